This design comes from an exercise in tuning for small area on the open sky130 flow, not from production work. At most, simulation tests tie the RTL to the original design; equivalence was not proved. The runs stand in the order in which they began. Some may have run side by side, so a run need not build on the results above it, and the first need not be the original design. The series may have gaps, and a smaller design here may also do less where the tests do not look. Only the layout flow was run in run 1; the RTL was not checked for function there. The clock port is modelled as an ideal driver; clocking choices that lean on that would not hold on a real chip. Power figures rest on the tool's default switching activity, not on a simulated workload.

==> flow/run.sh <==
#!/bin/bash
# synth_recipe.tcl (not shown) runs the flow's synth.tcl, then flattens the netlist and writes it again
# the make line also repeats each setting of config.mk as NAME=value (left out here)
make -C /OpenROAD-flow-scripts/flow DESIGN_CONFIG=/design/flow/config.mk WORK_HOME=/design/flow/orfs CLKGATE_MAP_FILE= SYNTH_SCRIPT=/design/flow/synth_recipe.tcl finish
==> flow/config.mk <==
export PLATFORM = sky130hd
export DESIGN_NAME = votingmachine
export DESIGN_NICKNAME = votingmachine
export VERILOG_FILES = /design/flow/design.v
export SDC_FILE = /design/flow/constraint.sdc
export NUM_CORES = 4
export LEC_CHECK = 0
export CAP_MARGIN = 20
export CORE_MARGIN = 2
export CORE_UTILIZATION = 40
export SLEW_MARGIN = 20
==> flow/constraint.sdc <==
create_clock -name core_clock -period 5.0 [get_ports {clk}]
set_input_delay 1.0000 -clock core_clock [delete_from_list [all_inputs] [get_ports {clk}]]
set_output_delay 1.0000 -clock core_clock [all_outputs]
set_load 0.01 [all_outputs]
==> flow/design.v <==
`timescale 1ns / 1ps
module votingmachine(
    input reset,
    input clk,
    input mode,
    input button1,
    input button2,
    input button3,
    input button4,
    output [7:0] leds
);
    wire any_valid_vote;
    wire valid_vote1;
    wire valid_vote2;
    wire valid_vote3;
    wire valid_vote4;
    wire [7:0] candidate1;
    wire [7:0] candidate2;
    wire [7:0] candidate3;
    wire [7:0] candidate4;
    buttonControl bc1(reset,clk,button1,valid_vote1); 
    buttonControl bc2(reset,clk,button2,valid_vote2); 
    buttonControl bc3(reset,clk,button3,valid_vote3); 
    buttonControl bc4(reset,clk,button4,valid_vote4); 
    assign any_valid_vote=valid_vote1|valid_vote2|valid_vote3|valid_vote4;
    vote_logger candidates_register(reset,clk,mode,valid_vote1,valid_vote2,valid_vote3,valid_vote4,candidate1,candidate2,candidate3,candidate4);
    modeControl mC(reset,clk,mode,any_valid_vote,valid_vote1,valid_vote2,valid_vote3,valid_vote4,candidate1,candidate2,candidate3,candidate4,leds);
endmodule
module buttonControl(
    input reset,
    input clk,
    input button,
    output reg valid_vote
    );
    reg [30:0] counter;
    always@(posedge clk or posedge reset) begin
        if(reset) counter<=0;
        else if(button & counter<11)
            counter<=counter+1;
        else if(!button) counter<=0;
    end 
    always@(posedge clk or posedge reset) begin
        if(reset) valid_vote<=0;
        else begin
            if(counter==10) valid_vote<=1;
            else valid_vote<=0;
        end
    end
endmodule
module vote_logger(
    input reset,
    input clk,
    input mode,
    input valid_vote1,
    input valid_vote2,
    input valid_vote3,
    input valid_vote4,
    output reg [7:0] candidate1,
    output reg [7:0] candidate2,
    output reg [7:0] candidate3,
    output reg [7:0] candidate4
);
    always@(posedge clk or posedge reset) begin
        if(reset) begin
            candidate1<=0;
            candidate2<=0;
            candidate3<=0;
            candidate4<=0;
        end
        else if(mode==0) begin
            if(valid_vote1) candidate1<=candidate1+1;
            else if(valid_vote2) candidate2<=candidate2+1;
            else if(valid_vote3) candidate3<=candidate3+1;
            else if(valid_vote4) candidate4<=candidate4+1;
        end
    end
endmodule
module modeControl(
    input reset,
    input clk,
    input mode,
    input any_valid_vote,
    input valid_vote1,
    input valid_vote2,
    input valid_vote3,
    input valid_vote4,
    input [7:0] candidate1,
    input [7:0] candidate2,
    input [7:0] candidate3,
    input [7:0] candidate4,
    output reg [7:0] leds
);
    always@(posedge clk or posedge reset) begin
        if(reset) leds<=0;
        else if(mode==0 & any_valid_vote) leds=8'hFF;
        else if(mode==0 & !any_valid_vote) leds=8'h00;
        else if(mode==1) begin
            if(valid_vote1) leds<=candidate1;
            else if(valid_vote2) leds<=candidate2;
            else if(valid_vote3) leds<=candidate3;
            else if(valid_vote4) leds<=candidate4;
            else leds<=0;
        end            
    end
endmodule
==> flow_summary_export.csv, run 1 <==
group,metric,value,unit
outcome,status,"finished clean",
die,fp.dieArea,17600,um2
drt,drtAntennaViolNets,0,
placed_design,place.port_buffers,14,
synthesis,synth_area_per_cell,12.4,um2
power,power_density,377,nW/um2
clocking,htree_num_levels,4,
timing,achievable-frequency,435,MHz
timing,timing_max_transition_violations_final,0,
critical_path,max_stage_delay,0.58,ns
clocking,clk-insertion-delay-late,0.42,ns
synthesis,synth-warning-count,3,
drt,detail_route.wl_per_cell,13.2,um
timing,timing.final.crit_share,46.0,%
global_routing,grt_first_pass_wirelength,18900,um
layout,antenna_cells_inserted,0,
critical_path,timing.critical_path.to_type,"flip-flop",
critical_path,slowest_stage_cell_on_the_critical_path,"sky130_fd_sc_hd__clkdlybuf4s50_1",
critical_path,crit_path_start_kind,"primary input",
die,dieWidth,133,um
die,rows,47,
drt,drt-pass1-iter-count,5,
clocking,path_clk_slew,0.06,ns
critical_path,reg_to_reg_critical_path_startpoint,"bc1.valid_vote$_DFF_PP0_",
timing,rsz0062_at_grt,"false",
synthesis,post_synth_instance_area,6610,um2
clocking,root_buffer,"sky130_fd_sc_hd__clkbuf_16",
timing,report.final.setup_viol,0,
critical_path,top_delay_family_on_crit_path,"simple AND/OR/NAND/NOR gates",
timing,hold_viol_final,0,
layout,ratio_of_cells_with_drive_above_1_in_the_final_layout,7.80,%
timing,worst_clock_skew,0.00730,ns
layout,net_count_of_the_finished_layout,570,
layout,layout_overhead_on_the_synthesized_area,15.6,%
critical_path,cp_cell_sequence,"clkdlybuf4s50_1, nor4b_4, and4_1, and3_1, xor2_1",
drt,route.detailed.drc,0,
drt,routed_wirelength,10300,um
power,design_power_total,2.88,mW
timing,finalWorstPathRequiredPeriod,2.30,ns
clocking,numCtsBuffers,17,
critical_path,worst-endpoint-required,5.34,ns
synthesis,synth.yosys.seq_area_share,63.6,%
critical_path,worstSetupPathType,"in -> reg",
timing,timing.setup.tns,0,ns
clocking,clockBufferDepth,2,
die,io_pins,15,
job,drv_cap,0,
clocking,postCtsHoldBufs,0,
placed_design,gp_congestion,0.802,
timing,max_slew_margin,38.1,%
drt,iteration_0_drc_markers,363,
drt,avgViaCountPerCell,4.82,
critical_path,crit_path_max_fanout,6,
global_routing,first_global_vias,3989,
layout,seqCellArea,4200,um2
clocking,setup_fix_buffers_added_after_clock_tree_synthesis,0,
layout,stdcell_count,784,
clocking,cts_tree,"yes",
global_routing,initial_antenna_violation_count,0,
synthesis,ys_seq_elements,168,
synthesis,syn_nets,552,
critical_path,worst_setup_startpoint,"mode",
die,coreArea,16300,um2
critical_path,worst-endpoint-arrival,2.64,ns
layout,fillerInstances,1470,
global_routing,grt_max_degree,52,
die,die_h,133,um
synthesis,post_synth_num_cell_types,34,
global_routing,globalRouteTotalUtil,13.3,%
power,power.ir.vdd_worst,0.211,mV
timing,slew_at_the_pin_closest_to_its_max_slew_limit,0.917,ns
clocking,cts_sinks,168,
hold_path,hold_path_class,"reg -> reg",
critical_path,cp_bufs_invs,1,
drt,vias,3776,
layout,multi_input_gate_area,2300,um2
synthesis,syn-instance-count,533,
hold_path,min-delay-start,"candidates_register.candidate2[7]$_DFFE_PP0P_",
die,start_util,40.4,%
placed_design,dp.final_hpwl,6770,um
power,leakage_component_of_the_power,3.79,nW
placed_design,place_inst,751,
global_routing,globalRoute.totalOverflow,0,
clocking,cts_repair_resize_count,0,
placed cells by master (no fill, tap or decap), drive strengths merged, types with 5 or more instances in the layout:
cell type	n
ha	12
inv	6
nor3	13
xor2	16
nand2b	8
xnor2	12
and3	5
dfrtp	168
nor4	29
nand3	12
nor4b	6
mux2i	12
clkbuf	22
nand3b	8
and2	109
a21oi	12
bufinv	5
a221oi	8
nand2	40
and4	5
clkdlybuf4s50	14
nand4	6
o21ai	8
nor2b	5
logic make-up after synthesis:
kind of cell | count (synthesis) | share of synthesized area (%)
simple gates | 251 | 23.1
flops | 168 | 63.6
compound gates | 33 | 3.16
xor+xnor | 28 | 3.71
buf+inv | 25 | 1.67
mux | 16 | 2.50
fa+ha+maj | 12 | 2.27
registers in the layout, summed over array words and instances, names as in the netlist:
name	flops
bc1.counter	31
bc3.counter	31
candidates_register.candidate3	8
mC.leds	8
bc4.counter	31
candidates_register.candidate2	8
bc4.valid_vote	1
bc2.valid_vote	1
bc3.valid_vote	1
bc2.counter	31
candidates_register.candidate1	8
candidates_register.candidate4	8
bc1.valid_vote	1
power breakdown:
part / switching, mW / internal [mW] / total [mW]
Clock: 0.515 / 0.916 / 1.43
Sequential: 0.0122 / 1.37 / 1.38
Combinational: 0.0503 / 0.0217 / 0.0720
Total: 0.578 / 2.31 / 2.88
Yosys cell counts, drive strengths merged:
library cell | instances | area [um2]
dfrtp | 168 | 4200
nor3 | 13 | 65.1
a21oi | 12 | 60.1
nor2b | 5 | 31.3
o41ai | 1 | 8.76
a221oi | 8 | 70.1
inv | 6 | 22.5
and3 | 5 | 31.3
buf | 3 | 27.5
nand3 | 12 | 60.1
nor4 | 29 | 188
clkbuf | 16 | 60.1
nor2 | 3 | 11.3
mux2 | 4 | 45.0
xor2 | 16 | 140
nand3b | 8 | 60.1
and2 | 109 | 682
o21ai | 8 | 40.0
ha | 12 | 150
o21a | 4 | 30.0
nand2b | 8 | 50.1
nand2 | 40 | 153
mux2i | 12 | 120
nor4b | 6 | 82.6
xnor2 | 12 | 105
nand4 | 6 | 43.8
and4 | 5 | 43.8
and2b | 1 | 7.51
nor3b | 1 | 18.8
metrics by stage:
stage / worst slack [ns] / cell area, um2 / utilization (%) / hold WS, ns
final: 2.70 / 7640 / 46.7 / 0.474
after global routing: 2.62 / 7640 / 46.7 / 0.489
after CTS: 2.59 / 7620 / 46.6 / 0.475
after detailed placement: 2.13 / 6970 / 42.6 / 0.460
after global placement: 2.24 / 6970 / 42.6 / 0.469
after floorplan: 1.86 / 6620 / - / 0.441
metal layers:
layer | vias to the layer above | GRT usage, % | wire, um
li1 | 1861 | - | -
met5 | - | 0 | 0
met4 | 0 | 6.39 | 199
met3 | 14 | 2.91 | 226
met2 | 41 | 19.9 | 4690
met1 | 1860 | 18.6 | 5220
cell type report:
class	instances	area share [%]
multi-input cells	340	30.1
clock inverters	10	2.51
well taps	220	3.60
clock buffers	22	6.07
inverters	6	0.344
repair buffers	18	2.39
flip-flops and latches	168	55.0
final timing paths:
check	end	cells past startpoint	slack [ns]
worst max-delay path	candidates_register.candidate3[7]$_DFFE_PP0P_	5	2.70
worst min-delay path	candidates_register.candidate2[7]$_DFFE_PP0P_	1	0.47
worst max register to register	candidates_register.candidate4[1]$_DFFE_PP0P_	3	2.90
worst min register to register	candidates_register.candidate2[7]$_DFFE_PP0P_	1	0.47
max in group asynchronous	bc4.counter[24]$_DFFE_PP0P_	4	2.92
min in group asynchronous	bc3.counter[10]$_DFFE_PP0P_	2	0.92
==> run 2: changes to the inputs <==
==> flow/design.v (replaced) <==
module votingmachine(
    input reset,
    input clk,
    input mode,
    input button1,
    input button2,
    input button3,
    input button4,
    output [7:0] leds
);
    wire [3:0] btn = {button4, button3, button2, button1};
    reg  [3:0] st [0:3];
    wire [3:0] vv;
    genvar g;
    generate
        for (g = 0; g < 4; g = g + 1) begin : deb
            assign vv[g] = st[g][3] & st[g][2] & st[g][1];
            always @(posedge clk or posedge reset) begin
                if (reset) st[g] <= 4'd0;
                else if (btn[g]) begin
                    if (st[g] == 4'd10) st[g] <= 4'hF;
                    else if (st[g][3] & st[g][1] & st[g][0]) st[g] <= 4'hB;   
                    else if (st[g] == 4'hE) st[g] <= 4'd1;
                    else st[g] <= st[g] + 4'd1;
                end else begin
                    if (st[g] == 4'd10) st[g] <= 4'hE;
                    else st[g] <= 4'd0;
                end
            end
        end
    endgenerate
    wire       any = |vv;
    wire [1:0] idx = vv[0] ? 2'd0 : vv[1] ? 2'd1 : vv[2] ? 2'd2 : 2'd3;
    reg [7:0] cnt [0:3];
    generate
        for (g = 0; g < 4; g = g + 1) begin : vc
            always @(posedge clk or posedge reset) begin
                if (reset) cnt[g] <= 8'd0;
                else if (!mode && any && idx == g) cnt[g] <= cnt[g] + 8'd1;
            end
        end
    endgenerate
    reg [2:0] ds;
    always @(posedge clk or posedge reset) begin
        if (reset) ds <= 3'd0;
        else if (mode) ds <= any ? {1'b1, idx} : 3'd0;
        else ds <= {2'b00, any};
    end
    assign leds = ds[2] ? cnt[ds[1:0]] : {8{ds[0]}};
endmodule
==> flow_summary_export.csv, run 2 <==
group,metric,value,unit
outcome,status,"finished clean",
synthesis,muxShareOfSynthArea,9.33,%
placed_design,placed_cell_area,2870,um2
drt,routed_wirelength,4870,um
timing,hold_viol_final,0,
layout,fin_area,3010,um2
global_routing,first_global_vias,1734,
global_routing,grt_first_pass_wirelength,8560,um
timing,max_slew_margin,41.1,%
hold_path,hold_path_class,"reg -> reg",
synthesis,syn-instance-count,263,
layout,net_count_of_the_finished_layout,283,
layout,top_register,"cnt",
clocking,postCtsHoldBufs,0,
synthesis,yosys.area_share.simple,16.2,%
critical_path,reg2reg_end,"cnt[1][1]$_DFFE_PP0P_",
power,power.ir.vdd_worst,0.151,mV
die,start_util,41.9,%
synthesis,synth.yosys.seq_area_share,47.1,%
clocking,root_buffer,"sky130_fd_sc_hd__clkbuf_8",
timing,worst_clock_skew,0.00816,ns
synthesis,post_synth_instance_area,2710,um2
timing,achievable-frequency,306,MHz
die,rows,29,
synthesis,synth_xor_xnor_area_share,9.33,%
synthesis,synthFlopType,"sky130_fd_sc_hd__dfrtp_1",
synthesis,post_synth_num_cell_types,36,
synthesis,dominant_combinational_cell_family_by_area_after_synthesis,"simple AND/OR/NAND/NOR gates",
hold_path,hold_end,"cnt[0][7]$_DFFE_PP0P_",
power,cellInternalPower,0.644,mW
layout,ratio_of_cells_with_drive_above_1_in_the_final_layout,11.0,%
synthesis,synth.top_cell.area_share,47.1,%
synthesis,synth.top_cells.by_area,"sky130_fd_sc_hd__dfrtp_1 (47%), sky130_fd_sc_hd__xnor2_1 (7.1%), sky130_fd_sc_hd__mux2_2 (5.8%)",
synthesis,synth.largest_area_cell,"sky130_fd_sc_hd__dfrtp_1",
job,drv_cap,0,
die,coreArea,6460,um2
clocking,htree_num_levels,2,
power,power_density,275,nW/um2
clocking,cts_sinks,51,
critical_path,rr_worst_depth,3,
timing,finalWorstPathRequiredPeriod,3.27,ns
synthesis,yosys.cell_count.top_type,"sky130_fd_sc_hd__dfrtp_1",
layout,layout_overhead_on_the_synthesized_area,11.1,%
clocking,setup_fix_buffers_added_after_clock_tree_synthesis,0,
synthesis,yosys-top-cells-count,"sky130_fd_sc_hd__dfrtp_1 (51), sky130_fd_sc_hd__nand2_1 (26), sky130_fd_sc_hd__xnor2_1 (22), sky130_fd_sc_hd__o21ai_0 (18), sky130_fd_sc_hd__a21oi_1 (17)",
critical_path,worst_setup_startpoint,"ds[1]$_DFF_PP0_",
drt,iteration_0_drc_markers,105,
global_routing,globalRoute.totalOverflow,0,
power,leakage_component_of_the_power,1.32,nW
power,switching_share,22.3,%
critical_path,timing.critical_path.to_type,"primary output",
timing,timing.final.crit_share,65.4,%
drt,drt-pass1-iter-count,4,
layout,mostFrequentLayoutCell,"sky130_fd_sc_hd__dfrtp_1",
power,p_clk_share,41.3,%
power,power_frac_comb,5.8,%
clocking,clockBufferDepth,2,
hold_path,instance_count_along_the_most_critical_hold_path,1,
timing,report.final.setup_viol,0,
drt,avgViaCountPerCell,5.33,
synthesis,synth-edff-count,0,
clocking,cts_repair_resize_count,0,
global_routing,initial_antenna_violation_count,0,
timing,timing.setup.tns,0,ns
drt,route.detailed.drc,0,
synthesis,synthAdderAreaFrac,1.85,%
synthesis,synth_area_in_compound_gates,12.3,%
drt,vias,1864,
placed_design,dp.final_hpwl,3410,um
critical_path,worstSetupPathType,"reg -> out",
synthesis,ys_seq_elements,51,
layout,antenna_cells_inserted,0,
clocking,path_clk_slew,0.10,ns
synthesis,syn_nets,274,
critical_path,crit_path_start_kind,"flip-flop",
die,dieWidth,86.3,um
layout,most-common-layout-cells,"sky130_fd_sc_hd__dfrtp_1 (51), sky130_fd_sc_hd__nand2_1 (26), sky130_fd_sc_hd__xnor2_1 (22), sky130_fd_sc_hd__o21ai_0 (18), sky130_fd_sc_hd__a21oi_1 (17)",
timing,rsz0062_at_grt,"false",
placed_design,place.port_buffers,14,
timing,slew_at_the_pin_closest_to_its_max_slew_limit,0.883,ns
clocking,clk-insertion-delay-late,0.31,ns
die,die_h,86.3,um
clocking,cts_tree,"yes",
critical_path,r2r_setup_slack,3.15,ns
power,power_switching,0.185,mW
power,seq_power_share,52.8,%
die,io_pins,15,
global_routing,grt_max_degree,52,
clocking,numCtsBuffers,5,
drt,drtAntennaViolNets,0,
critical_path,worst-endpoint-arrival,2.27,ns
placed_design,gp_congestion,0.749,
synthesis,synth-async-reset-ratio,100,%
drt,detail_route.wl_per_cell,13.9,um
die,fp.dieArea,7440,um2
synthesis,synth_area_per_cell,10.3,um2
hold_path,min-delay-start,"cnt[0][7]$_DFFE_PP0P_",
layout,largest_reg_flops,32,
global_routing,globalRouteTotalUtil,14.4,%
critical_path,crit_path_max_fanout,16,
synthesis,synth-warning-count,3,
layout,layout_top_registers,"cnt x32, st x16, ds x3",
critical_path,reg_to_reg_critical_path_startpoint,"st[0][1]$_DFF_PP0_",
timing,timing_max_transition_violations_final,0,
critical_path,worst-endpoint-required,4.00,ns
## run 2: cell count changes in the layout (fill, tap and decap cells not counted), moves of 11 or more
cell | before | now
sky130_fd_sc_hd__dfrtp_1 | 168 | 51
sky130_fd_sc_hd__and2_1 | 109 | 0
sky130_fd_sc_hd__nor4_1 | 28 | 0
sky130_fd_sc_hd__clkbuf_16 | 17 | 0
sky130_fd_sc_hd__nand2_1 | 39 | 26
sky130_fd_sc_hd__nor3_1 | 13 | 0
sky130_fd_sc_hd__xor2_1 | 16 | 5
## run 2: power groups by stage
stage / sequential [mW] / combinational, mW / clock (mW)
4_1_cts: 0.438 / 0.0493 / 0.352
6_report: 0.438 / 0.0481 / 0.343
3_5_place_dp: 0.446 / 0.0491 / 0
2_1_floorplan: 0.440 / 0.0386 / 0
5_1_grt: 0.441 / 0.0564 / 0.367
3_3_place_gp: 0.446 / 0.0478 / 0
## run 2: critical path, stage by stage (launching register included)
cell                              delay, ns
sky130_fd_sc_hd__dfrtp_1               0.81
sky130_fd_sc_hd__mux2_2                0.40
sky130_fd_sc_hd__a21oi_1               0.16
sky130_fd_sc_hd__a31oi_1               0.07
sky130_fd_sc_hd__clkdlybuf4s50_1       0.51
## run 2: stage by stage
stage | instances | hold WS [ns] | setup slack, ns | util [%] | total power, mW
6_report | 350 | 0.476 | 1.73 | 46.6 | 0.829
5_1_grt | 350 | 0.518 | 1.63 | 46.6 | 0.864
4_1_cts | 350 | 0.481 | 1.74 | 46.6 | 0.839
3_5_place_dp | 342 | 0.467 | 2.09 | 44.5 | 0.495
3_3_place_gp | 342 | 0.470 | 2.11 | 44.5 | 0.494
2_1_floorplan | 263 | 0.442 | 2.73 | - | 0.479
## run 2: how the worst max path moves through the flow
stage	end	slack, ns	depth (start not counted)
floorplan	leds[5]	2.73	5
global placement	leds[4]	2.11	4
detailed placement	leds[2]	2.09	4
CTS	leds[2]	1.74	4
global route	leds[4]	1.63	4
finish	leds[4]	1.73	4
## run 2: area by class of cell
cell class              count  area (um2)
fillers                   617        3450
multi-input cells         192        1330
flip-flops and latches     51        1280
repair buffers             14         140
well taps                  77        96.3
clock buffers               5        68.8
clock inverters             3        67.6
inverters                   8        31.3
## run 2: logic make-up after synthesis
kind of cell | count (synthesis)
adder cells (fa/ha/maj) | 4
XOR/XNOR | 28
multiplexers | 23
buffers and inverters | 20
flip-flops | 51
AND/OR/NAND/NOR | 81
AO/OA/AOI/OAI | 56
## run 2: per-layer routing
| metal | up-vias | wire (um) | GRT usage [%] |
|---|---|---|---|
| met3 | 5 | 120 | 2.76 |
| met2 | 16 | 2230 | 21.6 |
| met4 | 0 | 50 | 4.26 |
| li1 | 954 | - | - |
| met5 | - | 0 | 0 |
| met1 | 889 | 2470 | 21.2 |
==> run 3: changes to the inputs <==
==> flow/design.v (replaced) <==
module votingmachine(
    input reset,
    input clk,
    input mode,
    input button1,
    input button2,
    input button3,
    input button4,
    output [7:0] leds
);
    wire [3:0] btn = {button4, button3, button2, button1};
    wire [3:0] vv;
    genvar g;
    generate
        for (g = 0; g < 4; g = g + 1) begin : deb
            reg  [3:0] st;
            reg        nb, at10, v;
            always @(*) begin
                case (st)
                    4'b0001, 4'b0011, 4'b0101, 4'b1010: nb = 1'b0;
                    default:                            nb = 1'b1;
                endcase
                at10 = (st == 4'b1011) | (st == 4'b1110);
                v    = (st == 4'b0111) | (st == 4'b1000) | (st == 4'b1100);
            end
            assign vv[g] = v;
            always @(posedge clk or posedge reset) begin
                if (reset)       st <= 4'b0000;
                else if (btn[g]) st <= {st[2:0], nb};
                else             st <= {at10, 3'b000};
            end
        end
    endgenerate
    wire       any = |vv;
    wire [1:0] idx = vv[0] ? 2'd0 : vv[1] ? 2'd1 : vv[2] ? 2'd2 : 2'd3;
    wire [3:0] en;
    assign en[0] = !mode & vv[0];
    assign en[1] = !mode & !vv[0] & vv[1];
    assign en[2] = !mode & !vv[0] & !vv[1] & vv[2];
    assign en[3] = !mode & !vv[0] & !vv[1] & !vv[2] & vv[3];
    reg [7:0] cnt [0:3];
    generate
        for (g = 0; g < 4; g = g + 1) begin : vc
            wire [8:0] t;
            assign t[0] = en[g];
            genvar b;
            for (b = 0; b < 8; b = b + 1) begin : bt
                assign t[b+1] = t[b] & cnt[g][b];
            end
            always @(posedge clk or posedge reset) begin
                if (reset) cnt[g] <= 8'd0;
                else cnt[g] <= cnt[g] ^ t[7:0];
            end
        end
    endgenerate
    reg [2:0] ds;
    always @(posedge clk or posedge reset) begin
        if (reset) ds <= 3'd0;
        else if (mode) ds <= any ? {1'b1, idx} : 3'd0;
        else ds <= {2'b00, any};
    end
    assign leds = ds[2] ? cnt[ds[1:0]] : {8{ds[0]}};
endmodule
==> flow_summary_export.csv, run 3 <==
group,metric,value,unit
synthesis,synth.top_cell.area_share,54.0,%
critical_path,slowest_stage_cell_on_the_critical_path,"sky130_fd_sc_hd__dfrtp_1",
clocking,root_buffer,"sky130_fd_sc_hd__clkbuf_8",
timing,report.final.setup_viol,0,
timing,rsz0062_at_grt,"false",
critical_path,cp_cell_sequence,"mux2i_1, o21ai_0, clkdlybuf4s50_1",
drt,iteration_0_drc_markers,48,
layout,largest_reg_flops,32,
layout,mostFrequentLayoutCell,"sky130_fd_sc_hd__dfrtp_1",
clocking,cts_sinks,51,
job,drv_cap,0,
clocking,numCtsBuffers,5,
synthesis,syn_nets,229,
placed_design,placed_cell_area,2570,um2
critical_path,worst-endpoint-required,4.00,ns
critical_path,cp-endpoint,"leds[0]",
critical_path,reg2reg_end,"cnt[2][7]$_DFF_PP0_",
drt,routed_wirelength,3540,um
global_routing,grt_first_pass_wirelength,6290,um
timing,timing.hold.ws,0.467,ns
timing,slew_at_the_pin_closest_to_its_max_slew_limit,0.860,ns
die,fp.dieArea,6540,um2
timing,timing.final.crit_share,65.3,%
timing,finalWorstPathRequiredPeriod,3.27,ns
timing,achievable-frequency,306,MHz
die,io_pins,15,
drt,avgViaCountPerCell,4.92,
synthesis,synth-edff-count,0,
global_routing,first_global_vias,1440,
synthesis,synth_area_per_cell,12.2,um2
timing,max_slew_margin,42.6,%
placed_design,gp_congestion,0.693,
synthesis,post_synth_num_cell_types,29,
outcome,status,"finished clean",
critical_path,worst_setup_startpoint,"ds[1]$_DFF_PP0_",
placed_design,detailedPlace.worstSlack,1.76,ns
critical_path,max_stage_delay,0.91,ns
drt,drt-pass1-iter-count,4,
synthesis,post_synth_instance_area,2360,um2
global_routing,grt_max_degree,52,
global_routing,globalRouteTotalUtil,12.8,%
placed_design,place.port_buffers,14,
critical_path,rr_worst_depth,11,
global_routing,globalRoute.totalOverflow,0,
die,dieWidth,80.9,um
clocking,path_clk_slew,0.09,ns
synthesis,synthFlopType,"sky130_fd_sc_hd__dfrtp_1",
clocking,cts_repair_resize_count,0,
placed_design,place_inst,276,
clocking,setup_fix_buffers_added_after_clock_tree_synthesis,0,
layout,layout_overhead_on_the_synthesized_area,13.9,%
synthesis,synth-async-reset-ratio,100,%
synthesis,syn-instance-count,194,
synthesis,yosys-top-cells-count,"sky130_fd_sc_hd__dfrtp_1 (51), sky130_fd_sc_hd__nand2_1 (29), sky130_fd_sc_hd__ha_1 (28), sky130_fd_sc_hd__mux2i_1 (20), sky130_fd_sc_hd__o21ai_0 (13)",
critical_path,crit_path_start_kind,"flip-flop",
clocking,htree_num_levels,2,
critical_path,crit_path_max_fanout,16,
drt,detail_route.wl_per_cell,12.5,um
critical_path,worstSetupPathType,"reg -> out",
timing,hold_viol_final,0,
placed_design,dp.final_hpwl,2580,um
power,design_power_total,0.863,mW
synthesis,synth.largest_area_cell,"sky130_fd_sc_hd__dfrtp_1",
layout,fin_area,2690,um2
hold_path,hold_path_class,"reg -> reg",
die,coreArea,5610,um2
critical_path,timing.critical_path.depth,3,
layout,stdcell_count,284,
synthesis,synth.yosys.seq_area_share,54.0,%
critical_path,reg_to_reg_critical_path_startpoint,"deb[2].st[0]$_DFF_PP0_",
timing,timing.setup.tns,0,ns
power,power_density,321,nW/um2
die,die_h,80.9,um
drt,route.detailed.drc,0,
layout,antenna_cells_inserted,0,
power,power.ir.vdd_worst,0.168,mV
synthesis,synth.top_cells.by_area,"sky130_fd_sc_hd__dfrtp_1 (54%), sky130_fd_sc_hd__ha_1 (15%), sky130_fd_sc_hd__mux2i_1 (8.5%)",
synthesis,synth-warning-count,2,
die,start_util,42.1,%
timing,timing_max_transition_violations_final,0,
clocking,postCtsHoldBufs,0,
critical_path,top_delay_family_on_crit_path,"flip-flops",
layout,layout.core_utilization,48.0,%
layout,ratio_of_cells_with_drive_above_1_in_the_final_layout,7.55,%
synthesis,yosys.cell_count.top_type,"sky130_fd_sc_hd__dfrtp_1",
layout,top_register,"cnt",
synthesis,ys_seq_elements,51,
timing,worst_slack,1.73,ns
clocking,clockBufferDepth,2,
critical_path,cp_bufs_invs,1,
drt,vias,1398,
layout,net_count_of_the_finished_layout,246,
layout,layout_top_registers,"cnt x32, deb.st x16, ds x3",
clocking,cts_tree,"yes",
clocking,clk-insertion-delay-late,0.30,ns
power,leakage_component_of_the_power,1.34,nW
drt,drtAntennaViolNets,0,
global_routing,initial_antenna_violation_count,0,
layout,most-common-layout-cells,"sky130_fd_sc_hd__dfrtp_1 (51), sky130_fd_sc_hd__nand2_1 (29), sky130_fd_sc_hd__ha_1 (28), sky130_fd_sc_hd__mux2i_1 (20), sky130_fd_sc_hd__clkdlybuf4s50_1 (14)",
hold_path,min-delay-start,"cnt[2][7]$_DFF_PP0_",
die,rows,27,
timing,worst_clock_skew,0.00736,ns
critical_path,worst-endpoint-arrival,2.27,ns
critical_path,r2r_setup_slack,2.42,ns
critical_path,timing.critical_path.to_type,"primary output",
## run 3: cell types whose count changed after synthesis, sizes merged, moves of 7 or more
cell,previous run,this run
ha,4,28
xnor2,22,0
mux2,15,0
nand4,14,0
a21oi,17,4
mux2i,8,20
and2,0,10
a31oi,9,0
and3,9,0
buf,10,2
a22o,7,0
inv,8,1
## run 3: report_power, final
part           total [mW]  leakage, nW  switching (mW)  internal [mW]
logic              0.0842        0.586          0.0416         0.0426
clock network       0.294       0.0612           0.132          0.162
registers           0.485        0.688          0.0312          0.454
total               0.863         1.34           0.205          0.658
## run 3: kinds of logic after synthesis
family	after synthesis	share of synthesized area [%]
simple gates	58	12.1
flops	51	54.0
compound gates	28	8.05
fa+ha+maj	28	14.8
mux	20	8.47
buf+inv	5	1.01
xor+xnor	4	1.48
## run 3: worst min-delay path by stage
stage	to	cells after the start
after floorplan	cnt[0][7]$_DFF_PP0_	1
after global placement	cnt[2][7]$_DFF_PP0_	1
after detailed placement	cnt[2][7]$_DFF_PP0_	1
after CTS	cnt[2][7]$_DFF_PP0_	1
after global routing	cnt[2][7]$_DFF_PP0_	1
final	cnt[2][7]$_DFF_PP0_	1
## run 3: final cells by class
cell class / count / area [um2]
flip-flops and latches: 51 / 1280
multi-input cells: 138 / 1060
inverters: 1 / 5.00
clock buffers: 6 / 82.6
fillers: 530 / 2920
well taps: 72 / 90.1
clock inverters: 2 / 35.0
repair buffers: 14 / 140
## run 3: per-layer routing
layer | vias to the layer above | GRT usage (%) | share of wire [%]
met5 | - | 0 | 0
met4 | 0 | 4.58 | 1.4
met3 | 5 | 5.00 | 4.0
met2 | 19 | 20.7 | 47
met1 | 662 | 15.6 | 48
li1 | 712 | - | -
## run 3: worst register-to-register path, stage by stage, from the launching register on
cell and delay [ns]:
sky130_fd_sc_hd__dfrtp_1 0.45, sky130_fd_sc_hd__and2b_1 0.19, sky130_fd_sc_hd__a32oi_1 0.31, sky130_fd_sc_hd__nor3_1 0.10
sky130_fd_sc_hd__ha_1 0.20, sky130_fd_sc_hd__ha_1 0.18, sky130_fd_sc_hd__ha_1 0.18, sky130_fd_sc_hd__ha_1 0.18
sky130_fd_sc_hd__ha_1 0.18, sky130_fd_sc_hd__ha_1 0.18, sky130_fd_sc_hd__ha_1 0.18, sky130_fd_sc_hd__xor2_1 0.13
==> run 4: changes to the inputs <==
==> flow/flow/run.sh (new file) <==
#!/bin/bash
# Standard ORFS layout (standard.sh), with two changes:
#  - ports are buffered with the smallest buffer (buf_1) instead of the
#    default choice;
#  - CTS uses small clock buffers and inserts no dummy balancing loads.
set -euo pipefail
export BUFFER_PORTS_ARGS="-buffer_cell sky130_fd_sc_hd__buf_1"
export CTS_ARGS="-sink_clustering_enable -repair_clock_nets -dont_use_dummy_load -buf_list {sky130_fd_sc_hd__clkbuf_2 sky130_fd_sc_hd__clkbuf_4 sky130_fd_sc_hd__clkbuf_8}"
bash standard.sh > standard_flow.log 2>&1
==> flow/standard.sh (new file) <==
#!/bin/bash
# synth_recipe.tcl (not shown) runs the flow's synth.tcl, then flattens the netlist and writes it again
# the make line also repeats each setting of config.mk as NAME=value (left out here)
make -C /OpenROAD-flow-scripts/flow DESIGN_CONFIG=/design/flow/config.mk WORK_HOME=/design/flow/orfs CLKGATE_MAP_FILE= SYNTH_SCRIPT=/design/flow/synth_recipe.tcl "${@:-finish}"
removed: flow/run.sh
==> flow_summary_export.csv, run 4 <==
group,metric,value,unit
timing,max_slew_margin,42.8,%
synthesis,syn-instance-count,194,
drt,avgViaCountPerCell,5.09,
critical_path,worstSetupPathType,"reg -> out",
clocking,clk-insertion-delay-late,0.30,ns
placed_design,dp.final_hpwl,2510,um
critical_path,crit_path_max_fanout,16,
timing,report.final.setup_viol,0,
synthesis,synth.top_cells.by_area,"sky130_fd_sc_hd__dfrtp_1 (54%), sky130_fd_sc_hd__ha_1 (15%), sky130_fd_sc_hd__mux2i_1 (8.5%)",
timing,rsz0062_at_grt,"false",
die,rows,27,
clocking,cts_repair_resize_count,0,
die,io_pins,15,
global_routing,gr-usage-met1,15.0,%
synthesis,ys_seq_elements,51,
global_routing,first_global_vias,1405,
drt,vias,1429,
power,power_density,302,nW/um2
timing,finalWorstPathRequiredPeriod,2.87,ns
drt,drtAntennaViolNets,0,
layout,ratio_of_cells_with_drive_above_1_in_the_final_layout,6.22,%
layout,antenna_cells_inserted,0,
timing,timing_max_transition_violations_final,0,
hold_path,instance_count_along_the_most_critical_hold_path,1,
hold_path,hold_path_class,"reg -> reg",
drt,routed_wirelength,3430,um
synthesis,synth-edff-count,0,
clocking,cts_sinks,51,
layout,top_register,"cnt",
power,power.ir.vdd_worst,0.164,mV
layout,layout_top_registers,"cnt x32, deb.st x16, ds x3",
synthesis,synth-async-reset-ratio,100,%
clocking,postCtsHoldBufs,0,
global_routing,grt_first_pass_wirelength,6000,um
die,die_h,80.9,um
die,fp.dieArea,6540,um2
die,coreArea,5610,um2
timing,slew_at_the_pin_closest_to_its_max_slew_limit,0.857,ns
drt,drt-pass1-iter-count,4,
synthesis,synthFlopType,"sky130_fd_sc_hd__dfrtp_1",
critical_path,reg2reg_end,"cnt[3][7]$_DFF_PP0_",
synthesis,post_synth_instance_area,2360,um2
drt,detail_route.wl_per_cell,12.2,um
synthesis,yosys-top-cells-count,"sky130_fd_sc_hd__dfrtp_1 (51), sky130_fd_sc_hd__nand2_1 (29), sky130_fd_sc_hd__ha_1 (28), sky130_fd_sc_hd__mux2i_1 (20), sky130_fd_sc_hd__o21ai_0 (13)",
global_routing,use_met2,19.2,%
synthesis,synth_area_per_cell,12.2,um2
power,leakage_component_of_the_power,1.27,nW
critical_path,crit_path_start_kind,"flip-flop",
critical_path,rr_worst_depth,12,
drt,route.detailed.drc,0,
timing,timing.final.crit_share,57.4,%
clocking,path_clk_slew,0.08,ns
placed_design,place.port_buffers,14,
synthesis,post_synth_num_cell_types,29,
synthesis,synth-warning-count,2,
critical_path,worst_setup_startpoint,"ds[1]$_DFF_PP0_",
layout,largest_reg_flops,32,
timing,timing.hold.ws,0.474,ns
timing,hold_viol_final,0,
timing,worst_clock_skew,0.0184,ns
global_routing,groute.layer.met3.usage,3.56,%
die,start_util,42.1,%
synthesis,yosys.cell_count.top_type,"sky130_fd_sc_hd__dfrtp_1",
layout,stdcell_count,281,
layout,mostFrequentLayoutCell,"sky130_fd_sc_hd__dfrtp_1",
synthesis,syn_nets,229,
clocking,cts_tree,"yes",
layout,net_count_of_the_finished_layout,246,
drt,iteration_0_drc_markers,70,
layout,layout.core_utilization,45.6,%
critical_path,worst-endpoint-arrival,1.87,ns
layout,layout_overhead_on_the_synthesized_area,8.16,%
clocking,clockBufferDepth,2,
synthesis,synth.yosys.seq_area_share,54.0,%
layout,fillerInstances,553,
global_routing,globalRoute.totalOverflow,0,
placed_design,place_inst,276,
clocking,numCtsBuffers,5,
layout,most-common-layout-cells,"sky130_fd_sc_hd__dfrtp_1 (51), sky130_fd_sc_hd__nand2_1 (29), sky130_fd_sc_hd__ha_1 (28), sky130_fd_sc_hd__mux2i_1 (20), sky130_fd_sc_hd__buf_1 (14)",
global_routing,grt_max_degree,52,
synthesis,synth.largest_area_cell,"sky130_fd_sc_hd__dfrtp_1",
placed_design,gp_congestion,0.697,
global_routing,globalRouteTotalUtil,12.2,%
synthesis,synth.top_cell.area_share,54.0,%
job,drv_cap,0,
clocking,setup_fix_buffers_added_after_clock_tree_synthesis,0,
global_routing,initial_antenna_violation_count,0,
critical_path,timing.critical_path.to_type,"primary output",
clocking,root_buffer,"sky130_fd_sc_hd__clkbuf_8",
critical_path,r2r_setup_slack,2.40,ns
die,dieWidth,80.9,um
timing,timing.setup.tns,0,ns
timing,achievable-frequency,349,MHz
critical_path,cp-endpoint,"leds[0]",
critical_path,worst-endpoint-required,4.00,ns
global_routing,most_used_routing_layer_in_global_routing,"met2",
outcome,status,"finished clean",
clocking,htree_num_levels,2,
critical_path,reg_to_reg_critical_path_startpoint,"deb[0].st[0]$_DFF_PP0_",
run 4: changes by cell type in the layout (fill, tap and decap cells not counted), sizes merged:
cell,previous run,this run
buf,0,14
bufinv,1,0
clkbuf,6,5
clkdlybuf4s50,14,0
clkinv,2,1
run 4: cells by family (layout without fill, tap and decap cells):
| family | count (synthesis) | after routing | synth area share, % |
|---|---|---|---|
| simple gates | 58 | 58 | 12.1 |
| buf+inv | 5 | 20 | 1.01 |
| compound gates | 28 | 28 | 8.05 |
| fa+ha+maj | 28 | 28 | 14.8 |
| mux | 20 | 20 | 8.47 |
| xor+xnor | 4 | 4 | 1.48 |
| flops | 51 | 51 | 54.0 |
run 4: layout make-up:
type,count,area [um2],share of cell area [%]
Tap cell,72,90.1,3.53
Multi-Input combinational cell,138,1060,41.6
Timing Repair Buffer,14,52.6,2.06
Inverter,1,5.00,0.196
Sequential cell,51,1280,50.0
Clock buffer,5,68.8,2.69
run 4: stage by stage:
step | setup slack (ns) | total power [mW] | area (um2)
after floorplan | 2.50 | 0.543 | 2360
after global placement | 2.11 | 0.568 | 2480
after detailed placement | 2.10 | 0.572 | 2480
after CTS | 2.06 | 0.785 | 2550
after global routing | 1.95 | 0.822 | 2550
final | 2.13 | 0.771 | 2550
run 4: routing by layer:
layer | part of all wire, % | vias up
met5 | 0 | -
met4 | 2.2 | 0
met3 | 4.2 | 6
met2 | 45 | 20
met1 | 48 | 696
li1 | - | 707
run 4: worst min path at each step:
| stage | start | slack (ns) | end |
|---|---|---|---|
| floorplan | cnt[0][7]$_DFF_PP0_ | 0.44 | cnt[0][7]$_DFF_PP0_ |
| global placement | cnt[3][7]$_DFF_PP0_ | 0.46 | cnt[3][7]$_DFF_PP0_ |
| detailed placement | cnt[2][7]$_DFF_PP0_ | 0.47 | cnt[2][7]$_DFF_PP0_ |
| CTS | cnt[2][7]$_DFF_PP0_ | 0.48 | cnt[2][7]$_DFF_PP0_ |
| global route | cnt[2][7]$_DFF_PP0_ | 0.49 | cnt[2][7]$_DFF_PP0_ |
| finish | cnt[2][7]$_DFF_PP0_ | 0.47 | cnt[2][7]$_DFF_PP0_ |
run 4: report_power, final:
group	internal [mW]	switching, mW
logic	0.0326	0.0413
clock network	0.0905	0.121
registers	0.454	0.0315
run 4: worst max-delay path, stage by stage (launching register included):
cell and delay [ns]:
sky130_fd_sc_hd__dfrtp_1 0.90, sky130_fd_sc_hd__mux2i_1 0.28, sky130_fd_sc_hd__nand2_1 0.07, sky130_fd_sc_hd__nand2_1 0.08, sky130_fd_sc_hd__o21ai_0 0.10, sky130_fd_sc_hd__buf_1 0.15
==> run 5: changes to the inputs <==
==> flow/flow/run.sh (replaced) <==
#!/bin/bash
# Standard ORFS layout (standard.sh), with two changes:
#  - ports are buffered with the smallest buffer (buf_1) instead of the
#    default choice;
#  - CTS uses small clock buffers and inserts no dummy balancing loads.
set -euo pipefail
export BUFFER_PORTS_ARGS="-buffer_cell sky130_fd_sc_hd__buf_1"
export CTS_ARGS="-sink_clustering_enable -repair_clock_nets -dont_use_dummy_load -buf_list {sky130_fd_sc_hd__clkbuf_4}"
bash standard.sh > standard_flow.log 2>&1
--- a/flow/config.mk
+++ b/flow/config.mk
@@ -7,5 +7,5 @@
 export LEC_CHECK = 0
 export CAP_MARGIN = 20
 export CORE_MARGIN = 2
-export CORE_UTILIZATION = 40
+export CORE_UTILIZATION = 70
 export SLEW_MARGIN = 20
==> flow_summary_export.csv, run 5 <==
group,metric,value,unit
clocking,clockBufferDepth,2,
die,die_h,62.1,um
clocking,clk-insertion-delay-late,0.35,ns
critical_path,timing.critical_path.to_type,"primary output",
critical_path,rr_worst_depth,11,
global_routing,groute.layer.met3.usage,7.04,%
global_routing,first_global_vias,1415,
critical_path,worst_setup_startpoint,"ds[1]$_DFF_PP0_",
synthesis,synth.top_cell.area_share,54.0,%
clocking,path_clk_slew,0.12,ns
die,start_util,71.9,%
global_routing,globalRouteTotalUtil,21.1,%
outcome,status,"finished clean",
layout,most-common-layout-cells,"sky130_fd_sc_hd__dfrtp_1 (51), sky130_fd_sc_hd__nand2_1 (29), sky130_fd_sc_hd__ha_1 (28), sky130_fd_sc_hd__mux2i_1 (20), sky130_fd_sc_hd__buf_1 (14)",
die,dieWidth,62.1,um
timing,max_slew_margin,44.2,%
job,drv_cap,0,
drt,drt-pass1-iter-count,4,
drt,detail_route.wl_per_cell,13.5,um
critical_path,crit_path_max_fanout,16,
hold_path,instance_count_along_the_most_critical_hold_path,1,
die,fp.dieArea,3860,um2
timing,timing.final.crit_share,58.6,%
layout,layout_top_registers,"cnt x32, deb.st x16, ds x3",
synthesis,synth-async-reset-ratio,100,%
drt,iteration_0_drc_markers,55,
drt,avgViaCountPerCell,5.75,
drt,vias,1466,
layout,layout_overhead_on_the_synthesized_area,5.46,%
power,leakage_component_of_the_power,1.26,nW
synthesis,post_synth_instance_area,2360,um2
critical_path,worst-endpoint-arrival,1.93,ns
drt,routed_wirelength,3430,um
synthesis,yosys.cell_count.top_type,"sky130_fd_sc_hd__dfrtp_1",
die,io_pins,15,
global_routing,use_met2,38.7,%
global_routing,grt_first_pass_wirelength,5710,um
synthesis,post_synth_num_cell_types,29,
global_routing,most_used_routing_layer_in_global_routing,"met2",
placed_design,place.port_buffers,14,
timing,worst_clock_skew,0.0160,ns
clocking,cts_repair_resize_count,0,
die,coreArea,3280,um2
critical_path,worst-endpoint-required,4.00,ns
clocking,cts_tree,"yes",
critical_path,cp_cell_sequence,"mux2i_1, nand2_1, nand2_1, o21ai_0, buf_1",
global_routing,gr-usage-met1,22.2,%
critical_path,timing.critical_path.depth,5,
synthesis,synth_area_per_cell,12.2,um2
hold_path,hold_path_class,"reg -> reg",
critical_path,reg_to_reg_critical_path_startpoint,"deb[2].st[0]$_DFF_PP0_",
layout,top_register,"cnt",
critical_path,max_stage_delay,0.90,ns
timing,rsz0062_at_grt,"false",
timing,report.final.setup_viol,0,
synthesis,synth-edff-count,0,
layout,net_count_of_the_finished_layout,246,
critical_path,most_frequent_cell_on_the_critical_path,"sky130_fd_sc_hd__nand2_1",
critical_path,worstSetupPathType,"reg -> out",
global_routing,grt_max_degree,52,
synthesis,synthFlopType,"sky130_fd_sc_hd__dfrtp_1",
layout,antenna_cells_inserted,0,
critical_path,cp_bufs_invs,1,
placed_design,gp_congestion,0.723,
synthesis,syn_nets,229,
timing,timing.setup.tns,0,ns
power,power_density,287,nW/um2
synthesis,ys_seq_elements,51,
timing,finalWorstPathRequiredPeriod,2.93,ns
power,power.ir.vdd_worst,0.250,mV
critical_path,crit_path_start_kind,"flip-flop",
hold_path,min-delay-start,"cnt[0][7]$_DFF_PP0_",
timing,worst_slack,2.07,ns
timing,hold_viol_final,0,
critical_path,slowest_stage_cell_on_the_critical_path,"sky130_fd_sc_hd__dfrtp_1",
placed_design,detailedPlace.worstSlack,2.10,ns
drt,drtAntennaViolNets,0,
global_routing,initial_antenna_violation_count,0,
timing,achievable-frequency,341,MHz
clocking,postCtsHoldBufs,0,
clocking,root_buffer,"sky130_fd_sc_hd__clkbuf_4",
die,rows,21,
synthesis,synth.yosys.seq_area_share,54.0,%
layout,ratio_of_cells_with_drive_above_1_in_the_final_layout,6.22,%
synthesis,yosys-top-cells-count,"sky130_fd_sc_hd__dfrtp_1 (51), sky130_fd_sc_hd__nand2_1 (29), sky130_fd_sc_hd__ha_1 (28), sky130_fd_sc_hd__mux2i_1 (20), sky130_fd_sc_hd__o21ai_0 (13)",
synthesis,syn-instance-count,194,
drt,route.detailed.drc,0,
clocking,cts_sinks,51,
power,design_power_total,0.716,mW
timing,slew_at_the_pin_closest_to_its_max_slew_limit,0.836,ns
synthesis,synth.top_cells.by_area,"sky130_fd_sc_hd__dfrtp_1 (54%), sky130_fd_sc_hd__ha_1 (15%), sky130_fd_sc_hd__mux2i_1 (8.5%)",
synthesis,synth.largest_area_cell,"sky130_fd_sc_hd__dfrtp_1",
layout,largest_reg_flops,32,
clocking,htree_num_levels,2,
placed_design,dp.final_hpwl,2640,um
synthesis,synth-warning-count,2,
layout,mostFrequentLayoutCell,"sky130_fd_sc_hd__dfrtp_1",
global_routing,globalRoute.totalOverflow,0,
timing,timing_max_transition_violations_final,0,
critical_path,top_delay_family_on_crit_path,"flip-flops",
clocking,setup_fix_buffers_added_after_clock_tree_synthesis,0,
clocking,numCtsBuffers,5,
-- run 5: cell counts after synthesis --
Identical to the previous run, type by type.
-- run 5: logic make-up after synthesis --
logic type               after synthesis  share of synthesized area, %
AO/OA/AOI/OAI                         28                          8.05
flip-flops                            51                          54.0
adder cells (fa/ha/maj)               28                          14.8
XOR/XNOR                               4                          1.48
multiplexers                          20                          8.47
buffers and inverters                  5                          1.01
AND/OR/NAND/NOR                       58                          12.1
-- run 5: where the power goes --
group | switching (mW) | internal [mW]
clock network | 0.109 | 0.0472
logic | 0.0409 | 0.0325
registers | 0.0320 | 0.454
-- run 5: worst paths after layout --
path | to | slack, ns
max | leds[6] | 2.07
min | cnt[0][7]$_DFF_PP0_ | 0.48
max reg2reg | cnt[2][7]$_DFF_PP0_ | 2.38
min reg2reg | cnt[0][7]$_DFF_PP0_ | 0.48
max in group asynchronous | deb[1].st[3]$_DFF_PP0_ | 3.74
min in group asynchronous | cnt[2][0]$_DFF_PP0_ | 0.75
-- run 5: cell type report --
class | instances | area (um2)
clock buffer | 5 | 37.5
fill | 232 | 793
inverter | 1 | 5.00
multi-input combinational | 138 | 1060
sequential | 51 | 1280
tap | 46 | 57.6
timing repair buffer | 14 | 52.6
-- run 5: through the flow --
stage                     util [%]  instance area (um2)  hold WS (ns)  instances
after floorplan                  -                 2360         0.441        194
after global placement        74.7                 2450         0.457        250
after detailed placement      74.7                 2450         0.466        250
after CTS                     75.8                 2490         0.485        255
after global routing          75.8                 2490         0.499        255
final                         75.8                 2490         0.479        255
-- run 5: worst reg2reg max path, delay by kind of cell (launching register included) --
family	cells	cell delay, ns
AOI/OAI and AO/OA	1	0.33
xor gates and xnor gates	1	0.15
and+or+nand+nor	2	0.29
adders and majority gates	7	1.29
DFF	1	0.45
-- run 5: per-layer routing --
| layer | wire (um) | share of wire, % | up-vias |
|---|---|---|---|
| met5 | 0 | 0 | - |
| met4 | 63 | 1.8 | 0 |
| met3 | 119 | 3.5 | 6 |
| met2 | 1820 | 53 | 22 |
| met1 | 1430 | 42 | 727 |
| li1 | - | - | 711 |
==> run 6: changes to the inputs <==
--- a/flow/design.v
+++ b/flow/design.v
@@ -56,8 +56,7 @@
     reg [2:0] ds;
     always @(posedge clk or posedge reset) begin
         if (reset) ds <= 3'd0;
-        else if (mode) ds <= any ? {1'b1, idx} : 3'd0;
-        else ds <= {2'b00, any};
+        else ds <= {mode & any, idx[1], any & (!mode | idx[0])};
     end
     assign leds = ds[2] ? cnt[ds[1:0]] : {8{ds[0]}};
 endmodule
==> flow/flow/run.sh (replaced) <==
#!/bin/bash
# Layout flow: the standard ORFS flow (standard.sh) with these changes:
#  - synthesis is the standard flow's synthesis script unchanged except that ABC maps
#    the logic with an area-oriented script (flow/area.abc) instead of
#    ORFS's speed script; registers are mapped before ABC, as before;
#  - ports are buffered with sky130_fd_sc_hd__buf_1;
set -euo pipefail
HERE=$(pwd)

# Synthesis script: ORFS's synth.tcl with the ABC script swapped.
sed "s|log_cmd abc {\*}\$abc_args|set abc_args [lreplace \$abc_args 1 1 $HERE/flow/area.abc]\n  log_cmd abc {*}\$abc_args|" \
  "$FLOW_HOME/scripts/synth.tcl" > "$HERE/synth_area.tcl"
grep -q "flow/area.abc" "$HERE/synth_area.tcl"
sed "s|source \$::env(SCRIPTS_DIR)/synth.tcl|source $HERE/synth_area.tcl|" synth_recipe.tcl > "$HERE/synth_recipe_area.tcl"
grep -q "synth_area.tcl" "$HERE/synth_recipe_area.tcl"
sed "s|SYNTH_SCRIPT=[^ ]*|SYNTH_SCRIPT=$HERE/synth_recipe_area.tcl|" standard.sh > "$HERE/standard_area.sh"
grep -q "synth_recipe_area.tcl" "$HERE/standard_area.sh"

export BUFFER_PORTS_ARGS="-buffer_cell sky130_fd_sc_hd__buf_1"
export POST_CTS_TCL="$HERE/flow/post_cts.tcl"
export CTS_ARGS="-sink_clustering_enable -repair_clock_nets -dont_use_dummy_load -buf_list {sky130_fd_sc_hd__clkbuf_4}"

bash "$HERE/standard_area.sh" synth > "$HERE/synth.log" 2>&1
bash standard.sh > "$HERE/layout.log" 2>&1
==> flow/flow/area.abc (new file) <==
strash
dch
map -a
topo
dnsize
==> flow/flow/post_cts.tcl (new file) <==
proc clk_sink_slew { inst } {
  set net [get_nets -of_objects [get_pins [get_full_name $inst]/X]]
  set worst 0
  foreach p [get_pins -of_objects $net -filter "direction==input"] {
    set s [get_property $p slew_max]
    if { $s > $worst } { set worst $s }
  }
  return $worst
}
set leaves {}
set root {}
foreach inst [get_cells clkbuf_*] {
  set net [get_nets -of_objects [get_pins [get_full_name $inst]/X]]
  set has_ff 0
  foreach p [get_pins -of_objects $net -filter "direction==input"] {
    if { [get_property $p is_clock] } { set has_ff 1 }
  }
  if { $has_ff } { lappend leaves $inst } else { lappend root $inst }
}
estimate_parasitics -placement
foreach inst $root {
  puts "clock root [get_full_name $inst]: [get_property $inst ref_name] -> sky130_fd_sc_hd__clkbuf_2"
  replace_cell $inst sky130_fd_sc_hd__clkbuf_2
}
foreach inst $leaves {
  foreach cell {sky130_fd_sc_hd__clkbuf_4 sky130_fd_sc_hd__clkbuf_8 sky130_fd_sc_hd__clkbuf_16} {
    replace_cell $inst $cell
    estimate_parasitics -placement
    set s [clk_sink_slew $inst]
    puts "clock leaf [get_full_name $inst]: $cell slew $s"
    if { $s < 0.115 } { break }
  }
}
detailed_placement
check_placement -verbose
estimate_parasitics -placement
foreach inst $leaves { puts "final leaf [get_full_name $inst] [get_property $inst ref_name] [clk_sink_slew $inst]" }
==> flow_summary_export.csv, run 6 <==
group,metric,value,unit
global_routing,first_global_vias,1419,
layout,antenna_cells_inserted,0,
critical_path,r2r_setup_slack,2.43,ns
timing,timing.final.crit_share,59.9,%
hold_path,hold_path_class,"reg -> reg",
critical_path,worst_setup_startpoint,"ds[0]$_DFF_PP0_",
die,rows,20,
synthesis,synth.yosys.seq_area_share,57.3,%
synthesis,synth-async-reset-ratio,100,%
synthesis,synth.top_cell.area_share,57.3,%
placed_design,gp_congestion,0.750,
critical_path,cp-endpoint,"leds[1]",
drt,top_layer_reached_by_signal_wires,"met4",
die,io_pins,15,
drt,routed_wirelength,3440,um
die,dieWidth,60.4,um
critical_path,reg2reg_end,"cnt[3][7]$_DFF_PP0_",
die,start_util,73.6,%
synthesis,synthFlopType,"sky130_fd_sc_hd__dfrtp_1",
timing,rsz0062_at_grt,"false",
drt,vias,1473,
synthesis,synth-edff-count,0,
synthesis,syn-instance-count,197,
critical_path,reg_to_reg_critical_path_startpoint,"deb[1].st[3]$_DFF_PP0_",
synthesis,synth-warning-count,2,
timing,max_slew_margin,44.9,%
clocking,clk-insertion-delay-late,0.38,ns
layout,top_register,"cnt",
timing,finalWorstPathRequiredPeriod,3.00,ns
outcome,status,"finished clean",
global_routing,grt_max_degree,52,
layout,net_count_of_the_finished_layout,253,
critical_path,worstSetupPathType,"reg -> out",
timing,achievable-frequency,334,MHz
hold_path,instance_count_along_the_most_critical_hold_path,1,
drt,detail_route.wl_per_cell,13.2,um
drt,route.detailed.drc,0,
die,coreArea,3030,um2
layout,layout_top_registers,"cnt x32, deb.st x16, ds x3",
critical_path,timing.critical_path.to_type,"primary output",
layout,layout.core_utilization,78.7,%
layout,mostFrequentLayoutCell,"sky130_fd_sc_hd__dfrtp_1",
drt,drtAntennaViolNets,0,
layout,largest_reg_flops,32,
critical_path,crit_path_max_fanout,8,
global_routing,globalRouteTotalUtil,22.3,%
synthesis,post_synth_num_cell_types,16,
synthesis,post_synth_instance_area,2230,um2
critical_path,crit_path_start_kind,"flip-flop",
placed_design,place.port_buffers,14,
drt,met2_length,1830,um
global_routing,grt_first_pass_wirelength,5800,um
drt,iteration_0_drc_markers,71,
timing,timing_max_transition_violations_final,0,
synthesis,synth.top_cells.by_area,"sky130_fd_sc_hd__dfrtp_1 (57%), sky130_fd_sc_hd__ha_1 (16%), sky130_fd_sc_hd__clkinv_1 (3.9%)",
layout,layout_overhead_on_the_synthesized_area,7.02,%
power,power_density,358,nW/um2
power,power.ir.vdd_worst,0.248,mV
layout,ratio_of_cells_with_drive_above_1_in_the_final_layout,2.78,%
job,drv_cap,0,
clocking,cts_tree,"yes",
power,design_power_total,0.854,mW
synthesis,synth_area_per_cell,11.3,um2
critical_path,rr_worst_depth,14,
global_routing,initial_antenna_violation_count,0,
synthesis,synth.largest_area_cell,"sky130_fd_sc_hd__dfrtp_1",
clocking,path_clk_slew,0.08,ns
timing,slew_at_the_pin_closest_to_its_max_slew_limit,0.825,ns
timing,hold_viol_final,0,
drt,avgViaCountPerCell,5.67,
power,leakage_component_of_the_power,1.23,nW
critical_path,worst-endpoint-required,4.00,ns
drt,drt-pass1-iter-count,4,
timing,report.final.setup_viol,0,
clocking,cts_sinks,51,
timing,worst_clock_skew,0.0291,ns
global_routing,globalRoute.totalOverflow,0,
timing,timing.setup.tns,0,ns
die,fp.dieArea,3650,um2
critical_path,worst-endpoint-arrival,2.00,ns
synthesis,yosys.cell_count.top_type,"sky130_fd_sc_hd__dfrtp_1",
synthesis,syn_nets,232,
layout,most-common-layout-cells,"sky130_fd_sc_hd__dfrtp_1 (51), sky130_fd_sc_hd__ha_1 (28), sky130_fd_sc_hd__clkinv_1 (22), sky130_fd_sc_hd__nor2_1 (22), sky130_fd_sc_hd__nand2_1 (16)",
placed_design,dp.final_hpwl,2660,um
drt,met3_length,109,um
die,die_h,60.4,um
drt,wirelength_met1,1460,um
synthesis,ys_seq_elements,51,
synthesis,yosys-top-cells-count,"sky130_fd_sc_hd__dfrtp_1 (51), sky130_fd_sc_hd__ha_1 (28), sky130_fd_sc_hd__clkinv_1 (23), sky130_fd_sc_hd__nor2_1 (22), sky130_fd_sc_hd__nand2_1 (16)",
==> run 6: changes by cell type after synthesis, sizes merged, moves of 4 or more <==
cell / previous run / this run
clkinv: 0 / 23
mux2i: 20 / 0
nand2: 30 / 16
nor2: 10 / 22
and2: 10 / 0
a21oi: 4 / 12
a221oi: 0 / 8
a22o: 0 / 7
a32oi: 4 / 0
o31ai: 4 / 0
==> run 6: power by group <==
part	switching, mW	internal (mW)
Combinational	0.0964	0.0607
Sequential	0.0466	0.483
Clock	0.108	0.0598
Total	0.251	0.603
==> run 6: logic make-up (layout without fill, tap and decap cells) <==
family | Yosys count | in the layout | synth area share (%)
flip-flops | 51 | 51 | 57.3
AO/OA/AOI/OAI | 47 | 47 | 13.5
AND/OR/NAND/NOR | 43 | 43 | 7.58
adder cells (fa/ha/maj) | 28 | 28 | 15.7
buffers and inverters | 23 | 42 | 3.88
XOR/XNOR | 5 | 5 | 1.97
==> run 6: critical path, cell delays in order (launching register included) <==
cell	delay (ns)
sky130_fd_sc_hd__dfrtp_1	0.40
sky130_fd_sc_hd__clkinv_1	0.13
sky130_fd_sc_hd__nor2_1	0.44
sky130_fd_sc_hd__a22o_1	0.24
sky130_fd_sc_hd__a221oi_1	0.05
sky130_fd_sc_hd__o21ai_0	0.21
sky130_fd_sc_hd__buf_1	0.18
==> run 6: worst min-delay path by stage <==
stage | from | end
finish | cnt[1][7]$_DFF_PP0_ | cnt[1][7]$_DFF_PP0_
global placement | cnt[1][7]$_DFF_PP0_ | cnt[1][7]$_DFF_PP0_
floorplan | cnt[1][7]$_DFF_PP0_ | cnt[1][7]$_DFF_PP0_
global route | cnt[1][7]$_DFF_PP0_ | cnt[1][7]$_DFF_PP0_
detailed placement | cnt[0][7]$_DFF_PP0_ | cnt[0][7]$_DFF_PP0_
==> run 6: layout make-up <==
cell class / instances / area, um2
clock buffers: 5 / 47.5
multi-input cells: 123 / 865
repair buffers: 14 / 52.6
well taps: 44 / 55.1
inverters: 23 / 87.6
fillers: 192 / 644
flip-flops and latches: 51 / 1280
==> run 6: metal layers <==
metal,GRT usage [%],vias up
met1,24.9,716
met4,6.98,0
met2,41.0,21
met3,6.18,5
met5,0,-
li1,-,731
==> run 6: through the flow <==
stage | area (um2) | hold slack [ns] | setup WS (ns) | cells
5_1_grt | 2380 | 0.499 | 1.88 | 260
6_report | 2380 | 0.478 | 2.00 | 260
2_1_floorplan | 2230 | 0.442 | 2.37 | 197
3_5_place_dp | 2330 | 0.467 | 2.08 | 255
3_3_place_gp | 2330 | 0.457 | 2.13 | 255
==> run 7: changes to the inputs <==
--- a/flow/design.v
+++ b/flow/design.v
@@ -17,10 +17,10 @@
             reg        nb, at10, v;
             always @(*) begin
                 case (st)
-                    4'b0001, 4'b0011, 4'b0101, 4'b1010: nb = 1'b0;
-                    default:                            nb = 1'b1;
+                    4'b0001, 4'b0011, 4'b0101, 4'b1010, 4'b1110: nb = 1'b0;
+                    default: nb = 1'b1;
                 endcase
-                at10 = (st == 4'b1011) | (st == 4'b1110);
+                at10 = (st == 4'b1011);
                 v    = (st == 4'b0111) | (st == 4'b1000) | (st == 4'b1100);
             end
             assign vv[g] = v;
==> flow_summary_export.csv, run 7 <==
group,metric,value,unit
die,coreArea,3030,um2
timing,slew_at_the_pin_closest_to_its_max_slew_limit,0.828,ns
synthesis,synth.top_cells.by_area,"sky130_fd_sc_hd__dfrtp_1 (58%), sky130_fd_sc_hd__ha_1 (16%), sky130_fd_sc_hd__clkinv_1 (4.4%)",
timing,finalWorstPathRequiredPeriod,3.07,ns
clocking,path_clk_slew,0.08,ns
layout,largest_reg_flops,32,
layout,top_register,"cnt",
synthesis,post_synth_num_cell_types,19,
drt,route.detailed.drc,0,
drt,routed_wirelength,3840,um
clocking,cts_sinks,51,
global_routing,first_global_vias,1485,
layout,most-common-layout-cells,"sky130_fd_sc_hd__dfrtp_1 (51), sky130_fd_sc_hd__ha_1 (28), sky130_fd_sc_hd__clkinv_1 (25), sky130_fd_sc_hd__nor2_1 (17), sky130_fd_sc_hd__buf_1 (14)",
timing,max_slew_margin,44.7,%
critical_path,worst-endpoint-required,4.00,ns
drt,drtAntennaViolNets,0,
timing,worst_clock_skew,0.0381,ns
critical_path,crit_path_max_fanout,8,
layout,ratio_of_cells_with_drive_above_1_in_the_final_layout,2.94,%
critical_path,timing.critical_path.to_type,"primary output",
critical_path,worstSetupPathType,"reg -> out",
layout,antenna_cells_inserted,0,
synthesis,yosys.cell_count.top_type,"sky130_fd_sc_hd__dfrtp_1",
drt,iteration_0_drc_markers,67,
layout,layout_overhead_on_the_synthesized_area,7.35,%
timing,achievable-frequency,326,MHz
drt,detail_route.wl_per_cell,15.5,um
layout,mostFrequentLayoutCell,"sky130_fd_sc_hd__dfrtp_1",
global_routing,globalRouteTotalUtil,24.9,%
synthesis,synthFlopType,"sky130_fd_sc_hd__dfrtp_1",
synthesis,post_synth_instance_area,2210,um2
synthesis,synth-warning-count,2,
global_routing,grt_first_pass_wirelength,6420,um
critical_path,crit_path_start_kind,"flip-flop",
die,die_h,60.2,um
timing,report.final.setup_viol,0,
synthesis,syn_nets,220,
synthesis,synth-edff-count,0,
drt,vias,1552,
placed_design,dp.final_hpwl,2880,um
die,io_pins,15,
layout,layout_top_registers,"cnt x32, deb.st x16, ds x3",
synthesis,synth_area_per_cell,12.0,um2
global_routing,grt_max_degree,52,
synthesis,synth.largest_area_cell,"sky130_fd_sc_hd__dfrtp_1",
drt,avgViaCountPerCell,6.26,
die,dieWidth,60.2,um
synthesis,yosys-top-cells-count,"sky130_fd_sc_hd__dfrtp_1 (51), sky130_fd_sc_hd__ha_1 (28), sky130_fd_sc_hd__clkinv_1 (26), sky130_fd_sc_hd__nor2_1 (17), sky130_fd_sc_hd__o21ai_0 (10)",
timing,timing_max_transition_violations_final,0,
synthesis,synth.yosys.seq_area_share,57.7,%
placed_design,place.port_buffers,14,
critical_path,worst-endpoint-arrival,2.07,ns
power,power_density,322,nW/um2
die,start_util,73.1,%
power,design_power_total,0.765,mW
synthesis,synth-async-reset-ratio,100,%
die,rows,20,
placed_design,gp_congestion,0.799,
clocking,cts_tree,"yes",
synthesis,syn-instance-count,185,
timing,hold_viol_final,0,
global_routing,initial_antenna_violation_count,0,
timing,timing.final.crit_share,61.4,%
synthesis,synth.top_cell.area_share,57.7,%
power,power.ir.vdd_worst,0.241,mV
hold_path,hold_path_class,"reg -> reg",
layout,net_count_of_the_finished_layout,241,
timing,rsz0062_at_grt,"false",
timing,timing.hold.ws,0.475,ns
job,drv_cap,0,
outcome,status,"finished clean",
timing,timing.setup.tns,0,ns
clocking,clk-insertion-delay-late,0.40,ns
die,fp.dieArea,3630,um2
global_routing,globalRoute.totalOverflow,0,
drt,drt-pass1-iter-count,5,
synthesis,ys_seq_elements,51,
power,leakage_component_of_the_power,1.23,nW
==> run 7: cells by family after synthesis <==
| family | share of synthesized area [%] |
|---|---|
| compound gates | 13.6 |
| fa+ha+maj | 15.8 |
| buf+inv | 4.41 |
| simple gates | 6.95 |
| flops | 57.7 |
| xor+xnor | 1.58 |
==> run 7: worst max-delay path, cell delays in order (launching register included) <==
cell	delay, ns
sky130_fd_sc_hd__dfrtp_1	0.40
sky130_fd_sc_hd__clkinv_1	0.16
sky130_fd_sc_hd__nor2_1	0.48
sky130_fd_sc_hd__a22o_1	0.24
sky130_fd_sc_hd__a221oi_1	0.06
sky130_fd_sc_hd__o21ai_0	0.19
sky130_fd_sc_hd__buf_1	0.17
==> run 7: through the flow <==
stage | setup WS (ns) | cells | util (%) | area (um2)
after floorplan | 2.49 | 185 | - | 2210
after global placement | 2.16 | 243 | 76.7 | 2320
after detailed placement | 2.11 | 243 | 76.7 | 2320
after global routing | 1.79 | 248 | 78.5 | 2380
final | 1.93 | 248 | 78.5 | 2380
==> run 7: final timing paths <==
check                                        from  slack, ns  cells past startpoint                      to
max reg2reg                deb[1].st[1]$_DFF_PP0_       2.22                     11     cnt[2][7]$_DFF_PP0_
max                               ds[0]$_DFF_PP0_       1.93                      6                 leds[2]
min in group asynchronous                   reset       0.71                      2     cnt[1][7]$_DFF_PP0_
min reg2reg                   cnt[3][7]$_DFF_PP0_       0.47                      1     cnt[3][7]$_DFF_PP0_
min                           cnt[3][7]$_DFF_PP0_       0.47                      1     cnt[3][7]$_DFF_PP0_
max in group asynchronous                   reset       3.76                      2  deb[1].st[1]$_DFF_PP0_
==> run 7: area by class of cell <==
class | count | area [um2]
Sequential cell | 51 | 1280
Clock buffer | 5 | 53.8
Tap cell | 44 | 55.1
Multi-Input combinational cell | 108 | 840
Timing Repair Buffer | 14 | 52.6
Inverter | 26 | 98.8
Fill cell | 194 | 652
==> run 7: routing by layer <==
layer / share of wire, % / track usage (%) / vias up / wire length [um]
met5: 0 / 0 / - / 0
met4: 2.2 / 8.89 / 0 / 83
met3: 3.7 / 6.49 / 9 / 143
met2: 56 / 44.7 / 42 / 2130
met1: 39 / 28.3 / 788 / 1480
li1: - / - / 713 / -
==> run 7: report_power, final <==
| group | leakage, nW | switching (mW) | internal (mW) |
|---|---|---|---|
| clock | 0.0303 | 0.117 | 0.0682 |
| combinational | 0.514 | 0.0556 | 0.0350 |
| sequential | 0.681 | 0.0303 | 0.459 |
| total | 1.23 | 0.203 | 0.562 |
==> run 8: changes to the inputs <==
==> flow/flow/run.sh (replaced) <==
#!/bin/bash
# Layout flow: the standard ORFS flow (standard.sh) with these changes:
#  - synthesis is the standard flow's synthesis script unchanged except for the ABC
#    script that maps the logic: each area-oriented script in flow/abc/ is
#    tried (in its own scratch folder under trials/), and the one that gives
#    the smallest synthesized cell area is used for the real synthesis.
#    Registers are mapped before ABC runs, so they are the same for every
#    script;
#  - ports are buffered with sky130_fd_sc_hd__buf_1;
set -euo pipefail
HERE=$(pwd)

# synthesis script for ABC script $1: ORFS's synth.tcl with the ABC script
# swapped, sourced from the standard flow's synthesis script in place of synth.tcl.
make_synth() {
  local abc=$1 tag=$2
  sed "s|log_cmd abc {\*}\$abc_args|set abc_args [lreplace \$abc_args 1 1 $abc]\n  log_cmd abc {*}\$abc_args|" \
    "$FLOW_HOME/scripts/synth.tcl" > "$HERE/synth_$tag.tcl"
  grep -q "$abc" "$HERE/synth_$tag.tcl"
  sed "s|source \$::env(SCRIPTS_DIR)/synth.tcl|source $HERE/synth_$tag.tcl|" synth_recipe.tcl > "$HERE/synth_recipe_$tag.tcl"
  grep -q "synth_$tag.tcl" "$HERE/synth_recipe_$tag.tcl"
}

# Try each ABC script, 4 at a time.
mkdir -p "$HERE/trials"
for abc in "$HERE"/flow/abc/*.abc; do
  tag=$(basename "$abc" .abc)
  make_synth "$abc" "$tag"
  sed -e "s|SYNTH_SCRIPT=[^ ]*|SYNTH_SCRIPT=$HERE/synth_recipe_$tag.tcl|" \
      -e "s|WORK_HOME=[^ ]*|WORK_HOME=$HERE/trials/$tag|" standard.sh > "$HERE/trials/$tag.sh"
  grep -q "trials/$tag " "$HERE/trials/$tag.sh"
  ( bash "$HERE/trials/$tag.sh" synth > "$HERE/trials/$tag.log" 2>&1 || true ) &
  while [ "$(jobs -rp | wc -l)" -ge 4 ]; do sleep 1; done
done
wait
best=""; best_area=""
for abc in "$HERE"/flow/abc/*.abc; do
  tag=$(basename "$abc" .abc)
  stat=$(ls "$HERE"/trials/$tag/reports/*/votingmachine/base/synth_stat.txt 2>/dev/null | head -1 || true)
  [ -n "$stat" ] || continue
  area=$(awk '/Chip area for module/ {print $NF}' "$stat" | tail -1)
  [ -n "$area" ] || continue
  echo "$tag $area" >> "$HERE/trials/areas.txt"
  if [ -z "$best" ] || awk -v a="$area" -v b="$best_area" 'BEGIN{exit !(a<b)}'; then
    best=$tag; best_area=$area
  fi
done
[ -n "$best" ]
echo "chosen ABC script: $best ($best_area um2)" | tee -a "$HERE/trials/areas.txt"
rm -rf "$HERE"/trials/*/objects "$HERE"/trials/*/results

sed "s|SYNTH_SCRIPT=[^ ]*|SYNTH_SCRIPT=$HERE/synth_recipe_$best.tcl|" standard.sh > "$HERE/standard_area.sh"
grep -q "synth_recipe_$best.tcl" "$HERE/standard_area.sh"

export BUFFER_PORTS_ARGS="-buffer_cell sky130_fd_sc_hd__buf_1"
export POST_CTS_TCL="$HERE/flow/post_cts.tcl"
export CTS_ARGS="-sink_clustering_enable -repair_clock_nets -dont_use_dummy_load -buf_list {sky130_fd_sc_hd__clkbuf_4}"

bash "$HERE/standard_area.sh" synth > "$HERE/synth.log" 2>&1
bash standard.sh > "$HERE/layout.log" 2>&1
==> flow/flow/abc/a1.abc (new file) <==
strash
dch
map -a
topo
dnsize
==> flow/flow/abc/b6.abc (new file) <==
strash
dch -f
map -a
topo
dnsize
==> flow/flow/abc/c6.abc (new file) <==
strash
balance
dch
map -a
topo
dnsize
==> flow/flow/abc/e10.abc (new file) <==
strash
refactor
dch -f
map -a
topo
dnsize
==> flow/flow/abc/e2.abc (new file) <==
strash
balance
rewrite
dch
map -a
topo
dnsize
==> flow/flow/abc/e3.abc (new file) <==
strash
refactor
dch
map -a
topo
dnsize
==> flow/flow/abc/e5.abc (new file) <==
strash
balance
rewrite
refactor
balance
dch
map -a
topo
dnsize
==> flow/flow/abc/e9.abc (new file) <==
strash
refactor
rewrite
dch
map -a
topo
dnsize
removed: flow/flow/area.abc
==> flow_summary_export.csv, run 8 <==
group,metric,value,unit
outcome,status,"finished clean",
drt,avgViaCountPerCell,5.94,
layout,layout_top_registers,"cnt x32, deb.st x16, ds x3",
layout,most-common-layout-cells,"sky130_fd_sc_hd__dfrtp_1 (51), sky130_fd_sc_hd__ha_1 (28), sky130_fd_sc_hd__clkinv_1 (25), sky130_fd_sc_hd__nor2_1 (24), sky130_fd_sc_hd__buf_1 (14)",
synthesis,synth.top_cells.by_area,"sky130_fd_sc_hd__dfrtp_1 (58%), sky130_fd_sc_hd__ha_1 (16%), sky130_fd_sc_hd__a221oi_1 (4.8%)",
critical_path,worst-endpoint-arrival,1.99,ns
synthesis,synthFlopType,"sky130_fd_sc_hd__dfrtp_1",
layout,top_register,"cnt",
drt,detail_route.wl_per_cell,15.0,um
hold_path,hold_path_class,"reg -> reg",
synthesis,synth_area_per_cell,11.8,um2
drt,routed_wirelength,3560,um
synthesis,synth-edff-count,0,
synthesis,syn-instance-count,185,
global_routing,grt_max_degree,52,
clocking,cts_sinks,51,
placed_design,dp.final_hpwl,2640,um
critical_path,crit_path_start_kind,"flip-flop",
timing,rsz0062_at_grt,"false",
power,power_switching,0.259,mW
global_routing,grt_first_pass_wirelength,5890,um
clocking,cts_tree,"yes",
critical_path,crit_path_max_fanout,8,
timing,report.final.setup_viol,0,
layout,antenna_cells_inserted,0,
power,seq_power_share,61.5,%
clocking,clk-insertion-delay-late,0.39,ns
synthesis,synth-warning-count,2,
clocking,path_clk_slew,0.08,ns
die,dieWidth,59.9,um
die,fp.dieArea,3590,um2
die,coreArea,3000,um2
drt,drt-pass1-iter-count,4,
power,power_density,376,nW/um2
drt,vias,1407,
die,rows,20,
power,cellInternalPower,0.620,mW
synthesis,syn_nets,220,
power,p_clk_share,20.5,%
synthesis,synth.yosys.seq_area_share,58.4,%
timing,timing.final.crit_share,59.8,%
layout,mostFrequentLayoutCell,"sky130_fd_sc_hd__dfrtp_1",
timing,timing_max_transition_violations_final,0,
timing,finalWorstPathRequiredPeriod,2.99,ns
timing,slew_at_the_pin_closest_to_its_max_slew_limit,0.843,ns
placed_design,detailedPlace.worstSlack,2.08,ns
global_routing,globalRouteTotalUtil,23.2,%
placed_design,place.port_buffers,14,
drt,drtAntennaViolNets,0,
die,io_pins,15,
die,die_h,59.9,um
synthesis,yosys-top-cells-count,"sky130_fd_sc_hd__dfrtp_1 (51), sky130_fd_sc_hd__ha_1 (28), sky130_fd_sc_hd__clkinv_1 (26), sky130_fd_sc_hd__nor2_1 (24), sky130_fd_sc_hd__a221oi_1 (12)",
critical_path,worst-endpoint-required,4.00,ns
synthesis,post_synth_instance_area,2190,um2
critical_path,worstSetupPathType,"reg -> out",
placed_design,place_inst,232,
synthesis,synth.top_cell.area_share,58.4,%
drt,iteration_0_drc_markers,48,
layout,stdcell_count,237,
power,power_frac_comb,18.1,%
synthesis,synth-async-reset-ratio,100,%
timing,worst_clock_skew,0.0268,ns
synthesis,post_synth_num_cell_types,14,
layout,largest_reg_flops,32,
layout,layout_overhead_on_the_synthesized_area,6.81,%
placed_design,gp_congestion,0.776,
power,power.ir.vdd_worst,0.244,mV
global_routing,initial_antenna_violation_count,0,
synthesis,ys_seq_elements,51,
global_routing,first_global_vias,1438,
critical_path,timing.critical_path.to_type,"primary output",
synthesis,synth.largest_area_cell,"sky130_fd_sc_hd__dfrtp_1",
power,switching_share,29.4,%
timing,hold_viol_final,0,
power,leakage_component_of_the_power,1.21,nW
layout,ratio_of_cells_with_drive_above_1_in_the_final_layout,2.94,%
timing,achievable-frequency,334,MHz
timing,worst_slack,2.01,ns
drt,route.detailed.drc,0,
die,start_util,72.8,%
timing,max_slew_margin,43.7,%
layout,net_count_of_the_finished_layout,241,
job,drv_cap,0,
synthesis,yosys.cell_count.top_type,"sky130_fd_sc_hd__dfrtp_1",
timing,timing.setup.tns,0,ns
global_routing,globalRoute.totalOverflow,0,
run 8: changes by cell type after synthesis:
cell,previous run,this run
sky130_fd_sc_hd__nand3_1,5,0
sky130_fd_sc_hd__nor4_1,4,0
sky130_fd_sc_hd__nor3b_1,1,0
sky130_fd_sc_hd__a211oi_1,2,3
sky130_fd_sc_hd__o32ai_1,3,0
sky130_fd_sc_hd__a311oi_1,4,0
sky130_fd_sc_hd__o31ai_1,1,0
sky130_fd_sc_hd__a21oi_1,2,7
sky130_fd_sc_hd__nor2_1,17,24
sky130_fd_sc_hd__nand4_1,0,1
sky130_fd_sc_hd__a221oi_1,8,12
run 8: worst paths after layout:
kind	startpoint	end	slack (ns)	cells after the start
worst max-delay path	ds[0]$_DFF_PP0_	leds[3]	2.01	6
worst min-delay path	deb[0].st[2]$_DFF_PP0_	deb[0].st[3]$_DFF_PP0_	0.47	1
worst max register to register	deb[0].st[0]$_DFF_PP0_	cnt[1][7]$_DFF_PP0_	2.31	14
worst min register to register	deb[0].st[2]$_DFF_PP0_	deb[0].st[3]$_DFF_PP0_	0.47	1
max in group asynchronous	reset	cnt[3][0]$_DFF_PP0_	3.75	2
min in group asynchronous	reset	cnt[0][5]$_DFF_PP0_	0.73	2
run 8: critical path, stage by stage, from the launching register on:
cell and delay, ns:
sky130_fd_sc_hd__dfrtp_1 0.39, sky130_fd_sc_hd__clkinv_1 0.12, sky130_fd_sc_hd__nor2_1 0.44, sky130_fd_sc_hd__a22o_1 0.23, sky130_fd_sc_hd__a221oi_1 0.05, sky130_fd_sc_hd__o21ai_0 0.20, sky130_fd_sc_hd__buf_1 0.17
run 8: layout make-up:
cell class                 count  area [um2]
sequential                    51        1280
multi-input combinational    108         813
fill                         208         667
inverter                      26        98.8
clock buffer                   5        53.8
timing repair buffer          14        52.6
tap                           33        41.3
run 8: metal layers:
metal	up-vias	wire [um]	track usage (%)
li1	693	-	-
met1	683	1460	23.9
met2	19	1900	42.5
met3	12	93	5.84
met4	0	104	12.4
met5	-	0	0
run 8: cells by family after synthesis:
logic type	after synthesis	synth area share (%)
AO/OA/AOI/OAI	43	13.7
XOR/XNOR	4	1.60
adder cells (fa/ha/maj)	28	16.0
buffers and inverters	26	4.46
flip-flops	51	58.4
AND/OR/NAND/NOR	33	5.89
run 8: metrics by stage:
stage          hold WS (ns)  util (%)  power [mW]  area [um2]
5_1_grt               0.493      77.8       0.943        2340
3_3_place_gp          0.444      76.0       0.693        2280
6_report              0.471      77.8       0.879        2340
3_5_place_dp          0.457      76.0       0.712        2280
2_1_floorplan         0.441         -       0.647        2190
run 8: power by group through the flow:
stage                     clock, mW  combinational, mW  sequential [mW]
after detailed placement          0              0.163            0.549
after global placement            0              0.150            0.542
after global routing          0.204              0.189            0.550
after floorplan                   0              0.114            0.533
final                         0.180              0.159            0.540
==> run 9: changes to the inputs <==
--- a/flow/flow/post_cts.tcl
+++ b/flow/flow/post_cts.tcl
@@ -28,7 +28,7 @@
     estimate_parasitics -placement
     set s [clk_sink_slew $inst]
     puts "clock leaf [get_full_name $inst]: $cell slew $s"
-    if { $s < 0.115 } { break }
+    if { $s < 0.110 } { break }
   }
 }
 detailed_placement
==> flow_summary_export.csv, run 9 <==
group,metric,value,unit
critical_path,worst-endpoint-arrival,1.99,ns
synthesis,synth-async-reset-ratio,100,%
critical_path,top_delay_family_on_crit_path,"compound AO/OA/AOI/OAI gates",
drt,route.detailed.drc,0,
synthesis,synth.top_cells.by_area,"sky130_fd_sc_hd__dfrtp_1 (58%), sky130_fd_sc_hd__ha_1 (16%), sky130_fd_sc_hd__a221oi_1 (4.8%)",
critical_path,cp_cell_sequence,"clkinv_1, nor2_1, a22o_1, a221oi_1, o21ai_0, buf_1",
power,leakage_component_of_the_power,1.21,nW
global_routing,first_global_vias,1438,
placed_design,gp_congestion,0.776,
layout,net_count_of_the_finished_layout,241,
drt,avgViaCountPerCell,5.94,
placed_design,place.port_buffers,14,
global_routing,grt_first_pass_wirelength,5890,um
synthesis,synthFlopType,"sky130_fd_sc_hd__dfrtp_1",
timing,slew_at_the_pin_closest_to_its_max_slew_limit,0.843,ns
layout,largest_reg_flops,32,
critical_path,cp_bufs_invs,2,
synthesis,yosys-top-cells-count,"sky130_fd_sc_hd__dfrtp_1 (51), sky130_fd_sc_hd__ha_1 (28), sky130_fd_sc_hd__clkinv_1 (26), sky130_fd_sc_hd__nor2_1 (24), sky130_fd_sc_hd__a221oi_1 (12)",
job,drv_cap,0,
layout,layout.core_utilization,77.8,%
synthesis,synthAdderAreaFrac,16.0,%
critical_path,crit_path_max_fanout,8,
synthesis,muxShareOfSynthArea,0,%
layout,most-common-layout-cells,"sky130_fd_sc_hd__dfrtp_1 (51), sky130_fd_sc_hd__ha_1 (28), sky130_fd_sc_hd__clkinv_1 (25), sky130_fd_sc_hd__nor2_1 (24), sky130_fd_sc_hd__buf_1 (14)",
layout,ratio_of_cells_with_drive_above_1_in_the_final_layout,2.94,%
synthesis,synth.top_cell.area_share,58.4,%
power,power.ir.vdd_worst,0.244,mV
critical_path,crit_path_start_kind,"flip-flop",
clocking,path_clk_slew,0.08,ns
synthesis,ys_seq_elements,51,
synthesis,yosys.area_share.simple,5.89,%
drt,drtAntennaViolNets,0,
timing,max_slew_margin,43.7,%
clocking,cts_tree,"yes",
synthesis,syn-instance-count,185,
synthesis,synth.yosys.seq_area_share,58.4,%
die,dieWidth,59.9,um
drt,iteration_0_drc_markers,48,
critical_path,worst-endpoint-required,4.00,ns
timing,finalWorstPathRequiredPeriod,2.99,ns
layout,top_register,"cnt",
drt,routed_wirelength,3560,um
die,io_pins,15,
synthesis,synth-edff-count,0,
drt,drt-pass1-iter-count,4,
synthesis,synth-warning-count,2,
power,power_density,376,nW/um2
timing,timing.final.crit_share,59.8,%
synthesis,syn_nets,220,
layout,antenna_cells_inserted,0,
die,die_h,59.9,um
timing,report.final.setup_viol,0,
synthesis,synth_xor_xnor_area_share,1.60,%
placed_design,dp.final_hpwl,2640,um
clocking,cts_sinks,51,
clocking,clk-insertion-delay-late,0.39,ns
timing,worst_clock_skew,0.0268,ns
global_routing,globalRoute.totalOverflow,0,
outcome,status,"finished clean",
synthesis,synth_area_per_cell,11.8,um2
die,start_util,72.8,%
layout,layout_top_registers,"cnt x32, deb.st x16, ds x3",
timing,rsz0062_at_grt,"false",
layout,mostFrequentLayoutCell,"sky130_fd_sc_hd__dfrtp_1",
synthesis,yosys.cell_count.top_type,"sky130_fd_sc_hd__dfrtp_1",
global_routing,globalRouteTotalUtil,23.2,%
layout,layout_overhead_on_the_synthesized_area,6.81,%
synthesis,synth.largest_area_cell,"sky130_fd_sc_hd__dfrtp_1",
drt,detail_route.wl_per_cell,15.0,um
drt,vias,1407,
timing,achievable-frequency,334,MHz
synthesis,post_synth_instance_area,2190,um2
synthesis,dominant_combinational_cell_family_by_area_after_synthesis,"adder cells",
synthesis,synth_area_in_compound_gates,13.7,%
die,rows,20,
timing,timing_max_transition_violations_final,0,
die,coreArea,3000,um2
synthesis,post_synth_num_cell_types,14,
global_routing,initial_antenna_violation_count,0,
critical_path,timing.critical_path.to_type,"primary output",
timing,hold_viol_final,0,
critical_path,worstSetupPathType,"reg -> out",
die,fp.dieArea,3590,um2
global_routing,grt_max_degree,52,
hold_path,hold_path_class,"reg -> reg",
timing,timing.setup.tns,0,ns
critical_path,max_stage_delay,0.44,ns
critical_path,slowest_stage_cell_on_the_critical_path,"sky130_fd_sc_hd__nor2_1",
## run 9: cells by family after synthesis
| kind of cell | after synthesis |
|---|---|
| flops | 51 |
| fa+ha+maj | 28 |
| xor+xnor | 4 |
| compound gates | 43 |
| buf+inv | 26 |
| simple gates | 33 |
## run 9: area by class of cell
type                       count  area [um2]
sequential                    51        1280
multi-input combinational    108         813
fill                         208         667
inverter                      26        98.8
clock buffer                   5        53.8
timing repair buffer          14        52.6
tap                           33        41.3
## run 9: per-layer routing
layer	GRT usage (%)	vias to the layer above	wire (um)
met5	0	-	0
met4	12.4	0	104
met3	5.84	12	93
met2	42.5	19	1900
met1	23.9	683	1460
li1	-	693	-
## run 9: final timing paths
kind / slack, ns / start / to / depth (start not counted)
setup reg to reg: 2.31 / deb[0].st[0]$_DFF_PP0_ / cnt[1][7]$_DFF_PP0_ / 14
hold / removal: 0.47 / deb[0].st[2]$_DFF_PP0_ / deb[0].st[3]$_DFF_PP0_ / 1
min in group asynchronous: 0.73 / reset / cnt[0][5]$_DFF_PP0_ / 2
setup / recovery: 2.01 / ds[0]$_DFF_PP0_ / leds[3] / 6
hold reg to reg: 0.47 / deb[0].st[2]$_DFF_PP0_ / deb[0].st[3]$_DFF_PP0_ / 1
max in group asynchronous: 3.75 / reset / cnt[3][0]$_DFF_PP0_ / 2
## run 9: power breakdown
| group | leakage [nW] | switching, mW | internal (mW) |
|---|---|---|---|
| Combinational | 0.513 | 0.0971 | 0.0617 |
| Sequential | 0.668 | 0.0499 | 0.490 |
| Clock | 0.0303 | 0.112 | 0.0680 |
## run 9: stage by stage
step	cell area [um2]	total power, mW	hold WS [ns]	worst slack [ns]	cells
after floorplan	2190	0.647	0.441	2.38	185
after detailed placement	2280	0.712	0.457	2.08	232
after global routing	2340	0.943	0.493	1.82	237
final	2340	0.879	0.471	2.01	237
after global placement	2280	0.693	0.444	2.15	232
==> run 10: changes to the inputs <==
--- a/flow/config.mk
+++ b/flow/config.mk
@@ -8,4 +8,5 @@
 export CAP_MARGIN = 20
 export CORE_MARGIN = 2
 export CORE_UTILIZATION = 70
+export PLACE_DENSITY = 0.85
 export SLEW_MARGIN = 20
==> flow_summary_export.csv, run 10 <==
group,metric,value,unit
layout,top_register,"cnt",
clocking,cts_sinks,51,
timing,hold_viol_final,0,
placed_design,detailedPlace.worstSlack,2.04,ns
global_routing,grt_first_pass_wirelength,6470,um
critical_path,reg_to_reg_critical_path_startpoint,"deb[0].st[0]$_DFF_PP0_",
timing,timing.final.crit_share,61.5,%
critical_path,worst-endpoint-required,4.00,ns
drt,vias,1444,
die,dieWidth,59.9,um
timing,timing_max_transition_violations_final,0,
layout,most-common-layout-cells,"sky130_fd_sc_hd__dfrtp_1 (51), sky130_fd_sc_hd__ha_1 (28), sky130_fd_sc_hd__clkinv_1 (25), sky130_fd_sc_hd__nor2_1 (24), sky130_fd_sc_hd__buf_1 (14)",
drt,route.detailed.drc,0,
layout,ratio_of_cells_with_drive_above_1_in_the_final_layout,2.94,%
synthesis,synth.top_cell.area_share,58.4,%
synthesis,synth-warning-count,2,
job,drv_cap,0,
drt,detail_route.wl_per_cell,16.0,um
power,leakage_component_of_the_power,1.21,nW
hold_path,hold_path_class,"reg -> reg",
synthesis,synth-async-reset-ratio,100,%
hold_path,min-delay-start,"cnt[3][7]$_DFF_PP0_",
die,die_h,59.9,um
power,design_power_total,0.897,mW
timing,slew_at_the_pin_closest_to_its_max_slew_limit,0.831,ns
power,power_density,383,nW/um2
synthesis,synth_area_per_cell,11.8,um2
placed_design,dp.final_hpwl,2860,um
die,fp.dieArea,3590,um2
layout,antenna_cells_inserted,0,
global_routing,globalRoute.totalOverflow,0,
global_routing,use_met2,46.9,%
layout,net_count_of_the_finished_layout,241,
die,rows,20,
synthesis,synthFlopType,"sky130_fd_sc_hd__dfrtp_1",
critical_path,crit_path_start_kind,"flip-flop",
clocking,clk-insertion-delay-late,0.38,ns
global_routing,gr-usage-met1,26.8,%
die,coreArea,3000,um2
power,power.ir.vdd_worst,0.287,mV
critical_path,crit_path_max_fanout,8,
global_routing,grt_max_degree,52,
outcome,status,"finished clean",
synthesis,synth.top_cells.by_area,"sky130_fd_sc_hd__dfrtp_1 (58%), sky130_fd_sc_hd__ha_1 (16%), sky130_fd_sc_hd__a221oi_1 (4.8%)",
critical_path,worstSetupPathType,"reg -> out",
global_routing,globalRouteTotalUtil,25.0,%
timing,report.final.setup_viol,0,
synthesis,synth.largest_area_cell,"sky130_fd_sc_hd__dfrtp_1",
clocking,path_clk_slew,0.08,ns
synthesis,yosys.cell_count.top_type,"sky130_fd_sc_hd__dfrtp_1",
layout,layout_overhead_on_the_synthesized_area,7.09,%
layout,layout_top_registers,"cnt x32, deb.st x16, ds x3",
synthesis,yosys-top-cells-count,"sky130_fd_sc_hd__dfrtp_1 (51), sky130_fd_sc_hd__ha_1 (28), sky130_fd_sc_hd__clkinv_1 (26), sky130_fd_sc_hd__nor2_1 (24), sky130_fd_sc_hd__a221oi_1 (12)",
drt,iteration_0_drc_markers,74,
die,io_pins,15,
timing,max_slew_margin,44.6,%
timing,rsz0062_at_grt,"false",
layout,mostFrequentLayoutCell,"sky130_fd_sc_hd__dfrtp_1",
synthesis,synth-edff-count,0,
global_routing,first_global_vias,1536,
drt,avgViaCountPerCell,6.09,
die,start_util,72.8,%
global_routing,initial_antenna_violation_count,0,
timing,worst_slack,1.93,ns
critical_path,worst_setup_startpoint,"ds[0]$_DFF_PP0_",
placed_design,place.port_buffers,14,
global_routing,most_used_routing_layer_in_global_routing,"met2",
global_routing,groute.layer.met3.usage,4.98,%
drt,routed_wirelength,3790,um
synthesis,synth.yosys.seq_area_share,58.4,%
timing,timing.setup.tns,0,ns
placed_design,gp_congestion,0.828,
drt,drtAntennaViolNets,0,
timing,finalWorstPathRequiredPeriod,3.07,ns
synthesis,post_synth_num_cell_types,14,
synthesis,ys_seq_elements,51,
timing,achievable-frequency,325,MHz
timing,worst_clock_skew,0.00606,ns
layout,largest_reg_flops,32,
drt,drt-pass1-iter-count,4,
synthesis,syn-instance-count,185,
critical_path,timing.critical_path.to_type,"primary output",
critical_path,worst-endpoint-arrival,2.07,ns
synthesis,syn_nets,220,
clocking,cts_tree,"yes",
synthesis,post_synth_instance_area,2190,um2
==> run 10: worst max-delay path, cell delays in order (launching register included) <==
cell and delay, ns:
sky130_fd_sc_hd__dfrtp_1 0.39, sky130_fd_sc_hd__clkinv_1 0.13, sky130_fd_sc_hd__nor2_1 0.49, sky130_fd_sc_hd__a22o_1 0.25, sky130_fd_sc_hd__a221oi_1 0.05, sky130_fd_sc_hd__o21ai_0 0.20
sky130_fd_sc_hd__buf_1 0.18
==> run 10: worst paths after layout <==
kind,to,slack (ns),depth (start not counted)
worst max-delay path,leds[3],1.93,6
worst min-delay path,cnt[3][7]$_DFF_PP0_,0.48,1
worst max register to register,cnt[1][7]$_DFF_PP0_,2.29,14
worst min register to register,cnt[3][7]$_DFF_PP0_,0.48,1
max in group asynchronous,cnt[3][7]$_DFF_PP0_,3.78,2
min in group asynchronous,deb[0].st[3]$_DFF_PP0_,0.73,2
==> run 10: per-layer routing <==
| layer | part of all wire [%] | up-vias |
|---|---|---|
| li1 | - | 697 |
| met1 | 39 | 715 |
| met2 | 56 | 24 |
| met3 | 3.6 | 8 |
| met4 | 1.7 | 0 |
| met5 | 0 | - |
==> run 10: through the flow <==
stage          util (%)  hold WS (ns)  std cells  instance area [um2]
2_1_floorplan         -         0.441        185                 2190
3_3_place_gp       76.0         0.444        232                 2280
3_5_place_dp       76.0         0.468        232                 2280
5_1_grt            78.0         0.492        237                 2340
6_report           78.0         0.475        237                 2340
==> run 10: layout make-up <==
cell class / instances / area, um2
well taps: 33 / 41.3
fillers: 193 / 661
flip-flops and latches: 51 / 1280
clock buffers: 5 / 60.1
inverters: 26 / 98.8
repair buffers: 14 / 52.6
multi-input cells: 108 / 813
==> run 10: cell families after synthesis <==
logic type                 after synthesis  share of synthesized area (%)
DFF                                     51                           58.4
AOI/OAI and AO/OA                       43                           13.7
and+or+nand+nor                         33                           5.89
adders and majority gates               28                           16.0
buffers and inverters                   26                           4.46
xor gates and xnor gates                 4                           1.60
==> run 10: where the power goes <==
group	internal, mW	leakage (nW)	switching [mW]
Combinational	0.0623	0.513	0.101
Sequential	0.490	0.668	0.0506
Clock	0.0764	0.0329	0.117
Total	0.629	1.21	0.268
==> run 11: changes to the inputs <==
--- a/flow/config.mk
+++ b/flow/config.mk
@@ -8,5 +8,5 @@
 export CAP_MARGIN = 20
 export CORE_MARGIN = 2
 export CORE_UTILIZATION = 70
-export PLACE_DENSITY = 0.85
+export PLACE_DENSITY = 0.95
 export SLEW_MARGIN = 20
==> flow_summary_export.csv, run 11 <==
group,metric,value,unit
outcome,status,"finished clean",
placed_design,place.port_buffers,14,
layout,net_count_of_the_finished_layout,241,
synthesis,synth.top_cell.area_share,58.4,%
critical_path,worst_setup_startpoint,"ds[0]$_DFF_PP0_",
layout,top_register,"cnt",
synthesis,synth-async-reset-ratio,100,%
critical_path,timing.critical_path.to_type,"primary output",
critical_path,r2r_setup_slack,2.29,ns
synthesis,yosys.area_share.simple,5.89,%
die,start_util,72.8,%
global_routing,grt_first_pass_wirelength,6300,um
critical_path,reg_to_reg_critical_path_startpoint,"deb[0].st[0]$_DFF_PP0_",
power,power_density,384,nW/um2
synthesis,yosys.cell_count.top_type,"sky130_fd_sc_hd__dfrtp_1",
clocking,cts_sinks,51,
die,rows,20,
synthesis,syn_nets,220,
placed_design,place_inst,232,
critical_path,rr_worst_depth,14,
die,fp.dieArea,3590,um2
global_routing,initial_antenna_violation_count,0,
synthesis,dominant_combinational_cell_family_by_area_after_synthesis,"adder cells",
layout,mostFrequentLayoutCell,"sky130_fd_sc_hd__dfrtp_1",
drt,drt-pass1-iter-count,4,
timing,finalWorstPathRequiredPeriod,3.11,ns
drt,detail_route.wl_per_cell,16.2,um
hold_path,min-delay-start,"cnt[2][7]$_DFF_PP0_",
global_routing,globalRouteTotalUtil,25.0,%
synthesis,ys_seq_elements,51,
timing,hold_viol_final,0,
synthesis,synth.top_cells.by_area,"sky130_fd_sc_hd__dfrtp_1 (58%), sky130_fd_sc_hd__ha_1 (16%), sky130_fd_sc_hd__a221oi_1 (4.8%)",
synthesis,syn-instance-count,185,
critical_path,worst-endpoint-required,4.00,ns
critical_path,worstSetupPathType,"reg -> out",
placed_design,gp_congestion,0.830,
clocking,clk-insertion-delay-late,0.42,ns
layout,stdcell_count,237,
layout,layout_top_registers,"cnt x32, deb.st x16, ds x3",
die,die_h,59.9,um
synthesis,synthFlopType,"sky130_fd_sc_hd__dfrtp_1",
timing,achievable-frequency,321,MHz
hold_path,hold_end,"cnt[2][7]$_DFF_PP0_",
clocking,path_clk_slew,0.08,ns
placed_design,dp.final_hpwl,2970,um
layout,antenna_cells_inserted,0,
timing,timing.final.crit_share,62.2,%
timing,slew_at_the_pin_closest_to_its_max_slew_limit,0.830,ns
hold_path,hold_path_class,"reg -> reg",
drt,avgViaCountPerCell,6.17,
die,coreArea,3000,um2
layout,fillerInstances,184,
global_routing,first_global_vias,1537,
timing,timing.hold.ws,0.474,ns
timing,max_slew_margin,44.6,%
critical_path,crit_path_max_fanout,8,
synthesis,synth_xor_xnor_area_share,1.60,%
synthesis,synth.largest_area_cell,"sky130_fd_sc_hd__dfrtp_1",
die,dieWidth,59.9,um
critical_path,worst-endpoint-arrival,2.11,ns
synthesis,yosys-top-cells-count,"sky130_fd_sc_hd__dfrtp_1 (51), sky130_fd_sc_hd__ha_1 (28), sky130_fd_sc_hd__clkinv_1 (26), sky130_fd_sc_hd__nor2_1 (24), sky130_fd_sc_hd__a221oi_1 (12)",
power,power.ir.vdd_worst,0.242,mV
timing,timing_max_transition_violations_final,0,
timing,worst_clock_skew,0.0150,ns
drt,drtAntennaViolNets,0,
synthesis,synth-warning-count,2,
drt,iteration_0_drc_markers,63,
drt,route.detailed.drc,0,
synthesis,muxShareOfSynthArea,0,%
synthesis,synth.yosys.seq_area_share,58.4,%
timing,rsz0062_at_grt,"false",
critical_path,crit_path_start_kind,"flip-flop",
layout,most-common-layout-cells,"sky130_fd_sc_hd__dfrtp_1 (51), sky130_fd_sc_hd__ha_1 (28), sky130_fd_sc_hd__clkinv_1 (25), sky130_fd_sc_hd__nor2_1 (24), sky130_fd_sc_hd__buf_1 (14)",
synthesis,synth-edff-count,0,
timing,report.final.setup_viol,0,
layout,layout_overhead_on_the_synthesized_area,7.09,%
layout,ratio_of_cells_with_drive_above_1_in_the_final_layout,2.94,%
drt,vias,1462,
die,io_pins,15,
synthesis,post_synth_instance_area,2190,um2
drt,routed_wirelength,3850,um
synthesis,synthAdderAreaFrac,16.0,%
hold_path,instance_count_along_the_most_critical_hold_path,1,
power,leakage_component_of_the_power,1.21,nW
timing,timing.setup.tns,0,ns
synthesis,post_synth_num_cell_types,14,
global_routing,globalRoute.totalOverflow,0,
job,drv_cap,0,
critical_path,reg2reg_end,"cnt[1][7]$_DFF_PP0_",
layout,largest_reg_flops,32,
synthesis,synth_area_in_compound_gates,13.7,%
clocking,cts_tree,"yes",
global_routing,grt_max_degree,52,
synthesis,synth_area_per_cell,11.8,um2
==> run 11: cell counts in the layout (fill, tap and decap cells not counted) <==
Identical to the previous run, type by type.
==> run 11: how the worst max path moves through the flow <==
stage                                to  slack, ns  cells after the start
global placement    cnt[3][7]$_DFF_PP0_       2.15                     12
finish                          leds[0]       1.89                      6
global route                    leds[0]       1.71                      6
floorplan           cnt[2][7]$_DFF_PP0_       2.38                     11
detailed placement  cnt[3][7]$_DFF_PP0_       2.06                     12
==> run 11: power breakdown <==
part           total [mW]  internal, mW  switching, mW
Combinational       0.164        0.0619          0.102
Clock               0.196        0.0762          0.120
Sequential          0.540         0.490         0.0493
==> run 11: layout make-up <==
| type | count | area [um2] | area share, % |
|---|---|---|---|
| multi-input combinational | 108 | 813 | 34.7 |
| clock buffer | 5 | 60.1 | 2.56 |
| tap | 33 | 41.3 | 1.76 |
| timing repair buffer | 14 | 52.6 | 2.24 |
| sequential | 51 | 1280 | 54.5 |
| inverter | 26 | 98.8 | 4.22 |
==> run 11: cells by family (layout without fill, tap and decap cells) <==
kind of cell             count (synthesis)  in the layout
adder cells (fa/ha/maj)                 28             28
AO/OA/AOI/OAI                           43             43
XOR/XNOR                                 4              4
flip-flops                              51             51
AND/OR/NAND/NOR                         33             33
buffers and inverters                   26             45
==> run 11: per-layer routing <==
layer	track usage (%)	part of all wire [%]	wire (um)
met2	45.7	57	2190
met3	5.63	3.3	126
met5	0	0	0
met4	14.9	2.5	97
met1	25.6	37	1430
==> run 11: critical path: stages (launching register included) <==
cell	delay (ns)
sky130_fd_sc_hd__dfrtp_1	0.38
sky130_fd_sc_hd__clkinv_1	0.15
sky130_fd_sc_hd__nor2_1	0.48
sky130_fd_sc_hd__a22o_1	0.23
sky130_fd_sc_hd__a221oi_1	0.06
sky130_fd_sc_hd__o21ai_0	0.21
sky130_fd_sc_hd__buf_1	0.19
==> run 11: metrics by stage <==
step	cell area, um2	setup slack [ns]	power (mW)	utilization, %
global route	2340	1.71	0.956	78.0
global placement	2280	2.15	0.688	76.0
floorplan	2190	2.38	0.647	-
detailed placement	2280	2.06	0.716	76.0
finish	2340	1.89	0.900	78.0
==> run 12: changes to the inputs <==
--- a/flow/flow/post_cts.tcl
+++ b/flow/flow/post_cts.tcl
@@ -23,7 +23,7 @@
   replace_cell $inst sky130_fd_sc_hd__clkbuf_2
 }
 foreach inst $leaves {
-  foreach cell {sky130_fd_sc_hd__clkbuf_4 sky130_fd_sc_hd__clkbuf_8 sky130_fd_sc_hd__clkbuf_16} {
+  foreach cell {sky130_fd_sc_hd__clkbuf_4 sky130_fd_sc_hd__buf_6 sky130_fd_sc_hd__clkbuf_8 sky130_fd_sc_hd__clkbuf_16} {
     replace_cell $inst $cell
     estimate_parasitics -placement
     set s [clk_sink_slew $inst]
--- a/flow/config.mk
+++ b/flow/config.mk
@@ -8,5 +8,4 @@
 export CAP_MARGIN = 20
 export CORE_MARGIN = 2
 export CORE_UTILIZATION = 70
-export PLACE_DENSITY = 0.95
 export SLEW_MARGIN = 20
==> flow_summary_export.csv, run 12 <==
group,metric,value,unit
layout,ratio_of_cells_with_drive_above_1_in_the_final_layout,2.94,%
power,seq_power_share,61.9,%
power,leakage_component_of_the_power,1.21,nW
drt,drtAntennaViolNets,0,
placed_design,place_inst,232,
power,power_density,375,nW/um2
power,switching_share,29.8,%
die,coreArea,3000,um2
layout,net_count_of_the_finished_layout,241,
global_routing,globalRouteTotalUtil,22.6,%
synthesis,synth.largest_area_cell,"sky130_fd_sc_hd__dfrtp_1",
layout,largest_reg_flops,32,
placed_design,place.port_buffers,14,
power,power_frac_comb,18.1,%
global_routing,globalRoute.totalOverflow,0,
drt,detail_route.wl_per_cell,14.5,um
layout,stdcell_count,237,
clocking,clk-insertion-delay-late,0.40,ns
timing,slew_at_the_pin_closest_to_its_max_slew_limit,0.838,ns
synthesis,syn-instance-count,185,
die,io_pins,15,
global_routing,grt_first_pass_wirelength,5710,um
synthesis,synth.top_cells.by_area,"sky130_fd_sc_hd__dfrtp_1 (58%), sky130_fd_sc_hd__ha_1 (16%), sky130_fd_sc_hd__a221oi_1 (4.8%)",
drt,avgViaCountPerCell,5.92,
global_routing,first_global_vias,1396,
power,power_switching,0.260,mW
drt,iteration_0_drc_markers,52,
layout,multi_input_gate_area,813,um2
synthesis,yosys.cell_count.top_type,"sky130_fd_sc_hd__dfrtp_1",
clocking,cts_sinks,51,
drt,route.detailed.drc,0,
layout,top_register,"cnt",
synthesis,synth.top_cell.area_share,58.4,%
synthesis,synthFlopType,"sky130_fd_sc_hd__dfrtp_1",
synthesis,ys_seq_elements,51,
synthesis,synth-warning-count,2,
critical_path,crit_path_start_kind,"flip-flop",
timing,hold_viol_final,0,
drt,routed_wirelength,3430,um
critical_path,worstSetupPathType,"reg -> out",
layout,fillerInstances,210,
timing,worst_clock_skew,0.0566,ns
hold_path,hold_end,"deb[3].st[3]$_DFF_PP0_",
power,p_clk_share,20.0,%
synthesis,synth.yosys.seq_area_share,58.4,%
synthesis,post_synth_instance_area,2190,um2
synthesis,yosys-top-cells-count,"sky130_fd_sc_hd__dfrtp_1 (51), sky130_fd_sc_hd__ha_1 (28), sky130_fd_sc_hd__clkinv_1 (26), sky130_fd_sc_hd__nor2_1 (24), sky130_fd_sc_hd__a221oi_1 (12)",
placed_design,dp.final_hpwl,2640,um
placed_design,gp_congestion,0.776,
clocking,path_clk_slew,0.09,ns
layout,layout.core_utilization,77.5,%
synthesis,synth-edff-count,0,
global_routing,grt_max_degree,52,
power,power.ir.vdd_worst,0.251,mV
critical_path,crit_path_max_fanout,8,
timing,rsz0062_at_grt,"false",
critical_path,rr_worst_depth,14,
timing,timing.setup.tns,0,ns
power,cellInternalPower,0.613,mW
synthesis,synth_area_per_cell,11.8,um2
synthesis,synth-async-reset-ratio,100,%
die,die_h,59.9,um
layout,antenna_cells_inserted,0,
drt,vias,1402,
synthesis,post_synth_num_cell_types,14,
layout,layout_overhead_on_the_synthesized_area,6.46,%
timing,timing_max_transition_violations_final,0,
layout,seqCellArea,1280,um2
die,rows,20,
global_routing,initial_antenna_violation_count,0,
layout,most-common-layout-cells,"sky130_fd_sc_hd__dfrtp_1 (51), sky130_fd_sc_hd__ha_1 (28), sky130_fd_sc_hd__clkinv_1 (25), sky130_fd_sc_hd__nor2_1 (24), sky130_fd_sc_hd__buf_1 (14)",
synthesis,syn_nets,220,
layout,mostFrequentLayoutCell,"sky130_fd_sc_hd__dfrtp_1",
critical_path,reg_to_reg_critical_path_startpoint,"deb[0].st[0]$_DFF_PP0_",
timing,report.final.setup_viol,0,
timing,timing.final.crit_share,59.3,%
timing,max_slew_margin,44.0,%
hold_path,hold_path_class,"reg -> reg",
hold_path,min-delay-start,"deb[3].st[2]$_DFF_PP0_",
outcome,status,"finished clean",
hold_path,instance_count_along_the_most_critical_hold_path,1,
critical_path,worst-endpoint-required,4.00,ns
timing,achievable-frequency,337,MHz
critical_path,reg2reg_end,"cnt[1][7]$_DFF_PP0_",
critical_path,r2r_setup_slack,2.30,ns
die,start_util,72.8,%
critical_path,timing.critical_path.to_type,"primary output",
job,drv_cap,0,
timing,finalWorstPathRequiredPeriod,2.96,ns
die,dieWidth,59.9,um
layout,layout_top_registers,"cnt x32, deb.st x16, ds x3",
clocking,cts_tree,"yes",
critical_path,worst-endpoint-arrival,1.96,ns
drt,drt-pass1-iter-count,3,
die,fp.dieArea,3590,um2
run 12: how the worst max path moves through the flow:
stage	from	end	slack, ns
6_report	ds[0]$_DFF_PP0_	leds[3]	2.04
5_1_grt	ds[0]$_DFF_PP0_	leds[1]	1.83
2_1_floorplan	mode	cnt[2][7]$_DFF_PP0_	2.38
3_5_place_dp	mode	cnt[3][7]$_DFF_PP0_	2.08
3_3_place_gp	mode	cnt[2][7]$_DFF_PP0_	2.15
run 12: layout make-up:
| class | instances | area share, % |
|---|---|---|
| multi-input cells | 108 | 34.9 |
| inverters | 26 | 4.25 |
| clock buffers | 5 | 1.99 |
| repair buffers | 14 | 2.26 |
| well taps | 33 | 1.77 |
| flip-flops and latches | 51 | 54.8 |
run 12: cells by family after synthesis:
family | count (synthesis) | share of synthesized area (%)
simple gates | 33 | 5.89
xor+xnor | 4 | 1.60
buf+inv | 26 | 4.46
compound gates | 43 | 13.7
flops | 51 | 58.4
fa+ha+maj | 28 | 16.0
run 12: power groups by stage:
stage / registers [mW] / logic [mW] / clock network (mW)
finish: 0.540 / 0.158 / 0.174
global route: 0.550 / 0.188 / 0.199
detailed placement: 0.549 / 0.163 / 0
global placement: 0.542 / 0.150 / 0
floorplan: 0.533 / 0.114 / 0
run 12: layer usage:
layer	wire [um]	track usage [%]	up-vias
li1	-	-	692
met1	1410	23.8	679
met2	1820	40.7	19
met3	93	5.84	12
met4	105	12.4	0
met5	0	0	-
run 12: stage by stage:
| stage | total power [mW] | setup slack [ns] | hold WS [ns] | instance area [um2] |
|---|---|---|---|---|
| floorplan | 0.647 | 2.38 | 0.441 | 2190 |
| global placement | 0.693 | 2.15 | 0.444 | 2280 |
| detailed placement | 0.712 | 2.08 | 0.457 | 2280 |
| global route | 0.937 | 1.83 | 0.482 | 2330 |
| finish | 0.873 | 2.04 | 0.467 | 2330 |
run 12: critical path, stage by stage, from the launching register on:
cell and delay [ns]:
sky130_fd_sc_hd__dfrtp_1 0.38, sky130_fd_sc_hd__clkinv_1 0.12, sky130_fd_sc_hd__nor2_1 0.44, sky130_fd_sc_hd__a22o_1 0.23
sky130_fd_sc_hd__a221oi_1 0.05, sky130_fd_sc_hd__o21ai_0 0.20, sky130_fd_sc_hd__buf_1 0.17

port drivers added, routing unchanged:
No port has a modelled driver above. Below, the same layouts with a new extraction and two added sets of constraints.
Step 1, drivers: a clkbuf_16 drives clk and a buf_2 each remaining input, both assumed.
Step 2 adds t to the input delays and takes it off the output delays; t is the mean of the earliest and latest rising clock arrival at the registers after step 1. Input paths then give back, and output paths get back, about the clock's delay inside the block.
Three values: ideal ports, drivers, drivers and shift; two values: the first two.
| run | t (ns) | slack for setup (ns) | worst setup path at the end | worst slew at a driven data input, ns |
|---|---|---|---|---|
| run 1 | 0.455 | 2.700 / 2.694 / 2.259 | input to register | 0.03 |
| run 2 | 0.332 | 1.731 / 1.703 / 2.035 | register to output | 0.04 |
| run 3 | 0.325 | 1.733 / 1.706 / 1.760 | input to register | 0.04 |
| run 4 | 0.319 | 2.133 / 2.104 / 2.089 | input to register | 0.03 |
| run 5 | 0.371 | 2.070 / 2.045 / 2.106 | input to register | 0.03 |
| run 6 | 0.385 | 2.003 / 1.981 / 2.060 | input to register | 0.03 |
| run 7 | 0.408 | 1.932 / 1.909 / 2.051 | input to register | 0.04 |
| run 8 | 0.402 | 2.009 / 1.986 / 2.052 | input to register | 0.03 |
| run 9 | 0.402 | 2.009 / 1.986 / 2.052 | input to register | 0.03 |
| run 10 | 0.398 | 1.926 / 1.906 / 2.013 | input to register | 0.03 |
| run 11 | 0.431 | 1.888 / 1.866 / 2.058 | input to register | 0.03 |
| run 12 | 0.393 | 2.037 / 2.014 / 2.056 | input to register | 0.03 |
After both steps every run listed still meets setup and hold. The setup slack of run 1, which loses most, moves by -0.006 ns with the drivers and by -0.441 ns with both steps.
